What follows belongs to an exercise in optimizing a design on an open flow for small area; a production flow would make more cautious choices. Only simulation tests tie the RTL to the original design; equivalence was not proved. Order is by start time. A run may have started before the one above it ended, and the first run may already hold edits. The series may have gaps, and a smaller design here may also do less where the tests do not look. Power and IR drop assume default switching activity.

==> design.v <==
module Countdown(
 clock,
 reset,
 beep,
 bs0,
 bs1,
 clock_5,
 clock_10,
 clock_f,
 TimeH,
 TimeL
);
 input clock;
 input reset;
 output [6:0] bs0;
 output [6:0] bs1;
 output beep;
 output clock_5;
 output clock_10;
 output clock_f;
 output [3:0] TimeL;
 output [3:0] TimeH;
 reg [3:0] a;  
 reg [4:0] b;  
 reg [3:0] c;  
 reg [4:0] s;  
 wire first = (s == 5'd0) & (c == 4'd0);  
 wire a9 = (a == 4'd9);
 wire b19 = (b == 5'd19);
 wire tick = (c == 4'd6) & (b == 5'd0) & (a == 4'd8);  
 always @(posedge clock or negedge reset)
  if (!reset) begin
   a <= 4'd0; b <= 5'd0; c <= 4'd0; s <= 5'd0;
  end else begin
   a <= a9 ? 4'd0 : a + 4'd1;
   if (a9) b <= b19 ? 5'd0 : b + 5'd1;
   if (a9 & b19) c <= (c == 4'd9) ? 4'd0 : c + 4'd1;
   if (tick & (s != 5'd17)) s <= s + 5'd1;
  end
 assign clock_5 = (a >= 4'd6);
 assign clock_10 = ((b == 5'd11) & (a >= 4'd1)) | (b >= 5'd12) |
                   ((b == 5'd0) & (a <= 4'd6) & ~first);
 assign clock_f = (c >= 4'd7) | ((c == 4'd6) & ((b != 5'd0) | (a >= 4'd8))) |
                  ((c == 4'd0) & ((b <= 5'd10) | ((b == 5'd11) & (a <= 4'd1))) & (s != 5'd0));
 wire [4:0] cnt = (s >= 5'd15) ? 5'd0 : 5'd15 - s;
 wire [4:0] shw = (s <= 5'd2) ? 5'd15 : 5'd17 - s;
 wire [3:0] cntL = (cnt >= 5'd10) ? cnt - 5'd10 : cnt;
 wire [3:0] shwL = (shw >= 5'd10) ? shw - 5'd10 : shw;
 assign TimeH = {3'b000, cnt >= 5'd10};
 assign TimeL = cntL;
 assign beep = (cnt == 5'd0);
 assign bs1 = (shw >= 5'd10) ? 7'h79 : 7'h40;
 reg [6:0] seg;
 always @(*)
  case (shwL)
   4'd0: seg = 7'h40;
   4'd1: seg = 7'h79;
   4'd2: seg = 7'h24;
   4'd3: seg = 7'h30;
   4'd4: seg = 7'h19;
   4'd5: seg = 7'h12;
   4'd6: seg = 7'h02;
   4'd7: seg = 7'h78;
   4'd8: seg = 7'h00;
   default: seg = 7'h10;
  endcase
 assign bs0 = seg;
endmodule
==> run.sh <==
#!/bin/bash
# synth_recipe.tcl (not shown) runs the flow's synth.tcl, then flattens the netlist and writes it again
# the make line also repeats each setting of config.mk as NAME=value (left out here)
make -C /OpenROAD-flow-scripts/flow DESIGN_CONFIG=/design/flow/config.mk WORK_HOME=/design/flow/orfs CLKGATE_MAP_FILE= SYNTH_SCRIPT=/design/flow/synth_recipe.tcl finish
==> config.mk <==
export PLATFORM = sky130hd
export DESIGN_NAME = Countdown
export DESIGN_NICKNAME = Countdown
export VERILOG_FILES = /design/flow/design.v
export SDC_FILE = /design/flow/constraint.sdc
export NUM_CORES = 4
export LEC_CHECK = 0
export CAP_MARGIN = 20
export CORE_MARGIN = 2
export CORE_UTILIZATION = 40
export SLEW_MARGIN = 20
==> constraint.sdc <==
create_clock -name core_clock -period 12.0 [get_ports {clock}]
set_input_delay 2.4000 -clock core_clock [delete_from_list [all_inputs] [get_ports {clock}]]
set_output_delay 2.4000 -clock core_clock [all_outputs]
set_load 0.01 [all_outputs]
==> metrics.md, run 1 <==
| Metric | Value |
|---|---|
| Starting Density | `41.89%` |
| FF-to-FF path depth | `6` |
| Critical path fanouts, max | `14` |
| Post-Synthesis Cells | `194` |
| Max Cap Violations | `0` |
| Max transition margin | `45.68%` |
| PortBufs | `21` |
| Fmax | `0.1514 GHz` |
| Most used cell, CP | `ha_1` |
| Root Driver | `clkbuf_8` |
| CP Data Arrival Time | `4.21 ns` |
| Worst path cell trace | `inv_1 > ha_1 > o21a_2 > nor2_1 > ha_1 > o21ai_1 > a21o_2 > a32oi_4 > nor3_1 > a21oi_1 > and2_1 > inv_1 > ha_1 > mux2_4 > a21oi_2 > clkdlybuf4s50_1` |
| Worst r2r dst | `s[4]$_DFFE_PN0P_` |
| CTS tree | `done` |
| RSZ-0062 raised after global routing | `no` |
| Worst Tran Pin Value | `0.8122 ns` |
| Ports | `28` |
| Number of global-route vias before repair | `1266` |
| R2R setup slack | `9.80 ns` |
| Multi-input combinational cell area | `0.001072 mm2` |
| Synth Cell Area | `0.001688 mm2` |
| Req. time, crit path | `9.60 ns` |
| Number of hold buffers added after CTS | `0` |
| H-tree Lvls | `1` |
| Worst hold start | `a[0]$_DFF_PN0_` |
| Yosys cell types | `55` |
| FF+latch area | `450.4 um2` |
| Clock sinks | `18` |
| Antenna Nets Post-Route | `0` |
| Clock latency on the worst-skew pair | `0.25 ns` |
| Die X | `68.96 um` |
| Placer Congestion | `0.8394` |
| Prevailing post-synth register cell | `dfrtp_1` |
| Fill cell count | `399` |
| Slowest library cell on the worst path | `dfrtp_1` |
| Post-DP HPWL | `2496 um` |
| Sequential fraction of the synthesis area | `26.69%` |
| Wire length per cell | `12.72 um` |
| Area contributors post-synth | `dfrtp_1 27%, ha_1 12%, inv_1 4.2%, xnor2_1 4.2%, buf_4 4.0%` |
| Worst Hold Endpoint | `a[1]$_DFF_PN0_` |
| Largest net degree at the start of global routing | `19` |
| FFs w/ async S/R, synth | `100.0%` |
| Final setup fails | `0` |
| Post-synth EDFFs | `0` |
| Post-synth top area cell | `dfrtp_1` |
| Global Route Usage Sum | `15.70%` |
| Post-layout net count | `227` |
| Clk_skew | `0.004104 ns` |
| Row cnt | `23` |
| ANT cells | `0` |
| Hold Path Class | `reg -> reg` |
| Share of layout cells above drive strength 1 | `8.696%` |
| Cts bufs inserted | `3` |
| Total congestion overflow | `0` |
| Synth warn | `1` |
| Die area | `0.004755 mm2` |
| Final wirelength | `3268 um` |
| #FFs+latches synth | `18` |
| Post-CTS sizing | `0` |
| Commonest non-fill, non-tap cells in the layout | `21 x clkdlybuf4s50_1, 19 x inv_1, 18 x dfrtp_1` |
| Final TNS setup | `0 ns` |
| Via count | `1357` |
| Fin crit period | `6.605 ns` |
| Final-report hold violation count | `0` |
| Final Max Tran Viols | `0` |
| First drt pass iteration count | `4` |
| Hold slack | `0.5561 ns` |
| DRC | `0` |
| Area growth, synth to finish | `13.05%` |
| Initial antenna violation count | `0` |
| 1st-iter DRT viols | `45` |
| Hold path depth | `1` |
| Worst setup EP type | `output port` |
| Crit Path Class | `reg -> out` |
| Clock Pin Slew Worst Setup and Hold Paths | `0.07 ns` |
| Crit path launch type | `register` |
| Worst r2r src | `s[1]$_DFFE_PN0P_` |
| Post-CTS Repair Setup Buffers | `0` |
| Commonest non-fill, non-tap cell in the layout | `clkdlybuf4s50_1` |
| Status | `no timing/DRC/antenna violations` |
| Mean Syn Cell Area | `8.700 um2` |
| Final period util | `55.04%` |
| First-pass GRT wire length | `5761 um` |
| Die Span Y | `68.96 um` |
| Share of the synthesized area in the top cell type | `26.69%` |
| Buffer depth of the longest clock path | `2` |
| Via/cell ratio | `5.280` |
| Core area | `0.004029 mm2` |
| Max incr delay on CP | `0.60 ns` |
## per-layer routing
metal  wire length (um)  up-vias  GRT usage (%)
li1                   -      688              -
met1               1575      637          21.25
met2               1560       30          26.08
met3                120        2          3.409
met4                 12        0          2.451
met5                  0        -              0
## worst max-delay path: cells and delay by family, from the launching register on
family	cells	cell delay (ns)
flip-flops	1	0.60
multiplexers	1	0.27
buffers and inverters	3	0.75
AND/OR/NAND/NOR	3	0.45
adder cells (fa/ha/maj)	3	0.80
AO/OA/AOI/OAI	6	1.08
## synthesized netlist by cell type (all sizes together), types with 2 or more instances
cell type	count
a211oi	2
a21o	4
a21oi	4
and2	2
and3	5
buf	14
conb	2
dfrtp	18
ha	16
inv	19
mux2	3
mux2i	5
nand2	14
nand2b	2
nand3	5
nand4	4
nor2	14
nor2b	5
nor3	6
o21a	2
o21ai	14
o22ai	3
o311ai	3
or2b	2
or3	2
xnor2	8
## flip-flops by register name, indices dropped and copies added (netlist names)
register	flops
a	4
b	5
c	4
s	5
## worst max path at each step
stage / from / to / slack [ns] / depth (start not counted)
6_report: s[1]$_DFFE_PN0P_ / bs0[4] / 5.39 / 16
5_1_grt: s[1]$_DFFE_PN0P_ / bs0[4] / 5.01 / 16
4_1_cts: s[1]$_DFFE_PN0P_ / bs0[4] / 5.40 / 16
3_5_place_dp: s[1]$_DFFE_PN0P_ / bs0[4] / 5.66 / 16
3_3_place_gp: s[1]$_DFFE_PN0P_ / bs0[4] / 5.81 / 16
2_1_floorplan: s[1]$_DFFE_PN0P_ / bs0[4] / 6.51 / 16
## cell type report
type | instances | share of cell area [%]
clock buffer | 3 | 2.164
multi-input combinational | 146 | 56.20
inverter | 19 | 3.738
sequential | 18 | 23.61
timing repair buffer | 21 | 11.02
tap | 50 | 3.279
## through the flow
step	instances	worst slack (ns)	cell area, um2	utilization [%]
2_1_floorplan	198	6.512	1703	-
3_5_place_dp	254	5.660	1867	46.34
4_1_cts	257	5.397	1908	47.36
5_1_grt	257	5.005	1908	47.36
6_report	257	5.395	1908	47.36
3_3_place_gp	254	5.809	1867	46.34
## cell families (layout without fill, tap and decap cells)
kind of cell | Yosys count | in the layout | share of synthesized area, %
DFF | 18 | 18 | 26.69
buffers and inverters | 34 | 43 | 10.67
AOI/OAI and AO/OA | 42 | 42 | 19.50
adders and majority gates | 16 | 16 | 11.86
muxes | 8 | 8 | 5.412
xor gates and xnor gates | 8 | 8 | 4.151
and+or+nand+nor | 66 | 66 | 21.28
other | 2 | 6 | 0.4449
Power of run 1 is not shown: the default activity estimate is doubtful for this run.
==> run 2: changes to the inputs <==
==> design.v (replaced) <==
module Countdown(
 clock,
 reset,
 beep,
 bs0,
 bs1,
 clock_5,
 clock_10,
 clock_f,
 TimeH,
 TimeL
);
 input clock;
 input reset;
 output [6:0] bs0;
 output [6:0] bs1;
 output beep;
 output clock_5;
 output clock_10;
 output clock_f;
 output [3:0] TimeL;
 output [3:0] TimeH;
 reg [4:0] a;
 reg [4:0] b;
 reg [3:0] c;
 wire [1:0] h;
 wire ca = (~a[2] & a[3]);
 wire bw = (b[0] & b[1] & ~b[2] & b[4]);
 wire cb = ca & bw;
 assign h[0] = (~b[3] & ~b[4]) | (~b[1] & ~b[2] & ~b[4]) | (~a[1] & ~a[3] & ~b[0] & ~b[2] & ~b[4]);
 assign h[1] = (~a[2] & a[3] & b[0] & b[1] & b[4]);
 wire [4:0] na;
 assign na[0] = (~a[4]);
 assign na[1] = (a[0]);
 assign na[2] = (a[1]);
 assign na[3] = (a[2]);
 assign na[4] = (a[3]);
 wire [4:0] nb;
 assign nb[0] = (b[0] & ~ca) | (~b[0] & ca);
 assign nb[1] = (b[1] & ~ca) | (b[0] & ~b[1] & ca) | (~b[0] & b[1]);
 assign nb[2] = (b[2] & ~ca) | (b[0] & b[1] & ~b[2] & ~b[4] & ca) | (~b[1] & b[2]) | (~b[0] & b[2]);
 assign nb[3] = (b[3] & ~ca) | (b[0] & b[1] & b[2] & ~b[3] & ca) | (~b[2] & b[3]) | (~b[1] & b[3]) | (~b[0] & b[3]);
 assign nb[4] = (b[0] & b[1] & b[2] & b[3] & ~b[4] & ca) | (~b[1] & b[4]) | (~b[0] & b[4]) | (b[4] & ~ca);
 wire [3:0] nc;
 assign nc[0] = (c[0] & ~cb) | (~c[0] & cb) | (c[1] & c[3]);
 assign nc[1] = (c[1] & ~cb) | (c[0] & ~c[1] & ~c[3] & cb) | (~c[0] & c[1]);
 assign nc[2] = (c[2] & ~cb) | (c[0] & c[1] & ~c[2] & cb) | (~c[1] & c[2]) | (~c[0] & c[2]) | (c[1] & c[3]);
 assign nc[3] = (c[0] & c[1] & c[2] & ~c[3] & cb) | (c[3] & ~cb) | (~c[0] & c[3]);
 always @(posedge clock or negedge reset)
  if (!reset) begin
   a <= 5'd0; b <= 5'd31; c <= 4'd15;
  end else begin
   a <= na; b <= nb; c <= nc;
  end
 assign clock_5 = (~a[0] & a[4]);
 assign clock_10 = (~b[1] & b[4]) | (~b[0] & b[4]) | (b[2] & b[3] & ~b[4]) | (a[2] & b[1] & b[3] & ~b[4]) | (~a[3] & ~b[3] & b[4]) | (b[0] & b[1] & b[3] & ~b[4]) | (a[1] & ~b[3] & b[4]) | (a[0] & ~b[0] & b[1] & b[3]) | (a[3] & ~b[0] & b[1] & b[3]);
 assign clock_f = (~c[2] & ~c[3]) | (c[0] & ~c[2] & h[1]) | (~c[0] & ~c[1] & ~c[3] & h[0]);
 wire tick = (c[0] & ~c[1] & c[3] & h[1]);
 reg [4:0] e;
 always @(posedge clock or negedge reset)
  if (!reset) e <= 5'd23;
  else e <= {((e[1] & e[4]) | (e[4] & ~tick) | (e[2] & e[4]) | (e[0] & e[4])), ((~e[0] & ~e[1] & ~e[2] & e[4] & tick) | (e[3] & ~tick) | (e[0] & e[3])), ((e[2] & ~tick) | (~e[0] & e[3] & tick) | (e[1] & e[2]) | (e[0] & e[2])), ((e[1] & ~tick) | (~e[0] & ~e[1] & e[2] & tick) | (e[0] & e[1]) | (~e[0] & e[3] & tick)), ((e[0] & ~tick) | (~e[0] & e[1] & tick) | (~e[0] & e[2] & tick) | (~e[0] & e[3] & tick) | (~e[0] & e[4] & tick))};
 assign TimeH = {3'b000, (e[1] & e[4]) | (e[2] & e[4])};
 assign TimeL = {((~e[1] & ~e[2] & e[4])), ((e[1] & e[2]) | (e[3])), ((~e[1] & e[2]) | (e[3])), ((e[0] & e[1]) | (e[0] & e[2]) | (e[0] & e[3]) | (e[0] & e[4]))};
 assign beep = (~e[1] & ~e[2] & ~e[3] & ~e[4]) | (~e[0] & ~e[2] & ~e[3] & ~e[4]);
 wire d1 = (e[4]);
 assign bs1 = {1'b1, d1, d1, d1, 2'b00, d1};
 assign bs0 = {((~e[1] & ~e[2] & ~e[3]) | (e[0] & e[1] & e[2] & ~e[4])), ((e[0] & ~e[2] & ~e[3]) | (e[1] & ~e[2]) | (e[0] & e[1] & ~e[4])), ((e[0]) | (~e[1] & e[2]) | (e[2] & e[4])), ((e[0] & ~e[1] & ~e[2] & ~e[3]) | (~e[0] & ~e[1] & e[2]) | (e[0] & e[1] & e[2] & ~e[4])), ((~e[0] & e[1] & ~e[2])), ((e[0] & ~e[1] & e[2]) | (~e[0] & e[1] & e[2]) | (e[0] & e[2] & e[4])), ((~e[0] & ~e[1] & e[2]) | (e[0] & ~e[1] & ~e[2] & ~e[3]))};
endmodule
==> flow/run.sh (new file) <==
#!/bin/bash
# The standard layout (standard.sh), with the smallest buffer cell
# (buf_1) used for the buffer that ORFS puts on every input and output port.
export BUFFER_PORTS_ARGS="-buffer_cell sky130_fd_sc_hd__buf_1"
bash standard.sh > standard.log 2>&1
==> standard.sh (new file) <==
#!/bin/bash
# synth_recipe.tcl (not shown) runs the flow's synth.tcl, then flattens the netlist and writes it again
# the make line also repeats each setting of config.mk as NAME=value (left out here)
make -C /OpenROAD-flow-scripts/flow DESIGN_CONFIG=/design/flow/config.mk WORK_HOME=/design/flow/orfs CLKGATE_MAP_FILE= SYNTH_SCRIPT=/design/flow/synth_recipe.tcl "${@:-finish}"
--- a/config.mk
+++ b/config.mk
@@ -5,7 +5,9 @@
 export SDC_FILE = /design/flow/constraint.sdc
 export NUM_CORES = 4
 export LEC_CHECK = 0
+export ABC_AREA = 1
 export CAP_MARGIN = 20
-export CORE_MARGIN = 2
-export CORE_UTILIZATION = 40
+export CORE_AREA = 5 5 85 85
+export CTS_BUF_LIST = sky130_fd_sc_hd__clkbuf_4
+export DIE_AREA = 0 0 90 90
 export SLEW_MARGIN = 20
removed: run.sh
==> metrics.md, run 2 <==
| Metric | Value |
|---|---|
| Final-report hold violation count | `0 (unchanged)` |
| Area contributors post-synth | `dfstp_2 30%, dfrtp_1 13%, nand2_1 9.2%, inv_1 6.9%, buf_4 6.6%` |
| Worst hold start | `a[2]$_DFF_PN0_` |
| ANT cells | `0 (unchanged)` |
| PD cells | `79.17 mW/mm2` |
| Crit. Startpoint | `a[2]$_DFF_PN0_` |
| Worst setup EP type | `output port` |
| Crit path launch type | `register` |
| First-pass GRT wire length | `3946 um (-32%)` |
| Post-synth top area cell | `dfstp_2` |
| Number of hold buffers added after CTS | `0 (unchanged)` |
| H-tree Lvls | `1 (unchanged)` |
| Post-CTS sizing | `0 (unchanged)` |
| Largest net degree at the start of global routing | `20 (+1)` |
| Hold Path Class | `reg -> reg` |
| WL met3 | `146 um (+22%)` |
| Share of the synthesized area in the top cell type | `29.80% (+3.1 points)` |
| Total congestion overflow | `0 (unchanged)` |
| Largest regs | `a: 5 flops, b: 5 flops, e: 5 flops` |
| Commonest non-fill, non-tap cell in the layout | `nand2_1` |
| CP Data Arrival Time | `1.60 ns (-2.61 ns)` |
| Via/cell ratio | `3.771 (-29%)` |
| Prevailing post-synth register cell | `dfstp_2` |
| RSZ-0062 raised after global routing | `no` |
| Synth warn | `1 (unchanged)` |
| Top cells by count, synth | `28 x nand2_1, 21 x inv_1, 15 x nand3_1` |
| Final setup fails | `0 (unchanged)` |
| Fin crit period | `4.005 ns (-2.601 ns)` |
| Wire length per cell | `9.522 um (-25%)` |
| Max Cap Violations | `0 (unchanged)` |
| Most used cell, CP | `inv_1` |
| Global Route Usage Sum | `5.733% (-10 points)` |
| Fmax | `0.2497 GHz (+65%)` |
| Mean Syn Cell Area | `7.692 um2 (-12%)` |
| Worst path cell trace | `inv_1 > nand2_2 > inv_1 > ha_1 > nand3_2 > nor3_1 > nor2_1 > nand2_1 > buf_1` |
| Clock Pin Slew Worst Setup and Hold Paths | `0.11 ns (+0.04 ns)` |
| Peak VDD IR | `0.04598 mV` |
| Placer Congestion | `0.8243 (-1.8%)` |
| Leakage | `0.5806 nW` |
| Via count | `924 (-32%)` |
| Highest Signal Layer | `met4` |
| Final TNS setup | `0 ns (unchanged)` |
| Top-count cell post-synth | `nand2_1` |
| Die area | `0.008100 mm2 (+70%)` |
| Final wirelength | `2333 um (-29%)` |
| Worst r2r src | `a[2]$_DFF_PN0_` |
| Clock sinks | `19 (+1)` |
| Post-Synthesis Cells | `149 (-23%)` |
| Die Span Y | `90 um (+31%)` |
| Sequential fraction of the synthesis area | `42.90% (+16 points)` |
| Post-DP HPWL | `1783 um (-29%)` |
| Synth Cell Area | `0.001146 mm2 (-32%)` |
| Die X | `90 um (+31%)` |
| Post-layout net count | `172 (-24%)` |
| Antenna Nets Post-Route | `0 (unchanged)` |
| Critical path fanouts, max | `4 (-10)` |
| Root Driver | `clkbuf_4` |
| PortBufs | `21 (unchanged)` |
| Final period util | `33.37% (-22 points)` |
| Area growth, synth to finish | `12.88%` |
| WL met1 | `1200 um (-24%)` |
| 1st-iter DRT viols | `28 (-38%)` |
| Yosys cell types | `27 (-51%)` |
| Commonest non-fill, non-tap cells in the layout | `28 x nand2_1, 21 x inv_1, 21 x buf_1` |
| Max incr delay on CP | `0.39 ns (-0.21 ns)` |
| Clock latency on the worst-skew pair | `0.29 ns (+0.04 ns)` |
| FFs w/ async S/R, synth | `100.0% (unchanged)` |
| First drt pass iteration count | `4 (unchanged)` |
| Starting Density | `18.26% (-24 points)` |
| CTS tree | `done` |
| Cts bufs inserted | `3 (unchanged)` |
| Post-CTS Repair Setup Buffers | `0 (unchanged)` |
| DRC | `0 (unchanged)` |
| #FFs+latches synth | `19 (+1)` |
| Core area | `0.006277 mm2 (+56%)` |
| Req. time, crit path | `9.60 ns (about the same)` |
| Slowest library cell on the worst path | `dfrtp_1` |
| Share of layout cells above drive strength 1 | `20.24% (+12 points)` |
| Buffer depth of the longest clock path | `2 (unchanged)` |
| Crit Path Class | `reg -> out` |
| Clk_skew | `0.001213 ns (-0.002891 ns)` |
| Status | `no timing/DRC/antenna violations` |
| Ports | `28 (unchanged)` |
| Hold slack | `0.3890 ns (-0.1670 ns)` |
| Number of global-route vias before repair | `863 (-32%)` |
| Row cnt | `29 (+26%)` |
| Initial antenna violation count | `0 (unchanged)` |
| Final Max Tran Viols | `0 (unchanged)` |
| Post-synth EDFFs | `0 (unchanged)` |
| WL met2 | `973 um (-38%)` |
## run 2: cell count changes in the layout (fill, tap and decap cells not counted), sizes merged, moves of 6 or more
cell,change
buf,+22
clkdlybuf4s50,-21
nand2,+17
ha,-15
dfstp,+13
dfrtp,-12
nand3,+11
xnor2,-8
inv,+6
## run 2: final timing paths
path                                  end  slack [ns]  cells after the start
max                               clock_f        8.00                      9
min                        a[3]$_DFF_PN0_        0.39                      0
max reg2reg                e[3]$_DFF_PN0_       10.59                      9
min reg2reg                a[3]$_DFF_PN0_        0.39                      0
max in group asynchronous  b[1]$_DFF_PN1_        9.69                      2
min in group asynchronous  a[2]$_DFF_PN0_        2.04                      2
## run 2: final cells by class
| class | instances | area (um2) |
|---|---|---|
| Fill cell | 704 | 4984 |
| Multi-Input combinational cell | 98 | 495.5 |
| Timing Repair Buffer | 22 | 86.33 |
| Sequential cell | 19 | 491.7 |
| Clock buffer | 4 | 30.03 |
| Tap cell | 77 | 96.34 |
| Inverter | 25 | 93.84 |
## run 2: worst max-delay path, delay by kind of cell (launching register included)
family                     cells  cell delay (ns)
buffers and inverters          3             0.30
and+or+nand+nor                5             0.47
adders and majority gates      1             0.15
DFF                            1             0.39
## run 2: cells by family (layout without fill, tap and decap cells)
group | after synthesis | count (layout) | synth area share, %
adder cells (fa/ha/maj) | 1 | 1 | 1.092
flip-flops | 19 | 19 | 42.90
other | 2 | 6 | 0.6553
AND/OR/NAND/NOR | 73 | 73 | 30.68
AO/OA/AOI/OAI | 17 | 17 | 8.734
XOR/XNOR | 1 | 1 | 0.7643
buffers and inverters | 36 | 51 | 15.17
## run 2: where the power goes
part	total (mW)	switching, mW	internal [mW]
Combinational	0.00243	0.00214	0.000292
Clock	0.0357	0.0206	0.0152
Sequential	0.0643	0	0.0643
## run 2: metal layers
metal  global-route usage (%)  vias to the layer above
met2                    8.598                       21
met5                        0                        -
met3                    2.421                        2
met4                    1.117                        0
met1                    7.720                      405
li1                         -                      496
## run 2: per-stage QoR
stage | power [mW] | utilization (%) | setup slack [ns] | instance area (um2) | instances
after CTS | 0.1062 | 20.61 | 7.943 | 1294 | 245
after global placement | 0.06779 | 20.13 | 8.345 | 1264 | 241
after floorplan | 0.06757 | - | 8.516 | 1161 | 153
after global routing | 0.1095 | 20.61 | 7.758 | 1294 | 245
final | 0.1024 | 20.61 | 7.995 | 1294 | 245
after detailed placement | 0.06782 | 20.13 | 8.315 | 1264 | 241
==> run 3: changes to the inputs <==
==> flow/run.sh (replaced) <==
#!/bin/bash
# The standard layout (standard.sh) with two changes:
#  - the buffer that ORFS puts on every input and output port is buf_1;
#  - after the floorplan, OpenROAD's restructure re-maps the combinational
#    logic between the registers for area (registers are left as they are).
# Each tool's output goes to a log file of its own in this folder.
set -e
export BUFFER_PORTS_ARGS="-buffer_cell sky130_fd_sc_hd__buf_1"
bash standard.sh floorplan > standard_floorplan.log 2>&1
openroad -no_init -exit flow/restructure.tcl > restructure.log 2>&1
bash standard.sh > standard_finish.log 2>&1
==> flow/restructure.tcl (new file) <==
# Re-map the combinational logic of the floorplanned design for area.
set base orfs/results/sky130hd/Countdown/base
set plat $::env(FLOW_HOME)/platforms/sky130hd
set lib $plat/lib/sky130_fd_sc_hd__tt_025C_1v80.lib
read_lef $plat/lef/sky130_fd_sc_hd.tlef
read_lef $plat/lef/sky130_fd_sc_hd_merged.lef
read_liberty $lib
read_db $base/2_floorplan.odb
read_sdc $base/2_floorplan.sdc
source $plat/setRC.tcl
set_dont_use [list sky130_fd_sc_hd__probe_p_8 sky130_fd_sc_hd__probec_p_8 sky130_fd_sc_hd__lpflow_*]
report_design_area
file mkdir restructure_work
restructure -liberty_file $lib -target area \
  -tiehi_port {sky130_fd_sc_hd__conb_1 HI} -tielo_port {sky130_fd_sc_hd__conb_1 LO} \
  -work_dir restructure_work
report_design_area
write_db $base/2_floorplan.odb
==> metrics.md, run 3 <==
| Metric | Value |
|---|---|
| Status | `no timing/DRC/antenna violations` |
| Highest Signal Layer | `met3` |
| #FFs+latches synth | `19 (unchanged)` |
| Fin crit period | `4.238 ns (+0.2333 ns)` |
| Post-CTS sizing | `0 (unchanged)` |
| 1st-iter DRT viols | `30 (+7.1%)` |
| Via count | `811 (-12%)` |
| Number of global-route vias before repair | `739 (-14%)` |
| Post-placement cell count | `205 (-15%)` |
| Ports | `28 (unchanged)` |
| Initial antenna violation count | `0 (unchanged)` |
| Starting Density | `18.26% (unchanged)` |
| Final setup fails | `0 (unchanged)` |
| Peak VDD IR | `0.04167 mV (-9.4%)` |
| ANT cells | `0 (unchanged)` |
| Placer Congestion | `0.8029 (-2.6%)` |
| WL met3 | `174 um (+19%)` |
| DRC | `0 (unchanged)` |
| Clock Pin Slew Worst Setup and Hold Paths | `0.11 ns (about the same)` |
| Share of layout cells above drive strength 1 | `13.64% (-6.6 points)` |
| Top cells by count, synth | `28 x nand2_1, 21 x inv_1, 15 x nand3_1` |
| Commonest non-fill, non-tap cell in the layout | `buf_1` |
| First-pass GRT wire length | `3505 um (-11%)` |
| Hold Path Class | `reg -> reg` |
| Clock latency on the worst-skew pair | `0.29 ns (about the same)` |
| Antenna Nets Post-Route | `0 (unchanged)` |
| Share of the synthesized area in the top cell type | `29.80% (unchanged)` |
| Post-Synthesis Cells | `149 (unchanged)` |
| CTS tree | `done` |
| Max Cap Violations | `0 (unchanged)` |
| Buffer depth of the longest clock path | `2 (unchanged)` |
| Global Route Usage Sum | `5.104% (-0.63 points)` |
| Largest net degree at the start of global routing | `20 (unchanged)` |
| Post-Layout Cell Count | `209 (-15%)` |
| Final-report hold violation count | `0 (unchanged)` |
| Setup WS pre-CTS | `8.086 ns (-0.2287 ns)` |
| Crit Path Class | `reg -> out` |
| Top-count cell post-synth | `nand2_1` |
| Number of hold buffers added after CTS | `0 (unchanged)` |
| Die Span Y | `90 um (unchanged)` |
| Area growth, synth to finish | `-0.1090%` |
| Fmax | `0.2360 GHz (-5.5%)` |
| Die area | `0.008100 mm2 (unchanged)` |
| Via/cell ratio | `3.880 (+2.9%)` |
| Crit path launch type | `register` |
| Fill cell count | `705 (+0.14%)` |
| Leakage | `0.4143 nW (-29%)` |
| Worst setup EP type | `output port` |
| Final Max Tran Viols | `0 (unchanged)` |
| Clock sinks | `19 (unchanged)` |
| Cts bufs inserted | `3 (unchanged)` |
| Post-CTS Repair Setup Buffers | `0 (unchanged)` |
| Critical path fanouts, max | `5 (+1)` |
| RSZ-0062 raised after global routing | `no` |
| FF-to-FF path depth | `8 (-1)` |
| Area contributors post-synth | `dfstp_2 30%, dfrtp_1 13%, nand2_1 9.2%, inv_1 6.9%, buf_4 6.6%` |
| FF+latch area | `491.7 um2 (unchanged)` |
| Multi-input combinational cell area | `379.1 um2 (-23%)` |
| Final wirelength | `2146 um (-8.0%)` |
| PD cells | `87.91 mW/mm2 (+11%)` |
| Synth Cell Area | `0.001146 mm2 (unchanged)` |
| Mean Syn Cell Area | `7.692 um2 (unchanged)` |
| Root Driver | `clkbuf_4` |
| Synth warn | `1 (unchanged)` |
| Post-DP HPWL | `1663 um (-6.7%)` |
| Largest regs | `a: 5 flops, b: 5 flops, e: 5 flops` |
| Post-synth EDFFs | `0 (unchanged)` |
| Post-layout net count | `135 (-22%)` |
| Wire length per cell | `10.27 um (+7.8%)` |
| Commonest non-fill, non-tap cells in the layout | `20 x buf_1, 18 x clkinv_1, 17 x nor2_1` |
| Die X | `90 um (unchanged)` |
| Final period util | `35.32% (+1.9 points)` |
| Post-synth top area cell | `dfstp_2` |
| WL met2 | `832 um (-14%)` |
| Sequential fraction of the synthesis area | `42.90% (unchanged)` |
| Prevailing post-synth register cell | `dfstp_2` |
| Setup WS post-layout | `7.762 ns (-0.2333 ns)` |
| PortBufs | `21 (unchanged)` |
| Hold path depth | `0 (unchanged)` |
| Row cnt | `29 (unchanged)` |
| Hold slack | `0.4038 ns (+0.01477 ns)` |
| Final TNS setup | `0 ns (unchanged)` |
| FFs w/ async S/R, synth | `100.0% (unchanged)` |
| Yosys cell types | `27 (unchanged)` |
| Clk_skew | `0.008878 ns (+0.007665 ns)` |
| Core area | `0.006277 mm2 (unchanged)` |
| First drt pass iteration count | `5 (+1)` |
| H-tree Lvls | `1 (unchanged)` |
| CP Data Arrival Time | `1.84 ns (+0.24 ns)` |
| Req. time, crit path | `9.60 ns (about the same)` |
| Total congestion overflow | `0 (unchanged)` |
| WL met1 | `1139 um (-5.1%)` |
[run 3: worst paths after layout]
path | slack, ns | start | to
worst min register to register | 0.40 | a[2]$_DFF_PN0_ | a[3]$_DFF_PN0_
min in group asynchronous | 2.04 | reset | a[1]$_DFF_PN0_
worst min-delay path | 0.40 | a[2]$_DFF_PN0_ | a[3]$_DFF_PN0_
max in group asynchronous | 9.61 | reset | b[0]$_DFF_PN1_
worst max-delay path | 7.76 | b[0]$_DFF_PN1_ | clock_f
worst max register to register | 9.61 | b[0]$_DFF_PN1_ | c[3]$_DFF_PN1_
[run 3: through the flow]
| step | cell area (um2) | utilization (%) | total power, mW |
|---|---|---|---|
| finish | 1145 | 18.24 | 0.1006 |
| global route | 1145 | 18.24 | 0.1078 |
| CTS | 1144 | 18.22 | 0.1037 |
| detailed placement | 1114 | 17.74 | 0.06749 |
| global placement | 1114 | 17.74 | 0.06743 |
| floorplan | 1161 | - | 0.06757 |
[run 3: power by group]
| group | total, mW | leakage (nW) | switching [mW] | internal, mW |
|---|---|---|---|---|
| Clock | 0.0342 | 0.0184 | 0.0190 | 0.0152 |
| Sequential | 0.0643 | 0.214 | 0 | 0.0643 |
| Combinational | 0.00217 | 0.182 | 0.00205 | 0.000113 |
| Total | 0.101 | 0.414 | 0.0211 | 0.0795 |
[run 3: final cells by class]
| cell class | instances | area share [%] |
|---|---|---|
| Sequential cell | 19 | 42.95 |
| Multi-Input combinational cell | 70 | 33.11 |
| Tap cell | 77 | 8.415 |
| Timing Repair Buffer | 21 | 6.995 |
| Inverter | 18 | 5.902 |
| Clock buffer | 4 | 2.623 |
[run 3: kinds of logic after synthesis]
family,Yosys count,synth area share [%]
and+or+nand+nor,73,30.68
buffers and inverters,36,15.17
DFF,19,42.90
AOI/OAI and AO/OA,17,8.734
other,2,0.6553
xor gates and xnor gates,1,0.7643
adders and majority gates,1,1.092
[run 3: worst max-delay path: stages, from the launching register on]
cell and delay [ns]:
dfstp_2 0.54, clkinv_1 0.12, nor3_1 0.41, a31oi_1 0.14, o21ai_0 0.16, buf_1 0.18
[run 3: per-layer routing]
| metal | track usage (%) | vias up |
|---|---|---|
| met5 | 0 | - |
| met1 | 7.551 | 365 |
| met4 | 0.7444 | 0 |
| li1 | - | 419 |
| met3 | 2.588 | 0 |
| met2 | 6.646 | 27 |
==> run 4: changes to the inputs <==
--- a/config.mk
+++ b/config.mk
@@ -9,5 +9,7 @@
 export CAP_MARGIN = 20
 export CORE_AREA = 5 5 85 85
 export CTS_BUF_LIST = sky130_fd_sc_hd__clkbuf_4
+export CTS_CLUSTER_DIAMETER = 200
+export CTS_CLUSTER_SIZE = 30
 export DIE_AREA = 0 0 90 90
 export SLEW_MARGIN = 20
==> metrics.md, run 4 <==
| Metric | Value |
|---|---|
| Top-count cell post-synth | `nand2_1` |
| Hold Path Class | `reg -> reg` |
| Leakage | `0.4143 nW (unchanged)` |
| #FFs+latches synth | `19 (unchanged)` |
| Slowest library cell on the worst path | `dfstp_2` |
| Post-DP HPWL | `1663 um (unchanged)` |
| Fmax | `0.2360 GHz (unchanged)` |
| Max Cap Violations | `0 (unchanged)` |
| Mean Syn Cell Area | `7.692 um2 (unchanged)` |
| Antenna Nets Post-Route | `0 (unchanged)` |
| Largest regs | `a: 5 flops, b: 5 flops, e: 5 flops` |
| CP delay by family, top | `flip-flops` |
| Root Driver | `clkbuf_4` |
| Final-report hold violation count | `0 (unchanged)` |
| Die Span Y | `90 um (unchanged)` |
| Row cnt | `29 (unchanged)` |
| Prevailing post-synth register cell | `dfstp_2` |
| Clock latency on the worst-skew pair | `0.29 ns (about the same)` |
| Switch Pwr | `0.02110 mW (unchanged)` |
| Total Power | `0.1006 mW (unchanged)` |
| Post-synth top area cell | `dfstp_2` |
| Post-CTS sizing | `0 (unchanged)` |
| Clk pwr share | `34.0% (about the same)` |
| Via count | `811 (unchanged)` |
| Yosys cell types | `27 (unchanged)` |
| Max incr delay on CP | `0.54 ns (about the same)` |
| Req. time, crit path | `9.60 ns (about the same)` |
| Die area | `0.008100 mm2 (unchanged)` |
| Post-Layout Cell Count | `209 (unchanged)` |
| PortBufs | `21 (unchanged)` |
| Multi-input combinational cell area | `379.1 um2 (unchanged)` |
| Area contributors post-synth | `dfstp_2 30%, dfrtp_1 13%, nand2_1 9.2%, inv_1 6.9%, buf_4 6.6%` |
| Global Route Usage Sum | `5.104% (unchanged)` |
| Area growth, synth to finish | `-0.1090% (unchanged)` |
| Post-CTS Repair Setup Buffers | `0 (unchanged)` |
| FF+latch area | `491.7 um2 (unchanged)` |
| H-tree Lvls | `1 (unchanged)` |
| Post-synth EDFFs | `0 (unchanged)` |
| Sequential fraction of the synthesis area | `42.90% (unchanged)` |
| Seq pwr share | `63.8% (about the same)` |
| Core area | `0.006277 mm2 (unchanged)` |
| Synth Cell Area | `0.001146 mm2 (unchanged)` |
| Final wirelength | `2146 um (unchanged)` |
| Ports | `28 (unchanged)` |
| CP Data Arrival Time | `1.84 ns (about the same)` |
| First drt pass iteration count | `5 (unchanged)` |
| Number of hold buffers added after CTS | `0 (unchanged)` |
| Share of the synthesized area in the top cell type | `29.80% (unchanged)` |
| Commonest non-fill, non-tap cell in the layout | `buf_1` |
| Buffer depth of the longest clock path | `2 (unchanged)` |
| Combinational share of power | `2.2% (about the same)` |
| Critical path fanouts, max | `5 (unchanged)` |
| Setup WS pre-CTS | `8.086 ns (unchanged)` |
| Post-placement cell count | `205 (unchanged)` |
| RSZ-0062 raised after global routing | `no` |
| Worst path cell trace | `clkinv_1 > nor3_1 > a31oi_1 > o21ai_0 > buf_1` |
| Post-layout net count | `135 (unchanged)` |
| Cts bufs inserted | `3 (unchanged)` |
| Worst r2r dst | `c[3]$_DFF_PN1_` |
| Worst setup EP type | `output port` |
| DP Area | `0.001114 mm2 (unchanged)` |
| Number of global-route vias before repair | `739 (unchanged)` |
| Status | `no timing/DRC/antenna violations` |
| Fin crit period | `4.238 ns (unchanged)` |
| Setup WS post-layout | `7.762 ns (unchanged)` |
| Final TNS setup | `0 ns (unchanged)` |
| Initial antenna violation count | `0 (unchanged)` |
| Wire length per cell | `10.27 um (unchanged)` |
| ANT cells | `0 (unchanged)` |
| Pint | `0.07954 mW (unchanged)` |
| CP bufs+invs | `2 (unchanged)` |
| Final period util | `35.32% (unchanged)` |
| Commonest non-fill, non-tap cells in the layout | `20 x buf_1, 18 x clkinv_1, 17 x nor2_1` |
| 1st-iter DRT viols | `30 (unchanged)` |
| Crit path launch type | `register` |
| Net Sw Frac | `20.97% (unchanged)` |
| Final Max Tran Viols | `0 (unchanged)` |
| Worst r2r src | `b[0]$_DFF_PN1_` |
| Starting Density | `18.26% (unchanged)` |
| Placer Congestion | `0.8029 (unchanged)` |
| Clk_skew | `0.008878 ns (unchanged)` |
| Worst path depth | `5 (unchanged)` |
| FF-to-FF path depth | `8 (unchanged)` |
| Clock sinks | `19 (unchanged)` |
| Worst Hold Endpoint | `a[3]$_DFF_PN0_` |
| Post-route cell area | `0.001145 mm2 (unchanged)` |
| Hold path depth | `0 (unchanged)` |
| Total congestion overflow | `0 (unchanged)` |
| Synth warn | `1 (unchanged)` |
| R2R setup slack | `9.61 ns (about the same)` |
| Crit Path Class | `reg -> out` |
| Post-Synthesis Cells | `149 (unchanged)` |
| CTS tree | `done` |
| Largest net degree at the start of global routing | `20 (unchanged)` |
| First-pass GRT wire length | `3505 um (unchanged)` |
| Die X | `90 um (unchanged)` |
| PD cells | `87.91 mW/mm2 (unchanged)` |
| Peak VDD IR | `0.04167 mV (unchanged)` |
| DRC | `0 (unchanged)` |
| Final setup fails | `0 (unchanged)` |
| Share of layout cells above drive strength 1 | `13.64% (unchanged)` |
| Via/cell ratio | `3.880 (unchanged)` |
| FFs w/ async S/R, synth | `100.0% (unchanged)` |
| Top cells by count, synth | `28 x nand2_1, 21 x inv_1, 15 x nand3_1` |
| Fill cell count | `705 (unchanged)` |
| Worst hold start | `a[2]$_DFF_PN0_` |
| Clock Pin Slew Worst Setup and Hold Paths | `0.11 ns (about the same)` |
run 4: cell families (layout without fill, tap and decap cells):
group	after synthesis	after routing	synth area share, %
and+or+nand+nor	73	34	30.68
buffers and inverters	36	43	15.17
DFF	19	19	42.90
AOI/OAI and AO/OA	17	30	8.734
other	2	6	0.6553
adders and majority gates	1	0	1.092
xor gates and xnor gates	1	0	0.7643
run 4: worst max path at each step:
| stage | start | to | slack (ns) |
|---|---|---|---|
| after CTS | b[0]$_DFF_PN1_ | clock_f | 7.73 |
| after global placement | b[0]$_DFF_PN1_ | clock_f | 8.09 |
| after global routing | b[0]$_DFF_PN1_ | clock_f | 7.52 |
| final | b[0]$_DFF_PN1_ | clock_f | 7.76 |
| after floorplan | a[2]$_DFF_PN0_ | clock_f | 8.52 |
| after detailed placement | b[0]$_DFF_PN1_ | clock_f | 8.09 |
run 4: layout make-up:
| class | instances | area share, % |
|---|---|---|
| multi-input combinational | 70 | 33.11 |
| timing repair buffer | 21 | 6.995 |
| sequential | 19 | 42.95 |
| clock buffer | 4 | 2.623 |
| tap | 77 | 8.415 |
| inverter | 18 | 5.902 |
run 4: through the flow:
stage / utilization (%) / hold slack, ns
6_report: 18.24 / 0.4038
5_1_grt: 18.24 / 0.4111
4_1_cts: 18.22 / 0.4092
3_5_place_dp: 17.74 / 0.3870
3_3_place_gp: 17.74 / 0.3744
2_1_floorplan: - / 0.3537
run 4: layer usage:
metal	wire length [um]	global-route usage (%)	up-vias
met3	174	2.588	0
met2	832	6.646	27
met4	0	0.7444	0
met5	0	0	-
met1	1139	7.551	365
li1	-	-	419
run 4: power by group through the flow:
stage	clock, mW	combinational, mW	sequential, mW
6_report	0.0342	0.00217	0.0643
4_1_cts	0.0372	0.00219	0.0643
3_5_place_dp	0	0.00220	0.0653
5_1_grt	0.0409	0.00262	0.0643
2_1_floorplan	0	0.00226	0.0653
3_3_place_gp	0	0.00215	0.0653
==> run 5: changes to the inputs <==
--- a/config.mk
+++ b/config.mk
@@ -8,7 +8,7 @@
 export ABC_AREA = 1
 export CAP_MARGIN = 20
 export CORE_AREA = 5 5 85 85
-export CTS_BUF_LIST = sky130_fd_sc_hd__clkbuf_4
+export CTS_BUF_LIST = sky130_fd_sc_hd__clkbuf_8
 export CTS_CLUSTER_DIAMETER = 200
 export CTS_CLUSTER_SIZE = 30
 export DIE_AREA = 0 0 90 90
==> metrics.md, run 5 <==
| Metric | Value |
|---|---|
| Status | `no timing/DRC/antenna violations` |
| Max incr delay on CP | `0.53 ns (about the same)` |
| Total congestion overflow | `0 (unchanged)` |
| Yosys cell types | `27 (unchanged)` |
| Core area | `0.006277 mm2 (unchanged)` |
| Largest regs | `a: 5 flops, b: 5 flops, e: 5 flops` |
| Post-Synthesis Cells | `149 (unchanged)` |
| Setup WS pre-CTS | `8.086 ns (unchanged)` |
| RSZ-0062 raised after global routing | `no` |
| Setup WS post-layout | `7.820 ns (+0.05741 ns)` |
| 1st-iter DRT viols | `29 (-3.3%)` |
| Number of hold buffers added after CTS | `0 (unchanged)` |
| Top cells by count, synth | `28 x nand2_1, 21 x inv_1, 15 x nand3_1` |
| Peak VDD IR | `0.05206 mV (+25%)` |
| PD cells | `94.18 mW/mm2 (+7.1%)` |
| Wire length per cell | `10.26 um (about the same)` |
| Leakage | `0.4228 nW (+2.0%)` |
| #FFs+latches synth | `19 (unchanged)` |
| Synth warn | `1 (unchanged)` |
| Share of layout cells above drive strength 1 | `12.88% (-0.76 points)` |
| Crit path launch type | `register` |
| Met1 global-route usage | `7.551% (unchanged)` |
| Commonest non-fill, non-tap cell in the layout | `buf_1` |
| Synth Cell Area | `0.001146 mm2 (unchanged)` |
| Sequential fraction of the synthesis area | `42.90% (unchanged)` |
| GRT busiest layer | `met1` |
| Buffer depth of the longest clock path | `2 (unchanged)` |
| Die area | `0.008100 mm2 (unchanged)` |
| Post-layout net count | `135 (unchanged)` |
| First-pass GRT wire length | `3498 um (-0.20%)` |
| Clk_skew | `0.004222 ns (-0.004656 ns)` |
| First drt pass iteration count | `5 (unchanged)` |
| Mean Syn Cell Area | `7.692 um2 (unchanged)` |
| Share of the synthesized area in the top cell type | `29.80% (unchanged)` |
| Post-DP HPWL | `1663 um (unchanged)` |
| Max Cap Violations | `0 (unchanged)` |
| Die Span Y | `90 um (unchanged)` |
| Fmax | `0.2392 GHz (+1.4%)` |
| H-tree Lvls | `1 (unchanged)` |
| Root Driver | `clkbuf_8` |
| DRC | `0 (unchanged)` |
| Via/cell ratio | `3.885 (+0.12%)` |
| CTS tree | `done` |
| Crit Path Class | `reg -> out` |
| Crit. Startpoint | `b[0]$_DFF_PN1_` |
| Final wirelength | `2145 um (about the same)` |
| ANT cells | `0 (unchanged)` |
| Met2 usage | `6.646% (unchanged)` |
| Number of global-route vias before repair | `736 (-0.41%)` |
| Starting Density | `18.26% (unchanged)` |
| PortBufs | `21 (unchanged)` |
| Cts bufs inserted | `3 (unchanged)` |
| Worst path cell trace | `clkinv_1 > nor3_1 > a31oi_1 > o21ai_0 > buf_1` |
| Initial antenna violation count | `0 (unchanged)` |
| R2R setup slack | `9.63 ns (+0.02 ns)` |
| Final TNS setup | `0 ns (unchanged)` |
| Antenna Nets Post-Route | `0 (unchanged)` |
| Final Max Tran Viols | `0 (unchanged)` |
| Fin crit period | `4.180 ns (-0.05741 ns)` |
| Clock sinks | `19 (unchanged)` |
| Post-CTS Repair Setup Buffers | `0 (unchanged)` |
| Global Route Usage Sum | `5.104% (unchanged)` |
| FFs w/ async S/R, synth | `100.0% (unchanged)` |
| Post-synth EDFFs | `0 (unchanged)` |
| Die X | `90 um (unchanged)` |
| Hold Path Class | `reg -> reg` |
| Top-count cell post-synth | `nand2_1` |
| Worst r2r src | `b[0]$_DFF_PN1_` |
| Post-CTS sizing | `0 (unchanged)` |
| Slowest library cell on the worst path | `dfstp_2` |
| Placer Congestion | `0.8029 (unchanged)` |
| Post-synth top area cell | `dfstp_2` |
| Req. time, crit path | `9.60 ns (about the same)` |
| Worst hold start | `a[2]$_DFF_PN0_` |
| CP delay by family, top | `flip-flops` |
| Via count | `812 (+0.12%)` |
| Final-report hold violation count | `0 (unchanged)` |
| Commonest non-fill, non-tap cells in the layout | `20 x buf_1, 18 x clkinv_1, 17 x nor2_1` |
| Ports | `28 (unchanged)` |
| Area contributors post-synth | `dfstp_2 30%, dfrtp_1 13%, nand2_1 9.2%, inv_1 6.9%, buf_4 6.6%` |
| Final period util | `34.84% (-0.48 points)` |
| Largest net degree at the start of global routing | `20 (unchanged)` |
| Worst setup EP type | `output port` |
| Fill cell count | `707 (+0.28%)` |
| M3 GR Usage | `2.588% (unchanged)` |
| Prevailing post-synth register cell | `dfstp_2` |
| Critical path fanouts, max | `5 (unchanged)` |
| Row cnt | `29 (unchanged)` |
| Clock Pin Slew Worst Setup and Hold Paths | `0.07 ns (-0.04 ns)` |
| Total Power | `0.1092 mW (+8.5%)` |
| Clock latency on the worst-skew pair | `0.25 ns (-0.04 ns)` |
| Final setup fails | `0 (unchanged)` |
| Area growth, synth to finish | `1.201%` |
| CP Data Arrival Time | `1.78 ns (-0.06 ns)` |
| CP bufs+invs | `2 (unchanged)` |
[run 5: cell counts after synthesis]
No cell type changed its count.
[run 5: cell type report]
class / instances / area, um2 / area share (%)
Multi-Input combinational cell: 70 / 379.1 / 32.69
Timing Repair Buffer: 21 / 80.08 / 6.904
Sequential cell: 19 / 491.7 / 42.39
Clock buffer: 3 / 41.29 / 3.560
Inverter: 18 / 67.56 / 5.825
Clock inverter: 1 / 3.754 / 0.3236
Tap cell: 77 / 96.34 / 8.306
[run 5: worst paths after layout]
kind / endpoint / cells past startpoint
max in group asynchronous: b[0]$_DFF_PN1_ / 1
max reg2reg: c[3]$_DFF_PN1_ / 8
max: clock_f / 5
min in group asynchronous: a[3]$_DFF_PN0_ / 1
min: a[3]$_DFF_PN0_ / 0
min reg2reg: a[3]$_DFF_PN0_ / 0
[run 5: stage by stage]
stage	std cells	area, um2	utilization (%)	hold slack (ns)
6_report	209	1160	18.48	0.4016
5_1_grt	209	1160	18.48	0.4064
4_1_cts	209	1159	18.46	0.4008
3_5_place_dp	205	1114	17.74	0.3870
3_3_place_gp	205	1114	17.74	0.3744
2_1_floorplan	153	1161	-	0.3537
[run 5: kinds of logic after synthesis]
logic type | share of synthesized area (%)
adder cells (fa/ha/maj) | 1.092
AO/OA/AOI/OAI | 8.734
XOR/XNOR | 0.7643
other | 0.6553
buffers and inverters | 15.17
AND/OR/NAND/NOR | 30.68
flip-flops | 42.90
[run 5: worst reg2reg max path, delay by kind of cell, from the launching register on]
kind | cells | cell delay (ns)
buf+inv | 3 | 0.52
simple gates | 4 | 1.07
compound gates | 1 | 0.18
flops | 1 | 0.53
[run 5: power breakdown]
group | switching [mW] | internal, mW
clock | 0.0201 | 0.0227
sequential | 0 | 0.0643
combinational | 0.00207 | 0.000113
[run 5: layer usage]
layer  share of wire (%)  routed length [um]  vias up
met5                   0                   0        -
met4                   0                   0        0
met3                 8.3                 177        0
met2                  39                 831       27
met1                  53                1137      365
li1                    -                   -      420
==> run 6: changes to the inputs <==
==> design.v (replaced) <==
module Countdown(
 clock,
 reset,
 beep,
 bs0,
 bs1,
 clock_5,
 clock_10,
 clock_f,
 TimeH,
 TimeL
);
 input clock;
 input reset;
 output [6:0] bs0;
 output [6:0] bs1;
 output beep;
 output clock_5;
 output clock_10;
 output clock_f;
 output [3:0] TimeL;
 output [3:0] TimeH;
 reg [4:0] a;
 reg [4:0] b;
 reg [3:0] c;
 wire [1:0] h;
 wire ca = (~a[0] & ~a[4]);
 wire bw = (b[0] & b[1] & ~b[2] & b[4]);
 wire cb = ca & bw;
 assign h[0] = (~b[3] & ~b[4]) | (~b[1] & ~b[2] & ~b[4]) | (a[0] & ~a[3] & ~b[0] & ~b[2] & ~b[4]);
 assign h[1] = (~a[0] & ~a[4] & b[0] & b[1] & b[4]);
 wire [4:0] na;
 assign na[0] = (~a[4]);
 assign na[1] = (a[0]);
 assign na[2] = (a[1]);
 assign na[3] = (a[2]);
 assign na[4] = (a[3]);
 wire [4:0] nb;
 assign nb[0] = (b[0] & ~ca) | (~b[0] & ca);
 assign nb[1] = (b[1] & ~ca) | (b[0] & ~b[1] & ca) | (~b[0] & b[1]);
 assign nb[2] = (b[2] & ~ca) | (b[0] & b[1] & ~b[2] & ~b[4] & ca) | (~b[1] & b[2]) | (~b[0] & b[2]);
 assign nb[3] = (b[3] & ~ca) | (b[0] & b[1] & b[2] & ~b[3] & ca) | (~b[2] & b[3]) | (~b[1] & b[3]) | (~b[0] & b[3]);
 assign nb[4] = (b[0] & b[1] & b[2] & b[3] & ~b[4] & ca) | (~b[1] & b[4]) | (~b[0] & b[4]) | (b[4] & ~ca);
 wire [3:0] nc;
 assign nc[0] = (c[0] & ~cb) | (~c[0] & cb);
 assign nc[1] = (c[1] & ~cb) | (~c[0] & ~c[1] & cb) | (c[0] & c[1]) | (c[1] & c[3]);
 assign nc[2] = (c[2] & ~cb) | (~c[0] & ~c[1] & ~c[2] & cb) | (c[0] & c[2]) | (c[1] & c[2]);
 assign nc[3] = (~c[0] & ~c[1] & ~c[2] & cb) | (c[3] & ~cb) | (c[0] & c[3]);
 always @(posedge clock or negedge reset)
  if (!reset) begin
   a <= 5'd3; b <= 5'd31; c <= 4'd12;
  end else begin
   a <= na; b <= nb; c <= nc;
  end
 assign clock_5 = (~a[1] & ~a[2]);
 assign clock_10 = (~b[1] & b[4]) | (~b[0] & b[4]) | (b[2] & b[3] & ~b[4]) | (~a[0] & b[1] & b[3] & ~b[4]) | (a[2] & b[1] & b[3] & ~b[4]) | (a[2] & ~b[3] & b[4]) | (a[0] & ~b[3] & b[4]) | (b[0] & b[1] & b[3] & ~b[4]) | (a[3] & ~b[3] & b[4]);
 assign clock_f = (c[2] & ~c[3] & h[0]) | (~c[0] & c[1] & c[2]) | (c[0] & c[2] & h[1]) | (c[0] & c[2] & ~c[3]);
 wire tick = (c[0] & c[3] & h[1]);
 reg [4:0] e;
 always @(posedge clock or negedge reset)
  if (!reset) e <= 5'd15;
  else e <= {((e[4]) | (~e[0] & ~e[1] & ~e[2] & tick)), ((e[1]) | (e[2]) | (e[3] & ~tick) | (e[0] & e[3]) | (~e[0] & e[4] & tick)), ((e[2] & ~tick) | (e[1] & e[2]) | (e[0] & e[2]) | (~e[0] & ~e[3] & tick)), ((e[0] & e[1]) | (e[1] & ~tick) | (~e[0] & ~e[1] & e[2] & tick) | (~e[0] & ~e[3] & tick)), ((e[0] & ~tick) | (~e[0] & ~e[4] & tick) | (~e[0] & ~e[3] & tick) | (~e[0] & e[1] & tick) | (~e[0] & e[2] & tick))};
 assign TimeH = {3'b000, (e[1] & ~e[4]) | (e[2] & ~e[4])};
 assign TimeL = {((~e[1] & ~e[2] & ~e[4])), ((~e[3]) | (e[1] & e[2])), ((~e[3]) | (~e[1] & e[2])), ((e[0] & ~e[4]) | (e[0] & ~e[3]) | (e[0] & e[1]) | (e[0] & e[2]))};
 assign beep = (~e[1] & ~e[2] & e[3] & e[4]) | (~e[0] & ~e[2] & e[3] & e[4]);
 wire d1 = (~e[4]);
 assign bs1 = {1'b1, d1, d1, d1, 2'b00, d1};
 assign bs0 = {((~e[1] & ~e[2] & e[3]) | (e[0] & e[1] & e[2] & e[4])), ((e[1] & ~e[2]) | (e[0] & ~e[2] & e[3]) | (e[0] & e[1] & e[4])), ((e[0]) | (e[2] & ~e[4]) | (~e[1] & e[2])), ((~e[0] & ~e[1] & e[2]) | (e[0] & ~e[1] & ~e[2] & e[3]) | (e[0] & e[1] & e[2] & e[4])), ((~e[0] & e[1] & ~e[2])), ((e[0] & ~e[1] & e[2]) | (~e[0] & e[1] & e[2]) | (e[0] & e[2] & ~e[4])), ((~e[0] & ~e[1] & e[2]) | (e[0] & ~e[1] & ~e[2] & e[3]))};
endmodule
==> flow/run.sh (replaced) <==
#!/bin/bash
# The standard layout (standard.sh) with three changes:
#  - the buffer that ORFS puts on every input and output port is buf_1;
#  - after the floorplan, OpenROAD's restructure re-maps the combinational
#    logic between the registers for area (registers are left as they are).
#  - clock tree synthesis inserts no dummy load buffers.
# Each tool's output goes to a log file of its own in this folder.
set -e
export BUFFER_PORTS_ARGS="-buffer_cell sky130_fd_sc_hd__buf_1"
export CTS_ARGS="-sink_clustering_enable -repair_clock_nets -buf_list sky130_fd_sc_hd__clkbuf_4 -dont_use_dummy_load"
bash standard.sh floorplan > standard_floorplan.log 2>&1
openroad -no_init -exit flow/restructure.tcl > restructure.log 2>&1
bash standard.sh > standard_finish.log 2>&1
--- a/config.mk
+++ b/config.mk
@@ -8,8 +8,6 @@
 export ABC_AREA = 1
 export CAP_MARGIN = 20
 export CORE_AREA = 5 5 85 85
-export CTS_BUF_LIST = sky130_fd_sc_hd__clkbuf_8
-export CTS_CLUSTER_DIAMETER = 200
-export CTS_CLUSTER_SIZE = 30
+export CTS_BUF_LIST = sky130_fd_sc_hd__clkbuf_4
 export DIE_AREA = 0 0 90 90
 export SLEW_MARGIN = 20
==> metrics.md, run 6 <==
| Metric | Value |
|---|---|
| WL met1 | `1043 um (-8.3%)` |
| First-pass GRT wire length | `3325 um (-4.9%)` |
| Fin crit period | `4.249 ns (+0.06801 ns)` |
| Root Driver | `clkbuf_4` |
| Clk_skew | `0.01470 ns (+0.01048 ns)` |
| Total congestion overflow | `0 (unchanged)` |
| Post-synth top area cell | `dfstp_2` |
| Top cells by count, synth | `25 x nand2_1, 19 x inv_1, 17 x nand3_1` |
| Placer Congestion | `0.7842 (-2.3%)` |
| Crit Path Class | `reg -> out` |
| Net Sw Frac | `21.68% (+1.4 points)` |
| Number of global-route vias before repair | `715 (-2.9%)` |
| Post-synthesis simple-gate area fraction | `31.12% (+0.44 points)` |
| Starting Density | `18.00% (-0.26 points)` |
| #FFs+latches synth | `19 (unchanged)` |
| Combinational share of power | `2.2% (+0.2 points)` |
| Status | `no timing/DRC/antenna violations` |
| Final TNS setup | `0 ns (unchanged)` |
| Fmax | `0.2354 GHz (-1.6%)` |
| CP Data Arrival Time | `1.85 ns (+0.07 ns)` |
| PD cells | `88.18 mW/mm2 (-6.4%)` |
| Area contributors post-synth | `dfstp_2 30%, dfrtp_1 13%, nand2_1 8.3%, nand3_1 7.5%, buf_4 7.3%` |
| Final wirelength | `2018 um (-5.9%)` |
| Largest net degree at the start of global routing | `20 (unchanged)` |
| Share of the synthesized area in the top cell type | `30.23% (+0.43 points)` |
| H-tree Lvls | `1 (unchanged)` |
| Clock Pin Slew Worst Setup and Hold Paths | `0.11 ns (+0.04 ns)` |
| Crit. Startpoint | `b[0]$_DFF_PN1_` |
| Post-CTS Repair Setup Buffers | `0 (unchanged)` |
| WL met3 | `126 um (-29%)` |
| Final setup fails | `0 (unchanged)` |
| FFs w/ async S/R, synth | `100.0% (unchanged)` |
| Peak VDD IR | `0.02918 mV (-44%)` |
| WL met2 | `848 um (+2.0%)` |
| Max Cap Violations | `0 (unchanged)` |
| Setup WS pre-CTS | `8.103 ns (+0.01696 ns)` |
| Die Span Y | `90 um (unchanged)` |
| Post-synth EDFFs | `0 (unchanged)` |
| Leakage | `0.3743 nW (-11%)` |
| Post-DP HPWL | `1560 um (-6.2%)` |
| Setup WS post-layout | `7.752 ns (-0.06801 ns)` |
| Die X | `90 um (unchanged)` |
| Row cnt | `29 (unchanged)` |
| Wire length per cell | `10.04 um (-2.2%)` |
| Synth Cell Area | `0.001130 mm2 (-1.4%)` |
| Largest regs | `a: 5 flops, b: 5 flops, e: 5 flops` |
| CTS tree | `done` |
| Ports | `28 (unchanged)` |
| Slowest library cell on the worst path | `dfstp_2` |
| Antenna Nets Post-Route | `0 (unchanged)` |
| 1st-iter DRT viols | `37 (+28%)` |
| Commonest non-fill, non-tap cells in the layout | `20 x buf_1, 16 x clkinv_1, 14 x o21ai_0` |
| Total Power | `0.09709 mW (-11%)` |
| Seq pwr share | `66.2% (+7.4 points)` |
| Cts bufs inserted | `3 (unchanged)` |
| Most used cell, CP | `nand2_1` |
| Compound-Gate Fraction of Synth Area | `7.752% (-0.98 points)` |
| Area growth, synth to finish | `-2.547%` |
| Worst r2r src | `b[0]$_DFF_PN1_` |
| Die area | `0.008100 mm2 (unchanged)` |
| Global Route Usage Sum | `4.898% (-0.21 points)` |
| Post-layout net count | `128 (-5.2%)` |
| Sequential fraction of the synthesis area | `43.52% (+0.62 points)` |
| RSZ-0062 raised after global routing | `no` |
| Prevailing post-synth register cell | `dfstp_2` |
| Largest family of logic cells by synthesized area | `simple AND/OR/NAND/NOR gates` |
| Max incr delay on CP | `0.57 ns (+0.04 ns)` |
| Worst hold start | `a[0]$_DFF_PN1_` |
| Clk pwr share | `31.6% (-7.6 points)` |
| Clock latency on the worst-skew pair | `0.30 ns (+0.05 ns)` |
| Commonest non-fill, non-tap cell in the layout | `buf_1` |
| Worst setup EP type | `output port` |
| Clock sinks | `19 (unchanged)` |
| Post-Synthesis Cells | `145 (-2.7%)` |
| PortBufs | `21 (unchanged)` |
| Share of layout cells above drive strength 1 | `13.71% (+0.83 points)` |
| Synth warn | `1 (unchanged)` |
| Core area | `0.006277 mm2 (unchanged)` |
| Final period util | `35.40% (+0.57 points)` |
| Hold Path Class | `reg -> reg` |
| Post-synthesis xor/xnor area fraction | `0.7752% (+0.011 points)` |
| Final-report hold violation count | `0 (unchanged)` |
| Yosys cell types | `26 (-3.7%)` |
| Mean Syn Cell Area | `7.792 um2 (+1.3%)` |
| Initial antenna violation count | `0 (unchanged)` |
| Switch Pwr | `0.02105 mW (-5.0%)` |
| DRC | `0 (unchanged)` |
| Buffer depth of the longest clock path | `2 (unchanged)` |
| Worst path cell trace | `nand2_1 > nor2_1 > nand2_1 > o22ai_1 > o21a_1 > buf_1` |
| Post-synthesis mux area share | `0% (unchanged)` |
| First drt pass iteration count | `4 (-1)` |
| Fill cell count | `702 (-0.71%)` |
| Crit path launch type | `register` |
| Post-CTS sizing | `0 (unchanged)` |
| ANT cells | `0 (unchanged)` |
| Final Max Tran Viols | `0 (unchanged)` |
| Req. time, crit path | `9.60 ns (about the same)` |
| Highest Signal Layer | `met3` |
| Top-count cell post-synth | `nand2_1` |
| Post-Synth Adder-Cell Area | `1.107% (+0.016 points)` |
| Pint | `0.07603 mW (-13%)` |
| Via/cell ratio | `3.816 (-1.8%)` |
| Number of hold buffers added after CTS | `0 (unchanged)` |
| Critical path fanouts, max | `5 (unchanged)` |
| Via count | `767 (-5.5%)` |
-- run 6: cell types whose count changed after synthesis, sizes merged, moves of 2 or more --
cell	delta
nor3	-3
nand3b	+3
nand2	-3
nand3	+2
inv	-3
a31oi	-2
-- run 6: per-layer routing --
| metal | up-vias | GRT usage, % |
|---|---|---|
| met5 | - | 0 |
| met4 | 0 | 0.3722 |
| met3 | 0 | 2.588 |
| met2 | 18 | 7.256 |
| met1 | 360 | 6.592 |
| li1 | 389 | - |
-- run 6: power groups by stage --
stage	Combinational, mW	Clock (mW)	Sequential [mW]
detailed placement	0.00216	0	0.0653
floorplan	0.00226	0	0.0653
global route	0.00251	0.0343	0.0643
CTS	0.00216	0.0321	0.0643
global placement	0.00214	0	0.0653
finish	0.00216	0.0307	0.0643
-- run 6: path summary, 6_finish.rpt --
kind | end | slack, ns | cells after the start
min reg2reg | a[1]$_DFF_PN1_ | 0.40 | 0
max in group asynchronous | c[2]$_DFF_PN1_ | 9.60 | 1
min | a[1]$_DFF_PN1_ | 0.40 | 0
min in group asynchronous | a[2]$_DFF_PN0_ | 2.03 | 1
max | clock_f | 7.75 | 6
max reg2reg | e[0]$_DFF_PN1_ | 10.15 | 8
-- run 6: cell families (layout without fill, tap and decap cells) --
logic type	after synthesis	in the layout
and+or+nand+nor	72	23
buffers and inverters	34	40
DFF	19	19
AOI/OAI and AO/OA	16	35
other	2	6
adders and majority gates	1	0
xor gates and xnor gates	1	1
-- run 6: final cells by class --
class	instances	area (um2)	area share [%]
Sequential cell	19	491.7	44.66
Multi-Input combinational cell	65	350.3	31.82
Tap cell	77	96.34	8.750
Timing Repair Buffer	21	80.08	7.273
Inverter	16	60.06	5.455
Clock buffer	3	22.52	2.045
-- run 6: critical path, delay by kind of cell (launching register included) --
kind / cells / cell delay (ns)
buffers and inverters: 1 / 0.16
flip-flops: 1 / 0.57
AO/OA/AOI/OAI: 2 / 0.32
AND/OR/NAND/NOR: 3 / 0.50
-- run 6: stage by stage --
| stage | instance area, um2 | utilization (%) | hold slack, ns | std cells |
|---|---|---|---|---|
| global placement | 1077 | 17.16 | 0.3783 | 198 |
| finish | 1101 | 17.54 | 0.4007 | 201 |
| floorplan | 1145 | - | 0.3537 | 149 |
| CTS | 1100 | 17.52 | 0.4024 | 201 |
| detailed placement | 1077 | 17.16 | 0.3855 | 198 |
| global route | 1101 | 17.54 | 0.4088 | 201 |
==> run 7: changes to the inputs <==
==> flow/run.sh (replaced) <==
#!/bin/bash
# The standard layout (standard.sh) with these changes:
#  - the buffer that ORFS puts on every input and output port is buf_1;
#  - after the floorplan, OpenROAD's restructure re-maps the combinational
#    logic between the registers for area (registers are left as they are);
#  - after placement, the constant outputs share one tie cell;
#  - clock tree synthesis inserts no dummy load buffers.
# Each tool's output goes to a log file of its own in this folder.
set -e
export BUFFER_PORTS_ARGS="-buffer_cell sky130_fd_sc_hd__buf_1"
export CTS_ARGS="-sink_clustering_enable -repair_clock_nets -buf_list sky130_fd_sc_hd__clkbuf_4 -dont_use_dummy_load"
bash standard.sh floorplan > standard_floorplan.log 2>&1
openroad -no_init -exit flow/restructure.tcl > restructure.log 2>&1
bash standard.sh place > standard_place.log 2>&1
openroad -no_init -exit flow/merge_ties.tcl > merge_ties.log 2>&1
bash standard.sh > standard_finish.log 2>&1
==> flow/merge_ties.tcl (new file) <==
# After placement: drive all constant outputs from one tie cell (conb_1 has
# both a HI and a LO output) instead of one tie cell per output.
set base orfs/results/sky130hd/Countdown/base
set plat $::env(FLOW_HOME)/platforms/sky130hd
read_lef $plat/lef/sky130_fd_sc_hd.tlef
read_lef $plat/lef/sky130_fd_sc_hd_merged.lef
read_liberty $plat/lib/sky130_fd_sc_hd__tt_025C_1v80.lib
read_db $base/3_place.odb
set block [ord::get_db_block]
set ties {}
foreach inst [$block getInsts] {
  if {[[$inst getMaster] getName] eq "sky130_fd_sc_hd__conb_1"} { lappend ties $inst }
}
puts "tie cells before merge: [llength $ties]"
if {[llength $ties] > 1} {
  set main [lindex $ties 0]
  foreach pin {HI LO} {
    set mterm [$main findITerm $pin]
    set mnet [$mterm getNet]
    foreach t [lrange $ties 1 end] {
      set it [$t findITerm $pin]
      set net [$it getNet]
      if {$net eq "NULL"} { continue }
      $it disconnect
      if {$mnet eq "NULL"} { $mterm connect $net; set mnet $net; continue }
      foreach iterm [$net getITerms] { $iterm disconnect; $iterm connect $mnet }
      foreach bterm [$net getBTerms] { $bterm disconnect; $bterm connect $mnet }
      odb::dbNet_destroy $net
    }
  }
  foreach t [lrange $ties 1 end] { odb::dbInst_destroy $t }
}
set n 0
foreach inst [$block getInsts] {
  if {[[$inst getMaster] getName] eq "sky130_fd_sc_hd__conb_1"} { incr n }
}
puts "tie cells after merge: $n"
write_db $base/3_place.odb
==> metrics.md, run 7 <==
| Metric | Value |
|---|---|
| Mean Syn Cell Area | `7.792 um2 (unchanged)` |
| CP Data Arrival Time | `1.85 ns (about the same)` |
| Post-CTS sizing | `0 (unchanged)` |
| Fin crit period | `4.248 ns (-0.0008300 ns)` |
| First-pass GRT wire length | `3532 um (+6.2%)` |
| Post-synth top area cell | `dfstp_2` |
| Max incr delay on CP | `0.57 ns (about the same)` |
| Worst Hold Endpoint | `a[1]$_DFF_PN1_` |
| Initial antenna violation count | `0 (unchanged)` |
| Final TNS setup | `0 ns (unchanged)` |
| Yosys cell types | `26 (unchanged)` |
| Placer Congestion | `0.7842 (unchanged)` |
| Share of layout cells above drive strength 1 | `14.29% (+0.58 points)` |
| Req. time, crit path | `9.60 ns (about the same)` |
| Final wirelength | `2167 um (+7.4%)` |
| ANT cells | `0 (unchanged)` |
| Fmax | `0.2354 GHz (about the same)` |
| Row cnt | `29 (unchanged)` |
| Prevailing post-synth register cell | `dfstp_2` |
| Clock latency on the worst-skew pair | `0.30 ns (about the same)` |
| Critical path fanouts, max | `5 (unchanged)` |
| CTS tree | `done` |
| Ports | `28 (unchanged)` |
| R2R setup slack | `10.15 ns (about the same)` |
| FF-to-FF path depth | `8 (unchanged)` |
| Die Span Y | `90 um (unchanged)` |
| Worst r2r src | `b[0]$_DFF_PN1_` |
| Post-CTS Repair Setup Buffers | `0 (unchanged)` |
| Post-Synthesis Cells | `145 (unchanged)` |
| Post-Layout Cell Count | `196 (-2.5%)` |
| Post-DP HPWL | `1560 um (unchanged)` |
| Clock sinks | `19 (unchanged)` |
| Commonest non-fill, non-tap cells in the layout | `20 x buf_1, 16 x clkinv_1, 14 x o21ai_0` |
| PD cells | `89.80 mW/mm2 (+1.8%)` |
| Post-synth EDFFs | `0 (unchanged)` |
| Synth warn | `1 (unchanged)` |
| Crit path launch type | `register` |
| Total congestion overflow | `0 (unchanged)` |
| FFs w/ async S/R, synth | `100.0% (unchanged)` |
| Max Cap Violations | `0 (unchanged)` |
| Largest regs | `a: 5 flops, b: 5 flops, e: 5 flops` |
| Via/cell ratio | `3.913 (+2.6%)` |
| Hold path depth | `0 (unchanged)` |
| Global Route Usage Sum | `5.333% (+0.43 points)` |
| Crit Path Class | `reg -> out` |
| Cts bufs inserted | `3 (unchanged)` |
| Top-count cell post-synth | `nand2_1` |
| Commonest non-fill, non-tap cell in the layout | `buf_1` |
| Peak VDD IR | `0.03030 mV (+3.8%)` |
| Crit. Startpoint | `b[0]$_DFF_PN1_` |
| Buffer depth of the longest clock path | `2 (unchanged)` |
| Starting Density | `18.00% (unchanged)` |
| Worst path cell trace | `nand2_1 > nor2_1 > nand2_1 > o22ai_1 > o21a_1 > buf_1` |
| Final-report hold violation count | `0 (unchanged)` |
| Synth Cell Area | `0.001130 mm2 (unchanged)` |
| Hold slack | `0.4007 ns (unchanged)` |
| 1st-iter DRT viols | `25 (-32%)` |
| #FFs+latches synth | `19 (unchanged)` |
| Final period util | `35.40% (about the same)` |
| Most used cell, CP | `nand2_1` |
| Final Max Tran Viols | `0 (unchanged)` |
| Hold Path Class | `reg -> reg` |
| Die X | `90 um (unchanged)` |
| Status | `no timing/DRC/antenna violations` |
| Largest net degree at the start of global routing | `20 (unchanged)` |
| Slowest library cell on the worst path | `dfstp_2` |
| Number of hold buffers added after CTS | `0 (unchanged)` |
| Clk_skew | `0.01530 ns (+0.0006028 ns)` |
| PortBufs | `21 (unchanged)` |
| DRC | `0 (unchanged)` |
| Number of global-route vias before repair | `724 (+1.3%)` |
| Area growth, synth to finish | `-4.208%` |
| Worst r2r dst | `e[0]$_DFF_PN1_` |
| Sequential fraction of the synthesis area | `43.52% (unchanged)` |
| Top cells by count, synth | `25 x nand2_1, 19 x inv_1, 17 x nand3_1` |
| Via count | `767 (unchanged)` |
| Share of the synthesized area in the top cell type | `30.23% (unchanged)` |
| H-tree Lvls | `1 (unchanged)` |
| First drt pass iteration count | `4 (unchanged)` |
| Post-placement cell count | `198 (unchanged)` |
| Area contributors post-synth | `dfstp_2 30%, dfrtp_1 13%, nand2_1 8.3%, nand3_1 7.5%, buf_4 7.3%` |
| Worst setup EP type | `output port` |
| RSZ-0062 raised after global routing | `no` |
| Post-layout net count | `124 (-3.1%)` |
| Utilization after layout | `17.24% (-0.30 points)` |
| Wire length per cell | `11.06 um (+10%)` |
| Antenna Nets Post-Route | `0 (unchanged)` |
| Clock Pin Slew Worst Setup and Hold Paths | `0.11 ns (about the same)` |
| Worst hold start | `a[0]$_DFF_PN1_` |
| Root Driver | `clkbuf_4` |
| Total Power | `0.09719 mW (+0.10%)` |
| Final setup fails | `0 (unchanged)` |
| Leakage | `0.3581 nW (-4.3%)` |
| Die area | `0.008100 mm2 (unchanged)` |
| Core area | `0.006277 mm2 (unchanged)` |
-- run 7: cell counts after synthesis --
Identical to the previous run, type by type.
-- run 7: worst max path at each step --
stage / to / cells past startpoint
3_3_place_gp: bs0[3] / 7
6_report: clock_f / 6
4_1_cts: clock_f / 6
3_5_place_dp: clock_f / 6
5_1_grt: bs0[3] / 7
2_1_floorplan: clock_f / 6
-- run 7: kinds of logic after synthesis --
family / after synthesis / share of synthesized area (%)
AND/OR/NAND/NOR: 72 / 31.12
flip-flops: 19 / 43.52
AO/OA/AOI/OAI: 16 / 7.752
buffers and inverters: 34 / 15.06
XOR/XNOR: 1 / 0.7753
adder cells (fa/ha/maj): 1 / 1.107
other: 2 / 0.6647
-- run 7: cell type report --
cell class | count | area, um2
fillers | 704 | 5195
flip-flops and latches | 19 | 491.7
multi-input cells | 60 | 331.6
well taps | 77 | 96.34
repair buffers | 21 | 80.08
inverters | 16 | 60.06
clock buffers | 3 | 22.52
-- run 7: per-layer routing --
layer | share of wire [%] | global-route usage (%) | up-vias | wire length (um)
met3 | 8.9 | 3.589 | 0 | 193
met5 | 0 | 0 | - | 0
met2 | 43 | 7.988 | 23 | 934
met1 | 48 | 6.643 | 358 | 1039
li1 | - | - | 386 | -
met4 | 0 | 0.3722 | 0 | 0
-- run 7: critical path: cells and delay by family, from the launching register on --
kind                   cells  cell delay [ns]
DFF                        1             0.57
and+or+nand+nor            3             0.50
AOI/OAI and AO/OA          2             0.32
buffers and inverters      1             0.16
-- run 7: through the flow --
stage	worst slack, ns	area (um2)
global placement	8.145	1077
CTS	7.754	1081
global route	7.604	1082
floorplan	8.488	1145
finish	7.752	1082
detailed placement	8.103	1077
-- run 7: where the power goes --
| group | total [mW] | leakage (nW) | internal (mW) | switching [mW] |
|---|---|---|---|---|
| Combinational | 0.00239 | 0.131 | 0.000113 | 0.00228 |
| Sequential | 0.0643 | 0.214 | 0.0643 | 0 |
| Clock | 0.0305 | 0.0138 | 0.0117 | 0.0189 |
==> run 8: changes to the inputs <==
--- a/design.v
+++ b/design.v
@@ -25,10 +25,10 @@
  reg [3:0] c;
  wire [1:0] h;
  wire ca = (~a[0] & ~a[4]);
- wire bw = (b[0] & b[1] & ~b[2] & b[4]);
+ wire bw = (~b[0] & ~b[1] & b[2] & b[4]);
  wire cb = ca & bw;
- assign h[0] = (~b[3] & ~b[4]) | (~b[1] & ~b[2] & ~b[4]) | (a[0] & ~a[3] & ~b[0] & ~b[2] & ~b[4]);
- assign h[1] = (~a[0] & ~a[4] & b[0] & b[1] & b[4]);
+ assign h[0] = (b[3] & ~b[4]) | (b[1] & b[2] & ~b[4]) | (a[0] & ~a[3] & b[0] & b[2] & ~b[4]);
+ assign h[1] = (~a[0] & ~a[4] & ~b[0] & ~b[1] & b[4]);
  wire [4:0] na;
  assign na[0] = (~a[4]);
  assign na[1] = (a[0]);
@@ -37,10 +37,10 @@
  assign na[4] = (a[3]);
  wire [4:0] nb;
  assign nb[0] = (b[0] & ~ca) | (~b[0] & ca);
- assign nb[1] = (b[1] & ~ca) | (b[0] & ~b[1] & ca) | (~b[0] & b[1]);
- assign nb[2] = (b[2] & ~ca) | (b[0] & b[1] & ~b[2] & ~b[4] & ca) | (~b[1] & b[2]) | (~b[0] & b[2]);
- assign nb[3] = (b[3] & ~ca) | (b[0] & b[1] & b[2] & ~b[3] & ca) | (~b[2] & b[3]) | (~b[1] & b[3]) | (~b[0] & b[3]);
- assign nb[4] = (b[0] & b[1] & b[2] & b[3] & ~b[4] & ca) | (~b[1] & b[4]) | (~b[0] & b[4]) | (b[4] & ~ca);
+ assign nb[1] = (b[1] & ~ca) | (~b[0] & ~b[1] & ca) | (b[0] & b[1]);
+ assign nb[2] = (b[2] & ~ca) | (~b[0] & ~b[1] & ~b[2] & ca) | (b[0] & b[2]) | (b[1] & b[2]) | (b[4] & ca);
+ assign nb[3] = (b[3] & ~ca) | (~b[0] & ~b[1] & ~b[2] & ~b[3] & ca) | (b[0] & b[3]) | (b[1] & b[3]) | (b[2] & b[3]) | (b[4]);
+ assign nb[4] = (~b[0] & ~b[1] & ~b[2] & ~b[3] & ca) | (b[4] & ~ca) | (b[0] & b[4]) | (b[1] & b[4]);
  wire [3:0] nc;
  assign nc[0] = (c[0] & ~cb) | (~c[0] & cb);
  assign nc[1] = (c[1] & ~cb) | (~c[0] & ~c[1] & cb) | (c[0] & c[1]) | (c[1] & c[3]);
@@ -48,12 +48,12 @@
  assign nc[3] = (~c[0] & ~c[1] & ~c[2] & cb) | (c[3] & ~cb) | (c[0] & c[3]);
  always @(posedge clock or negedge reset)
   if (!reset) begin
-   a <= 5'd3; b <= 5'd31; c <= 4'd12;
+   a <= 5'd3; b <= 5'd24; c <= 4'd12;
   end else begin
    a <= na; b <= nb; c <= nc;
   end
  assign clock_5 = (~a[1] & ~a[2]);
- assign clock_10 = (~b[1] & b[4]) | (~b[0] & b[4]) | (b[2] & b[3] & ~b[4]) | (~a[0] & b[1] & b[3] & ~b[4]) | (a[2] & b[1] & b[3] & ~b[4]) | (a[2] & ~b[3] & b[4]) | (a[0] & ~b[3] & b[4]) | (b[0] & b[1] & b[3] & ~b[4]) | (a[3] & ~b[3] & b[4]);
+ assign clock_10 = (~b[2] & ~b[3]) | (~b[0] & ~b[1] & ~b[3]) | (a[3] & b[2] & b[4]) | (~a[0] & ~b[1] & ~b[3]) | (b[0] & b[4]) | (a[2] & ~b[1] & ~b[3]) | (b[1] & b[4]) | (a[0] & b[2] & b[4]);
  assign clock_f = (c[2] & ~c[3] & h[0]) | (~c[0] & c[1] & c[2]) | (c[0] & c[2] & h[1]) | (c[0] & c[2] & ~c[3]);
  wire tick = (c[0] & c[3] & h[1]);
  reg [4:0] e;
==> metrics.md, run 8 <==
| Metric | Value |
|---|---|
| DRC | `0 (unchanged)` |
| Req. time, crit path | `9.60 ns (about the same)` |
| Area contributors post-synth | `dfstp_2 23%, dfrtp_1 20%, nand2_1 9.3%, buf_4 6.6%, inv_1 5.3%` |
| Top-count cell post-synth | `nand2_1` |
| Area growth, synth to finish | `-5.298%` |
| Placer Congestion | `0.7696 (-1.9%)` |
| Die Span Y | `90 um (unchanged)` |
| PD cells | `90.01 mW/mm2 (+0.24%)` |
| Combinational share of power | `2.6% (about the same)` |
| #FFs+latches synth | `19 (unchanged)` |
| Post-CTS sizing | `0 (unchanged)` |
| Final TNS setup | `0 ns (unchanged)` |
| Largest regs | `a: 5 flops, b: 5 flops, e: 5 flops` |
| Peak VDD IR | `0.03169 mV (+4.6%)` |
| Worst Hold Endpoint | `a[1]$_DFF_PN1_` |
| Fmax | `0.2282 GHz (-3.1%)` |
| Antenna Nets Post-Route | `0 (unchanged)` |
| Post-synthesis mux area share | `0% (unchanged)` |
| Synth warn | `1 (unchanged)` |
| Pint | `0.07595 mW (-0.11%)` |
| Initial antenna violation count | `0 (unchanged)` |
| Die X | `90 um (unchanged)` |
| R2R setup slack | `9.83 ns (-0.32 ns)` |
| Mean Syn Cell Area | `7.983 um2 (+2.5%)` |
| Post-synth top area cell | `dfstp_2` |
| Post-synthesis xor/xnor area fraction | `0% (-0.78 points)` |
| Synth Cell Area | `0.001134 mm2 (+0.33%)` |
| First drt pass iteration count | `4 (unchanged)` |
| Top cells by count, synth | `28 x nand2_1, 16 x inv_1, 13 x nor2_1` |
| Switch Pwr | `0.02069 mW (-2.2%)` |
| Net Sw Frac | `21.41% (-0.36 points)` |
| CP Data Arrival Time | `1.98 ns (+0.13 ns)` |
| Via/cell ratio | `3.887 (-0.67%)` |
| PortBufs | `21 (unchanged)` |
| Total Power | `0.09663 mW (-0.57%)` |
| Wire length per cell | `11.53 um (+4.3%)` |
| Number of global-route vias before repair | `695 (-4.0%)` |
| Ports | `28 (unchanged)` |
| CTS tree | `done` |
| Final-report hold violation count | `0 (unchanged)` |
| Final setup fails | `0 (unchanged)` |
| Compound-Gate Fraction of Synth Area | `9.161% (+1.4 points)` |
| Buffer depth of the longest clock path | `2 (unchanged)` |
| Worst path cell trace | `or3_1 > nor2_1 > nand2_1 > a31o_1 > o41ai_1 > buf_1` |
| Root Driver | `clkbuf_4` |
| Clk_skew | `0.03354 ns (+0.01824 ns)` |
| Utilization after layout | `17.10% (-0.14 points)` |
| Die area | `0.008100 mm2 (unchanged)` |
| Yosys cell types | `25 (-3.8%)` |
| RSZ-0062 raised after global routing | `no` |
| Status | `no timing/DRC/antenna violations` |
| Max incr delay on CP | `0.42 ns (-0.15 ns)` |
| Post-Synthesis Cells | `142 (-2.1%)` |
| Clk pwr share | `31.0% (-0.4 points)` |
| Seq pwr share | `66.4% (+0.3 points)` |
| Share of layout cells above drive strength 1 | `11.86% (-2.4 points)` |
| ANT cells | `0 (unchanged)` |
| Largest net degree at the start of global routing | `20 (unchanged)` |
| Core area | `0.006277 mm2 (unchanged)` |
| 1st-iter DRT viols | `69 (+180%)` |
| Hold slack | `0.3956 ns (-0.005146 ns)` |
| Post-layout net count | `123 (-0.81%)` |
| FF-to-FF path depth | `7 (-1)` |
| Post-DP HPWL | `1566 um (+0.40%)` |
| Commonest non-fill, non-tap cell in the layout | `buf_1` |
| Post-Synth Adder-Cell Area | `1.104% (-0.0037 points)` |
| Hold path depth | `0 (unchanged)` |
| Via count | `758 (-1.2%)` |
| Starting Density | `18.06% (+0.060 points)` |
| Row cnt | `29 (unchanged)` |
| Slowest library cell on the worst path | `or3_1` |
| Leakage | `0.3568 nW (-0.37%)` |
| Worst setup EP type | `output port` |
| Clock sinks | `19 (unchanged)` |
| Critical path fanouts, max | `5 (unchanged)` |
| Fin crit period | `4.382 ns (+0.1345 ns)` |
| Final wirelength | `2248 um (+3.7%)` |
| Share of the synthesized area in the top cell type | `23.18% (-7.1 points)` |
| Worst hold start | `a[0]$_DFF_PN1_` |
| Crit Path Class | `reg -> out` |
| Max Cap Violations | `0 (unchanged)` |
| Worst r2r dst | `c[2]$_DFF_PN1_` |
| Commonest non-fill, non-tap cells in the layout | `20 x buf_1, 14 x clkinv_1, 13 x o21ai_0` |
| H-tree Lvls | `1 (unchanged)` |
| Worst r2r src | `a[0]$_DFF_PN1_` |
| FFs w/ async S/R, synth | `100.0% (unchanged)` |
| Largest family of logic cells by synthesized area | `simple AND/OR/NAND/NOR gates` |
| Crit path launch type | `register` |
| Global Route Usage Sum | `5.330% (about the same)` |
| Number of hold buffers added after CTS | `0 (unchanged)` |
| First-pass GRT wire length | `3525 um (-0.20%)` |
| Clock Pin Slew Worst Setup and Hold Paths | `0.12 ns (about the same)` |
| Final period util | `36.52% (+1.1 points)` |
| Clock latency on the worst-skew pair | `0.30 ns (about the same)` |
| Post-synthesis simple-gate area fraction | `31.02% (-0.10 points)` |
| Post-synth EDFFs | `0 (unchanged)` |
| Hold Path Class | `reg -> reg` |
| Fill cell count | `699 (-0.71%)` |
| Cts bufs inserted | `3 (unchanged)` |
| Post-CTS Repair Setup Buffers | `0 (unchanged)` |
| Prevailing post-synth register cell | `dfstp_2` |
| Sequential fraction of the synthesis area | `43.05% (-0.48 points)` |
| Total congestion overflow | `0 (unchanged)` |
| Final Max Tran Viols | `0 (unchanged)` |
[run 8: cell count changes after synthesis, sizes merged, moves of 2 or more]
cell | previous run | this run
dfrtp | 6 | 9
nand2 | 28 | 33
o21ai | 10 | 12
dfstp | 13 | 10
nand3 | 18 | 13
nand3b | 3 | 0
[run 8: per-layer routing]
metal  routed length (um)  up-vias  track usage [%]
met3                  103        2            1.836
met2                 1127       10            9.329
met4                   16        0            1.489
li1                     -      381                -
met1                 1001      365            6.122
met5                    0        -                0
[run 8: cells by family after synthesis]
family                     Yosys count
buffers and inverters               33
AOI/OAI and AO/OA                   17
DFF                                 19
adders and majority gates            1
other                                2
and+or+nand+nor                     70
[run 8: power by group through the flow]
stage               registers, mW  logic, mW  clock network (mW)
detailed placement         0.0653    0.00222                   0
global route               0.0642    0.00307              0.0348
finish                     0.0642    0.00250              0.0299
floorplan                  0.0653    0.00226                   0
CTS                        0.0642    0.00225              0.0328
global placement           0.0653    0.00224                   0
[run 8: worst max-delay path by stage]
stage	start	endpoint
global route	a[0]$_DFF_PN1_	clock_f
detailed placement	a[0]$_DFF_PN1_	clock_f
finish	a[0]$_DFF_PN1_	clock_f
floorplan	a[0]$_DFF_PN1_	clock_f
CTS	a[0]$_DFF_PN1_	clock_f
global placement	a[0]$_DFF_PN1_	clock_f
[run 8: metrics by stage]
stage	std cells	area [um2]	worst slack [ns]
floorplan	146	1149	8.515
global placement	197	1069	7.997
detailed placement	197	1069	7.967
CTS	195	1072	7.598
global route	195	1074	7.501
finish	195	1074	7.618
[run 8: layout make-up]
cell class                 instances  area [um2]  area share [%]
inverter                          14       52.55           4.895
clock buffer                       3       22.52           2.098
multi-input combinational         61       334.1           31.12
sequential                        19       488.0           45.45
timing repair buffer              21       80.08           7.459
tap                               77       96.34           8.974
[run 8: worst max-delay path: cells and delay by family (launching register included)]
kind | cells | cell delay (ns)
flops | 1 | 0.41
buf+inv | 1 | 0.19
simple gates | 3 | 0.83
compound gates | 2 | 0.27
==> run 9: changes to the inputs <==
--- a/config.mk
+++ b/config.mk
@@ -7,7 +7,8 @@
 export LEC_CHECK = 0
 export ABC_AREA = 1
 export CAP_MARGIN = 20
-export CORE_AREA = 5 5 85 85
+export CORE_AREA = 5 5 75 75
 export CTS_BUF_LIST = sky130_fd_sc_hd__clkbuf_4
-export DIE_AREA = 0 0 90 90
+export DIE_AREA = 0 0 80 80
+export PLACE_DENSITY = 0.85
 export SLEW_MARGIN = 20
==> metrics.md, run 9 <==
| Metric | Value |
|---|---|
| Status | `no timing/DRC/antenna violations` |
| Worst r2r src | `a[0]$_DFF_PN1_` |
| Commonest non-fill, non-tap cell in the layout | `buf_1` |
| Number of hold buffers added after CTS | `0 (unchanged)` |
| Number of global-route vias before repair | `744 (+7.1%)` |
| Worst Hold Endpoint | `a[1]$_DFF_PN1_` |
| Fin crit period | `4.366 ns (-0.01575 ns)` |
| Leakage | `0.3568 nW (unchanged)` |
| Sequential fraction of the synthesis area | `43.05% (unchanged)` |
| Placer Congestion | `0.7564 (-1.7%)` |
| Fmax | `0.2290 GHz (+0.36%)` |
| Slowest library cell on the worst path | `or3_1` |
| Post-DP HPWL | `1567 um (about the same)` |
| 1st-iter DRT viols | `17 (-75%)` |
| Die Span Y | `80 um (-11%)` |
| Clk_skew | `0.01755 ns (-0.01598 ns)` |
| Cts bufs inserted | `3 (unchanged)` |
| Root Driver | `clkbuf_4` |
| Commonest non-fill, non-tap cells in the layout | `20 x buf_1, 14 x clkinv_1, 13 x o21ai_0` |
| Mean Syn Cell Area | `7.983 um2 (unchanged)` |
| Final wirelength | `2169 um (-3.5%)` |
| CTS tree | `done` |
| Post-synth top area cell | `dfstp_2` |
| PD cells | `89.70 mW/mm2 (-0.34%)` |
| Worst path cell trace | `or3_1 > nor2_1 > nand2_1 > a31o_1 > o41ai_1 > buf_1` |
| Top cells by count, synth | `28 x nand2_1, 16 x inv_1, 13 x nor2_1` |
| Ports | `28 (unchanged)` |
| Final setup fails | `0 (unchanged)` |
| Yosys cell types | `25 (unchanged)` |
| Hold path depth | `0 (unchanged)` |
| Die area | `0.006400 mm2 (-21%)` |
| FF-to-FF path depth | `7 (unchanged)` |
| PortBufs | `21 (unchanged)` |
| Global Route Usage Sum | `6.681% (+1.4 points)` |
| Clock Pin Slew Worst Setup and Hold Paths | `0.08 ns (-0.04 ns)` |
| Synth Cell Area | `0.001134 mm2 (unchanged)` |
| Die X | `80 um (-11%)` |
| Crit path launch type | `register` |
| H-tree Lvls | `1 (unchanged)` |
| Via/cell ratio | `4.184 (+7.6%)` |
| Final-report hold violation count | `0 (unchanged)` |
| Post-CTS Repair Setup Buffers | `0 (unchanged)` |
| #FFs+latches synth | `19 (unchanged)` |
| Post-synth EDFFs | `0 (unchanged)` |
| Prevailing post-synth register cell | `dfstp_2` |
| Initial antenna violation count | `0 (unchanged)` |
| Worst setup EP type | `output port` |
| Via count | `774 (+2.1%)` |
| Share of layout cells above drive strength 1 | `11.86% (unchanged)` |
| Max Cap Violations | `0 (unchanged)` |
| Req. time, crit path | `9.60 ns (about the same)` |
| Largest regs | `a: 5 flops, b: 5 flops, e: 5 flops` |
| ANT cells | `0 (unchanged)` |
| Final TNS setup | `0 ns (unchanged)` |
| Total congestion overflow | `0 (unchanged)` |
| Hold Path Class | `reg -> reg` |
| Clock sinks | `19 (unchanged)` |
| Worst hold start | `a[0]$_DFF_PN1_` |
| Largest net degree at the start of global routing | `20 (unchanged)` |
| CP bufs+invs | `1 (unchanged)` |
| First drt pass iteration count | `4 (unchanged)` |
| First-pass GRT wire length | `3394 um (-3.7%)` |
| CP Data Arrival Time | `1.97 ns (about the same)` |
| Row cnt | `25 (-14%)` |
| DRC | `0 (unchanged)` |
| Starting Density | `23.84% (+5.8 points)` |
| Post-layout net count | `123 (unchanged)` |
| FFs w/ async S/R, synth | `100.0% (unchanged)` |
| Critical path fanouts, max | `5 (unchanged)` |
| Share of the synthesized area in the top cell type | `23.18% (unchanged)` |
| Peak VDD IR | `0.04554 mV (+44%)` |
| Worst r2r dst | `c[2]$_DFF_PN1_` |
| Area contributors post-synth | `dfstp_2 23%, dfrtp_1 20%, nand2_1 9.3%, buf_4 6.6%, inv_1 5.3%` |
| R2R setup slack | `9.82 ns (about the same)` |
| Post-Synthesis Cells | `142 (unchanged)` |
| Hold slack | `0.3959 ns (+0.0002860 ns)` |
| Area growth, synth to finish | `-6.402%` |
| Antenna Nets Post-Route | `0 (unchanged)` |
| Top-count cell post-synth | `nand2_1` |
| Synth warn | `1 (unchanged)` |
| CP delay by family, top | `simple AND/OR/NAND/NOR gates` |
| Wire length per cell | `11.72 um (+1.7%)` |
| Buffer depth of the longest clock path | `2 (unchanged)` |
| Crit Path Class | `reg -> out` |
| Final period util | `36.39% (-0.13 points)` |
| Post-CTS sizing | `0 (unchanged)` |
| Clock latency on the worst-skew pair | `0.29 ns (about the same)` |
| Final Max Tran Viols | `0 (unchanged)` |
| Core area | `0.004755 mm2 (-24%)` |
| RSZ-0062 raised after global routing | `no` |
| Max incr delay on CP | `0.41 ns (about the same)` |
[run 9: cell counts after synthesis]
Identical to the previous run, type by type.
[run 9: worst max-delay path by stage]
stage	from	to	slack, ns	cells after the start
after global placement	a[0]$_DFF_PN1_	clock_f	8.01	6
after detailed placement	a[0]$_DFF_PN1_	clock_f	7.98	6
after floorplan	a[0]$_DFF_PN1_	clock_f	8.52	6
final	a[0]$_DFF_PN1_	clock_f	7.63	6
after global routing	a[0]$_DFF_PN1_	clock_f	7.53	6
after CTS	a[0]$_DFF_PN1_	clock_f	7.66	6
[run 9: layout make-up]
class	instances	area (um2)
fill	562	3694
timing repair buffer	21	80.08
tap	67	83.83
multi-input combinational	61	334.1
inverter	14	52.55
sequential	19	488.0
clock buffer	3	22.52
[run 9: layer usage]
metal	vias up	wire, um	track usage [%]
met5	-	0	0
met4	0	0	1.520
met3	0	71	1.129
met2	20	1124	12.00
met1	369	973	8.247
li1	385	-	-
[run 9: power by group]
group          internal [mW]  total, mW  leakage, nW  switching [mW]
clock network         0.0116     0.0286       0.0138          0.0170
registers             0.0642     0.0642        0.199               0
logic               0.000113    0.00236        0.144         0.00225
total                 0.0759     0.0952        0.357          0.0192
[run 9: kinds of logic (layout without fill, tap and decap cells)]
group | Yosys count | after routing | share of synthesized area (%)
AOI/OAI and AO/OA | 17 | 34 | 9.160
adders and majority gates | 1 | 0 | 1.104
buffers and inverters | 33 | 38 | 15.01
DFF | 19 | 19 | 43.05
other | 2 | 1 | 0.6625
and+or+nand+nor | 70 | 26 | 31.02
[run 9: through the flow]
step | cell area, um2 | util, % | worst slack, ns | std cells | total power, mW
after CTS | 1060 | 22.29 | 7.656 | 185 | 0.09659
after floorplan | 1149 | - | 8.515 | 146 | 0.06756
after detailed placement | 1056 | 22.21 | 7.976 | 187 | 0.06739
after global placement | 1056 | 22.21 | 8.007 | 187 | 0.06735
after global routing | 1061 | 22.32 | 7.529 | 185 | 0.1012
final | 1061 | 22.32 | 7.634 | 185 | 0.09518
==> run 10: changes to the inputs <==
--- a/design.v
+++ b/design.v
@@ -20,21 +20,20 @@
  output clock_f;
  output [3:0] TimeL;
  output [3:0] TimeH;
- reg [4:0] a;
+ reg [3:0] a;
  reg [4:0] b;
  reg [3:0] c;
  wire [1:0] h;
- wire ca = (~a[0] & ~a[4]);
+ wire ca = (~a[0] & ~a[1] & a[2]);
  wire bw = (~b[0] & ~b[1] & b[2] & b[4]);
  wire cb = ca & bw;
- assign h[0] = (b[3] & ~b[4]) | (b[1] & b[2] & ~b[4]) | (a[0] & ~a[3] & b[0] & b[2] & ~b[4]);
- assign h[1] = (~a[0] & ~a[4] & ~b[0] & ~b[1] & b[4]);
- wire [4:0] na;
- assign na[0] = (~a[4]);
+ assign h[0] = (b[3] & ~b[4]) | (b[1] & b[2] & ~b[4]) | (~a[1] & ~a[2] & b[0] & b[2] & ~b[3]);
+ assign h[1] = (~a[0] & ~a[1] & a[2] & ~b[0] & ~b[1] & b[4]);
+ wire [3:0] na;
+ assign na[0] = (~a[0] & ~a[3]) | (a[0] & ~a[1]) | (a[0] & a[3]);
  assign na[1] = (a[0]);
  assign na[2] = (a[1]);
  assign na[3] = (a[2]);
- assign na[4] = (a[3]);
  wire [4:0] nb;
  assign nb[0] = (b[0] & ~ca) | (~b[0] & ca);
  assign nb[1] = (b[1] & ~ca) | (~b[0] & ~b[1] & ca) | (b[0] & b[1]);
@@ -48,12 +47,12 @@
  assign nc[3] = (~c[0] & ~c[1] & ~c[2] & cb) | (c[3] & ~cb) | (c[0] & c[3]);
  always @(posedge clock or negedge reset)
   if (!reset) begin
-   a <= 5'd3; b <= 5'd24; c <= 4'd12;
+   a <= 4'd0; b <= 5'd24; c <= 4'd12;
   end else begin
    a <= na; b <= nb; c <= nc;
   end
- assign clock_5 = (~a[1] & ~a[2]);
- assign clock_10 = (~b[2] & ~b[3]) | (~b[0] & ~b[1] & ~b[3]) | (a[3] & b[2] & b[4]) | (~a[0] & ~b[1] & ~b[3]) | (b[0] & b[4]) | (a[2] & ~b[1] & ~b[3]) | (b[1] & b[4]) | (a[0] & b[2] & b[4]);
+ assign clock_5 = (~a[0] & a[3]) | (a[0] & a[1] & a[2]);
+ assign clock_10 = (~b[2] & ~b[3]) | (~b[0] & ~b[1] & ~b[3]) | (a[0] & ~b[1] & ~b[3]) | (a[2] & ~b[1] & ~b[3]) | (~a[3] & b[2] & b[4]) | (a[0] & b[2] & b[4]) | (b[0] & b[4]) | (b[1] & b[4]) | (~a[2] & b[2] & b[4]);
  assign clock_f = (c[2] & ~c[3] & h[0]) | (~c[0] & c[1] & c[2]) | (c[0] & c[2] & h[1]) | (c[0] & c[2] & ~c[3]);
  wire tick = (c[0] & c[3] & h[1]);
  reg [4:0] e;
==> metrics.md, run 10 <==
| Metric | Value |
|---|---|
| Status | `no timing/DRC/antenna violations` |
| Clock Pin Slew Worst Setup and Hold Paths | `0.10 ns (+0.02 ns)` |
| Via count | `783 (+1.2%)` |
| Post-layout net count | `128 (+4.1%)` |
| Synth Cell Area | `0.001097 mm2 (-3.2%)` |
| Die X | `80 um (unchanged)` |
| Commonest non-fill, non-tap cell in the layout | `buf_1` |
| Multi-input combinational cell area | `345.3 um2 (+3.4%)` |
| Worst r2r dst | `e[2]$_DFF_PN1_` |
| Req. time, crit path | `9.60 ns (about the same)` |
| H-tree Lvls | `1 (unchanged)` |
| WL met2 | `894 um (-20%)` |
| R2R setup slack | `9.97 ns (+0.15 ns)` |
| Starting Density | `23.08% (-0.76 points)` |
| Post-DP HPWL | `1471 um (-6.2%)` |
| Clock latency on the worst-skew pair | `0.29 ns (about the same)` |
| Sequential fraction of the synthesis area | `41.96% (-1.1 points)` |
| Final setup fails | `0 (unchanged)` |
| Worst path cell trace | `nor3b_1 > nand2_1 > nor2_1 > nand2_1 > a21oi_1 > o21a_1 > buf_1` |
| Max Cap Violations | `0 (unchanged)` |
| Max incr delay on CP | `0.44 ns (+0.03 ns)` |
| Critical path fanouts, max | `6 (+1)` |
| Commonest non-fill, non-tap cells in the layout | `21 x buf_1, 16 x clkinv_1, 15 x o21ai_0` |
| Root Driver | `clkbuf_4` |
| 1st-iter DRT viols | `20 (+3)` |
| Die Span Y | `80 um (unchanged)` |
| Share of the synthesized area in the top cell type | `22.81% (-0.37 points)` |
| Max transition margin | `39.51%` |
| Row cnt | `25 (unchanged)` |
| PD cells | `87.48 mW/mm2 (-2.5%)` |
| Total congestion overflow | `0 (unchanged)` |
| Top-count cell post-synth | `nand2_1` |
| Setup WS pre-CTS | `7.974 ns (-0.001940 ns)` |
| Number of global-route vias before repair | `708 (-4.8%)` |
| Via/cell ratio | `4.121 (-1.5%)` |
| Area growth, synth to finish | `-4.219%` |
| Post-Synthesis Cells | `146 (+2.8%)` |
| Global Route Usage Sum | `6.436% (-0.24 points)` |
| Synth warn | `1 (unchanged)` |
| First drt pass iteration count | `4 (unchanged)` |
| Worst setup EP type | `output port` |
| Post-synth EDFFs | `0 (unchanged)` |
| Buffer depth of the longest clock path | `2 (unchanged)` |
| RSZ-0062 raised after global routing | `no` |
| Post-CTS sizing | `0 (unchanged)` |
| WL met1 | `943 um (-3.1%)` |
| Antenna Nets Post-Route | `0 (unchanged)` |
| Clock sinks | `18 (-1)` |
| Largest net degree at the start of global routing | `19 (-5.0%)` |
| First-pass GRT wire length | `3305 um (-2.6%)` |
| Initial antenna violation count | `0 (unchanged)` |
| Worst r2r src | `a[0]$_DFF_PN0_` |
| Post-CTS Repair Setup Buffers | `0 (unchanged)` |
| Die area | `0.006400 mm2 (unchanged)` |
| ANT cells | `0 (unchanged)` |
| #FFs+latches synth | `18 (-1)` |
| PortBufs | `21 (unchanged)` |
| Yosys cell types | `26 (+4.0%)` |
| Crit path launch type | `register` |
| CP delay by family, top | `simple AND/OR/NAND/NOR gates` |
| Prevailing post-synth register cell | `dfrtp_1` |
| Clk_skew | `0.01434 ns (-0.003218 ns)` |
| Fin crit period | `4.385 ns (+0.01881 ns)` |
| Final period util | `36.54% (+0.16 points)` |
| FF-to-FF path depth | `8 (+1)` |
| FF+latch area | `460.4 um2 (-5.6%)` |
| Worst Hold Endpoint | `a[2]$_DFF_PN0_` |
| Wire length per cell | `10.68 um (-8.9%)` |
| Core area | `0.004755 mm2 (unchanged)` |
| Setup WS post-layout | `7.615 ns (-0.01881 ns)` |
| Share of layout cells above drive strength 1 | `8.943% (-2.9 points)` |
| Slowest library cell on the worst path | `dfrtp_1` |
| Total Power | `0.09194 mW (-3.4%)` |
| Worst Tran Pin Value | `0.9073 ns` |
| CTS tree | `done` |
| Final-report hold violation count | `0 (unchanged)` |
| Ports | `28 (unchanged)` |
| DRC | `0 (unchanged)` |
| Most used cell, CP | `nand2_1` |
| Final Max Tran Viols | `0 (unchanged)` |
| Peak VDD IR | `0.03318 mV (-27%)` |
| Cts bufs inserted | `3 (unchanged)` |
| Fill cell count | `548 (-2.5%)` |
| Final wirelength | `2029 um (-6.5%)` |
| Fmax | `0.2280 GHz (-0.43%)` |
| Post-synth top area cell | `dfrtp_1` |
| Final TNS setup | `0 ns (unchanged)` |
| Top cells by count, synth | `34 x nand2_1, 17 x inv_1, 17 x nor2_1` |
| CP bufs+invs | `1 (unchanged)` |
| Worst hold start | `a[1]$_DFF_PN0_` |
| Largest regs | `b: 5 flops, e: 5 flops` |
| Number of hold buffers added after CTS | `0 (unchanged)` |
| Leakage | `0.3722 nW (+4.3%)` |
| CP Data Arrival Time | `1.99 ns (+0.02 ns)` |
| Hold Path Class | `reg -> reg` |
| WL met3 | `173 um (+140%)` |
| Crit Path Class | `reg -> out` |
| Placer Congestion | `0.7792 (+3.0%)` |
| Area contributors post-synth | `dfrtp_1 23%, dfstp_2 19%, nand2_1 12%, buf_4 6.8%, nand3_1 6.4%` |
| Mean Syn Cell Area | `7.516 um2 (-5.9%)` |
| Hold path depth | `0 (unchanged)` |
| FFs w/ async S/R, synth | `100.0% (unchanged)` |
| Highest Signal Layer | `met4` |
run 10: report_power, final:
group          internal, mW  switching (mW)
Clock                0.0117          0.0174
Sequential           0.0608               0
Combinational     0.0000654         0.00205
run 10: worst max path at each step:
stage	start	to	cells after the start
3_5_place_dp	a[0]$_DFF_PN0_	clock_f	7
6_report	a[0]$_DFF_PN0_	clock_f	7
2_1_floorplan	a[0]$_DFF_PN0_	clock_f	8
5_1_grt	a[0]$_DFF_PN0_	clock_f	7
3_3_place_gp	a[0]$_DFF_PN0_	clock_f	7
4_1_cts	a[0]$_DFF_PN0_	clock_f	7
run 10: cell type report:
type,instances,share of cell area [%]
inverter,16,5.714
multi-input combinational,65,32.86
timing repair buffer,21,7.500
sequential,18,43.81
clock buffer,3,2.143
tap,67,7.976
run 10: routing by layer:
layer | track usage, % | vias to the layer above
li1 | - | 397
met1 | 8.556 | 355
met2 | 9.851 | 29
met3 | 2.709 | 2
met4 | 1.014 | 0
met5 | 0 | -
run 10: metrics by stage:
stage	cell area [um2]	hold slack [ns]	util, %	instances
finish	1051	0.4501	22.11	190
global route	1051	0.4799	22.11	190
floorplan	1112	0.4504	-	150
global placement	1047	0.4286	22.03	192
CTS	1051	0.4503	22.11	190
detailed placement	1047	0.4435	22.03	192
run 10: kinds of logic after synthesis:
| group | share of synthesized area, % |
|---|---|
| AOI/OAI and AO/OA | 8.667 |
| adders and majority gates | 1.140 |
| DFF | 41.96 |
| other | 0.6844 |
| and+or+nand+nor | 33.75 |
| buffers and inverters | 13.80 |
==> run 11: changes to the inputs <==
==> design.v (replaced) <==
module Countdown(
 clock,
 reset,
 beep,
 bs0,
 bs1,
 clock_5,
 clock_10,
 clock_f,
 TimeH,
 TimeL
);
 input clock;
 input reset;
 output [6:0] bs0;
 output [6:0] bs1;
 output beep;
 output clock_5;
 output clock_10;
 output clock_f;
 output [3:0] TimeL;
 output [3:0] TimeH;
 reg [3:0] a;
 reg [4:0] b;
 reg [3:0] c;
 wire [1:0] h;
 wire ca = (~a[0] & ~a[1] & a[2]);
 wire bw = (~b[0] & ~b[1] & b[2] & b[4]);
 wire cb = ca & bw;
 assign h[0] = (b[3] & ~b[4]) | (b[1] & b[2] & ~b[4]) | (~a[1] & ~a[2] & b[0] & b[2] & ~b[3]);
 assign h[1] = (~a[0] & ~a[1] & a[2] & ~b[0] & ~b[1] & b[4]);
 wire [3:0] na;
 assign na[0] = (~a[0] & ~a[3]) | (a[0] & ~a[1]) | (a[0] & a[3]);
 assign na[1] = (a[0]);
 assign na[2] = (a[1]);
 assign na[3] = (a[2]);
 wire [4:0] nb;
 assign nb[0] = (b[0] & ~ca) | (~b[0] & ca);
 assign nb[1] = (b[1] & ~ca) | (~b[0] & ~b[1] & ca) | (b[0] & b[1]);
 assign nb[2] = (b[2] & ~ca) | (~b[0] & ~b[1] & ~b[2] & ca) | (b[0] & b[2]) | (b[1] & b[2]) | (b[4] & ca);
 assign nb[3] = (b[3] & ~ca) | (~b[0] & ~b[1] & ~b[2] & ~b[3] & ca) | (b[0] & b[3]) | (b[1] & b[3]) | (b[2] & b[3]) | (b[4]);
 assign nb[4] = (~b[0] & ~b[1] & ~b[2] & ~b[3] & ca) | (b[4] & ~ca) | (b[0] & b[4]) | (b[1] & b[4]);
 wire [3:0] nc;
 assign nc[0] = (c[0] & ~cb) | (~c[0] & cb);
 assign nc[1] = (c[1] & ~cb) | (~c[0] & ~c[1] & cb) | (c[0] & c[1]) | (c[3]);
 assign nc[2] = (c[2] & ~cb) | (~c[0] & ~c[1] & ~c[2] & cb) | (c[0] & c[2]) | (c[1] & c[2]);
 assign nc[3] = (~c[0] & ~c[1] & c[2] & cb) | (c[0] & c[3]) | (c[3] & ~cb);
 always @(posedge clock or negedge reset)
  if (!reset) begin
   a <= 4'd0; b <= 5'd24; c <= 4'd14;
  end else begin
   a <= na; b <= nb; c <= nc;
  end
 assign clock_5 = (~a[0] & a[3]) | (a[0] & a[1] & a[2]);
 assign clock_10 = (~b[2] & ~b[3]) | (~b[0] & ~b[1] & ~b[3]) | (a[0] & ~b[1] & ~b[3]) | (a[2] & ~b[1] & ~b[3]) | (~a[3] & b[2] & b[4]) | (a[0] & b[2] & b[4]) | (b[0] & b[4]) | (b[1] & b[4]) | (~a[2] & b[2] & b[4]);
 assign clock_f = (c[1] & ~c[2] & ~c[3]) | (~c[2] & h[0] & h[1]) | (c[0] & ~c[2] & ~c[3]) | (~c[0] & c[1] & ~c[2]) | (~c[0] & ~c[2] & h[0]) | (c[0] & ~c[2] & h[1]);
 wire tick = (c[0] & c[3] & h[1]);
 reg [4:0] e;
 always @(posedge clock or negedge reset)
  if (!reset) e <= 5'd6;
  else e <= {((e[4]) | (e[0] & ~e[1] & ~e[2] & tick)), ((e[0] & ~e[1] & ~e[2] & ~e[4] & tick) | (~e[0] & e[3]) | (e[3] & ~tick)), ((~e[0] & e[2]) | (e[1] & e[2]) | (e[2] & ~tick) | (e[0] & e[3] & tick)), ((~e[0] & e[1]) | (e[1] & ~tick) | (e[0] & ~e[1] & e[2] & tick) | (e[0] & e[3] & tick)), ((e[0] & ~tick) | (~e[0] & tick) | (~e[1] & ~e[2] & ~e[3] & e[4] & tick))};
 assign TimeH = {3'b000, (e[1] & ~e[4]) | (e[2] & ~e[4])};
 assign TimeL = {((~e[1] & ~e[2] & ~e[4])), ((e[1] & e[2]) | (e[3])), ((~e[1] & e[2]) | (e[3])), ((~e[0] & ~e[4]) | (~e[0] & e[1]) | (~e[0] & e[2]) | (~e[0] & e[3]))};
 assign beep = (~e[1] & ~e[2] & ~e[3] & e[4]) | (e[0] & e[1] & ~e[2] & e[4]);
 wire d1 = (~e[4]);
 assign bs1 = {1'b1, d1, d1, d1, 2'b00, d1};
 assign bs0 = {((~e[1] & ~e[2] & ~e[3]) | (~e[0] & e[1] & e[2] & e[4])), ((~e[0] & ~e[2] & ~e[3]) | (e[1] & ~e[2]) | (~e[0] & e[1] & e[4])), ((~e[0]) | (e[2] & ~e[4]) | (~e[1] & e[2])), ((~e[0] & ~e[1] & ~e[2] & ~e[3]) | (e[0] & ~e[1] & e[2]) | (~e[0] & e[1] & e[2] & e[4])), ((e[0] & e[1] & ~e[2])), ((~e[0] & ~e[1] & e[2]) | (e[0] & e[1] & e[2]) | (~e[0] & e[2] & ~e[4])), ((~e[0] & ~e[1] & ~e[2] & ~e[3]) | (e[0] & ~e[1] & e[2]))};
endmodule
==> metrics.md, run 11 <==
| Metric | Value |
|---|---|
| Post-Layout Cell Count | `181 (-4.7%)` |
| Area growth, synth to finish | `-6.908%` |
| Largest net degree at the start of global routing | `19 (unchanged)` |
| Final setup fails | `0 (unchanged)` |
| Setup WS pre-CTS | `7.837 ns (-0.1366 ns)` |
| Hold Path Class | `reg -> reg` |
| Fill cell count | `541 (-1.3%)` |
| Post-CTS Repair Setup Buffers | `0 (unchanged)` |
| Area contributors post-synth | `dfrtp_1 25%, dfstp_2 17%, nand2_1 10%, inv_1 7.8%, buf_4 7.5%` |
| Post-synthesis mux area share | `0% (unchanged)` |
| Die Span Y | `80 um (unchanged)` |
| Starting Density | `23.24% (+0.16 points)` |
| PortBufs | `21 (unchanged)` |
| FF-to-FF path depth | `7 (-1)` |
| Total congestion overflow | `0 (unchanged)` |
| Placer Congestion | `0.7232 (-7.2%)` |
| Peak VDD IR | `0.02709 mV (-18%)` |
| Post-DP HPWL | `1438 um (-2.2%)` |
| Core area | `0.004755 mm2 (unchanged)` |
| Final TNS setup | `0 ns (unchanged)` |
| Via/cell ratio | `4.066 (-1.3%)` |
| Crit path launch type | `register` |
| Clock sinks | `18 (unchanged)` |
| Status | `no timing/DRC/antenna violations` |
| Post-placement cell count | `183 (-4.7%)` |
| Worst setup EP type | `output port` |
| Largest regs | `b: 5 flops, e: 5 flops` |
| Commonest non-fill, non-tap cell in the layout | `buf_1` |
| Largest family of logic cells by synthesized area | `simple AND/OR/NAND/NOR gates` |
| Top cells by count, synth | `30 x nand2_1, 23 x inv_1, 17 x nor2_1` |
| Row cnt | `25 (unchanged)` |
| Hold slack | `0.4535 ns (+0.003405 ns)` |
| Commonest non-fill, non-tap cells in the layout | `20 x buf_1, 13 x clkinv_1, 11 x dfrtp_1` |
| Post-synth top area cell | `dfrtp_1` |
| Number of hold buffers added after CTS | `0 (unchanged)` |
| Fin crit period | `4.510 ns (+0.1243 ns)` |
| Prevailing post-synth register cell | `dfrtp_1` |
| Antenna Nets Post-Route | `0 (unchanged)` |
| Sequential fraction of the synthesis area | `41.56% (-0.40 points)` |
| Post-Synth Adder-Cell Area | `1.133% (-0.0077 points)` |
| Root Driver | `clkbuf_4` |
| Clk_skew | `0.01556 ns (+0.001228 ns)` |
| Final Max Tran Viols | `0 (unchanged)` |
| Die X | `80 um (unchanged)` |
| Mean Syn Cell Area | `7.619 um2 (+1.4%)` |
| Buffer depth of the longest clock path | `2 (unchanged)` |
| FFs w/ async S/R, synth | `100.0% (unchanged)` |
| Worst r2r src | `a[0]$_DFF_PN0_` |
| Synth warn | `1 (unchanged)` |
| First-pass GRT wire length | `2932 um (-11%)` |
| Leakage | `0.3575 nW (-4.0%)` |
| Post-Synthesis Cells | `145 (-0.68%)` |
| Clock latency on the worst-skew pair | `0.29 ns (about the same)` |
| Global Route Usage Sum | `5.994% (-0.44 points)` |
| CP Data Arrival Time | `2.11 ns (+0.12 ns)` |
| Post-layout net count | `119 (-7.0%)` |
| Crit. Startpoint | `a[0]$_DFF_PN0_` |
| R2R setup slack | `9.91 ns (-0.06 ns)` |
| Final period util | `37.58% (+1.0 points)` |
| Cts bufs inserted | `3 (unchanged)` |
| Max Cap Violations | `0 (unchanged)` |
| PD cells | `89.70 mW/mm2 (+2.5%)` |
| Setup crit end | `clock_f` |
| First drt pass iteration count | `4 (unchanged)` |
| RSZ-0062 raised after global routing | `no` |
| Wire length per cell | `10.85 um (+1.6%)` |
| 1st-iter DRT viols | `32 (+60%)` |
| Ports | `28 (unchanged)` |
| Post-synth EDFFs | `0 (unchanged)` |
| Final-report hold violation count | `0 (unchanged)` |
| Compound-Gate Fraction of Synth Area | `10.42% (+1.8 points)` |
| Clock Pin Slew Worst Setup and Hold Paths | `0.11 ns (about the same)` |
| CTS tree | `done` |
| Number of global-route vias before repair | `611 (-14%)` |
| H-tree Lvls | `1 (unchanged)` |
| Req. time, crit path | `9.60 ns (about the same)` |
| Synth Cell Area | `0.001105 mm2 (+0.68%)` |
| Top-count cell post-synth | `nand2_1` |
| Post-synthesis xor/xnor area fraction | `0% (unchanged)` |
| Die area | `0.006400 mm2 (unchanged)` |
| Share of the synthesized area in the top cell type | `24.92% (+2.1 points)` |
| DRC | `0 (unchanged)` |
| Worst r2r dst | `e[3]$_DFF_PN0_` |
| Critical path fanouts, max | `6 (unchanged)` |
| Share of layout cells above drive strength 1 | `9.649% (+0.71 points)` |
| Total Power | `0.09225 mW (+0.34%)` |
| Initial antenna violation count | `0 (unchanged)` |
| Setup WS post-layout | `7.490 ns (-0.1243 ns)` |
| Final wirelength | `1963 um (-3.3%)` |
| #FFs+latches synth | `18 (unchanged)` |
| Post-CTS sizing | `0 (unchanged)` |
| Fmax | `0.2218 GHz (-2.8%)` |
| Via count | `736 (-6.0%)` |
| Crit Path Class | `reg -> out` |
| Yosys cell types | `24 (-7.7%)` |
| Post-synthesis simple-gate area fraction | `29.90% (-3.9 points)` |
| ANT cells | `0 (unchanged)` |
[run 11: changes by cell type after synthesis, sizes merged, moves of 2 or more]
cell	delta
nand3	-5
inv	+4
a21oi	+3
nand2	-2
[run 11: critical path, stage by stage (launching register included)]
cell,delay [ns]
dfrtp_1,0.44
nor3b_1,0.36
nand2_1,0.15
nor2_1,0.27
nand2_1,0.14
a311oi_1,0.27
buf_1,0.18
[run 11: cell type report]
cell class | count | area (um2) | area share, %
Timing Repair Buffer | 21 | 80.08 | 7.786
Multi-Input combinational cell | 59 | 334.1 | 32.48
Clock buffer | 3 | 22.52 | 2.190
Inverter | 13 | 48.80 | 4.745
Sequential cell | 18 | 459.2 | 44.65
Tap cell | 67 | 83.83 | 8.151
[run 11: how the worst min path moves through the flow]
stage	slack, ns	to	cells after the start	from
finish	0.45	a[3]$_DFF_PN0_	0	a[2]$_DFF_PN0_
global route	0.48	a[3]$_DFF_PN0_	0	a[2]$_DFF_PN0_
CTS	0.45	a[3]$_DFF_PN0_	0	a[2]$_DFF_PN0_
detailed placement	0.43	a[3]$_DFF_PN0_	0	a[2]$_DFF_PN0_
global placement	0.42	a[3]$_DFF_PN0_	0	a[2]$_DFF_PN0_
floorplan	0.43	a[3]$_DFF_PN0_	0	a[2]$_DFF_PN0_
[run 11: kinds of logic (layout without fill, tap and decap cells)]
group,Yosys count,after routing
DFF,18,18
buffers and inverters,35,37
AOI/OAI and AO/OA,19,31
and+or+nand+nor,70,26
adders and majority gates,1,0
other,2,1
xor gates and xnor gates,0,1
[run 11: metrics by stage]
stage                     utilization [%]  area [um2]
after floorplan                         -        1120
after global placement              21.53        1023
after detailed placement            21.53        1023
after CTS                           21.61        1027
after global routing                21.63        1028
final                               21.63        1028
[run 11: power by group]
group          total (mW)  internal [mW]  switching, mW  leakage, nW
clock network      0.0292         0.0116         0.0176       0.0138
registers          0.0608         0.0608              0        0.201
logic             0.00229       0.000113        0.00218        0.143
total              0.0923         0.0725         0.0197        0.357
[run 11: layer usage]
metal	vias to the layer above	track usage [%]	share of wire, %
li1	376	-	-
met1	333	7.750	47
met2	27	9.106	43
met3	0	2.596	10
met4	0	1.520	0
met5	-	0	0
==> run 12: changes to the inputs <==
--- a/design.v
+++ b/design.v
@@ -30,10 +30,10 @@
  assign h[0] = (b[3] & ~b[4]) | (b[1] & b[2] & ~b[4]) | (~a[1] & ~a[2] & b[0] & b[2] & ~b[3]);
  assign h[1] = (~a[0] & ~a[1] & a[2] & ~b[0] & ~b[1] & b[4]);
  wire [3:0] na;
- assign na[0] = (~a[0] & ~a[3]) | (a[0] & ~a[1]) | (a[0] & a[3]);
+ assign na[0] = (~a[0] & a[3]) | (a[0] & ~a[1]) | (a[0] & ~a[3]);
  assign na[1] = (a[0]);
  assign na[2] = (a[1]);
- assign na[3] = (a[2]);
+ assign na[3] = (~a[2]);
  wire [4:0] nb;
  assign nb[0] = (b[0] & ~ca) | (~b[0] & ca);
  assign nb[1] = (b[1] & ~ca) | (~b[0] & ~b[1] & ca) | (b[0] & b[1]);
@@ -47,12 +47,12 @@
  assign nc[3] = (~c[0] & ~c[1] & c[2] & cb) | (c[0] & c[3]) | (c[3] & ~cb);
  always @(posedge clock or negedge reset)
   if (!reset) begin
-   a <= 4'd0; b <= 5'd24; c <= 4'd14;
+   a <= 4'd8; b <= 5'd24; c <= 4'd14;
   end else begin
    a <= na; b <= nb; c <= nc;
   end
- assign clock_5 = (~a[0] & a[3]) | (a[0] & a[1] & a[2]);
- assign clock_10 = (~b[2] & ~b[3]) | (~b[0] & ~b[1] & ~b[3]) | (a[0] & ~b[1] & ~b[3]) | (a[2] & ~b[1] & ~b[3]) | (~a[3] & b[2] & b[4]) | (a[0] & b[2] & b[4]) | (b[0] & b[4]) | (b[1] & b[4]) | (~a[2] & b[2] & b[4]);
+ assign clock_5 = (~a[0] & ~a[3]) | (a[0] & a[2] & a[3]);
+ assign clock_10 = (~b[2] & ~b[3]) | (~b[0] & ~b[1] & ~b[3]) | (a[2] & ~b[1] & ~b[3]) | (a[0] & ~b[1] & ~b[3]) | (a[0] & b[2] & b[4]) | (a[3] & b[2] & b[4]) | (b[0] & b[4]) | (b[1] & b[4]) | (~a[2] & b[2] & b[4]);
  assign clock_f = (c[1] & ~c[2] & ~c[3]) | (~c[2] & h[0] & h[1]) | (c[0] & ~c[2] & ~c[3]) | (~c[0] & c[1] & ~c[2]) | (~c[0] & ~c[2] & h[0]) | (c[0] & ~c[2] & h[1]);
  wire tick = (c[0] & c[3] & h[1]);
  reg [4:0] e;
==> flow/restructure.tcl (replaced) <==
# Re-map the combinational logic of the floorplanned design for area.
set base orfs/results/sky130hd/Countdown/base
set plat $::env(FLOW_HOME)/platforms/sky130hd
set lib $plat/lib/sky130_fd_sc_hd__tt_025C_1v80.lib

# restructure hands its liberty file to ABC as is, so give it a copy
# without the cells the platform marks don't-use.
proc filter_lib {src dst pats} {
  set in [open $src r]; set out [open $dst w]
  set skip 0; set depth 0; set dropped 0
  while {[gets $in line] >= 0} {
    if {!$skip && [regexp {^\s*cell\s*\(\s*"?([A-Za-z0-9_]+)"?\s*\)} $line -> name]} {
      foreach p $pats {
        if {[string match $p $name]} { set skip 1; set depth 0; incr dropped; break }
      }
    }
    if {$skip} {
      incr depth [expr {[regexp -all {\{} $line] - [regexp -all {\}} $line]}]
      if {$depth <= 0} { set skip 0 }
      continue
    }
    puts $out $line
  }
  close $in; close $out
  return $dropped
}
set dont_use {sky130_fd_sc_hd__probe_p_8 sky130_fd_sc_hd__probec_p_8 sky130_fd_sc_hd__lpflow_*}
file mkdir restructure_work
set abc_lib [file normalize restructure_work/abc_cells.lib]
puts "cells left out of the liberty file for restructure: [filter_lib $lib $abc_lib $dont_use]"

read_lef $plat/lef/sky130_fd_sc_hd.tlef
read_lef $plat/lef/sky130_fd_sc_hd_merged.lef
read_liberty $lib
read_db $base/2_floorplan.odb
read_sdc $base/2_floorplan.sdc
source $plat/setRC.tcl
set_dont_use $dont_use
report_design_area
restructure -liberty_file $abc_lib -target area \
  -tiehi_port {sky130_fd_sc_hd__conb_1 HI} -tielo_port {sky130_fd_sc_hd__conb_1 LO} \
  -work_dir restructure_work
report_design_area
set bad 0
foreach inst [[ord::get_db_block] getInsts] {
  set m [[$inst getMaster] getName]
  foreach p $dont_use { if {[string match $p $m]} { incr bad } }
}
puts "don't-use cells after restructure: $bad"
if {$bad > 0} { error "restructure used don't-use cells" }
write_db $base/2_floorplan.odb
==> metrics.md, run 12 <==
| Metric | Value |
|---|---|
| Final-report hold violation count | `0 (unchanged)` |
| Mean Syn Cell Area | `7.683 um2 (+0.84%)` |
| Fin crit period | `4.668 ns (+0.1587 ns)` |
| Die X | `80 um (unchanged)` |
| Crit. Startpoint | `a[0]$_DFF_PN0_` |
| Via count | `734 (-0.27%)` |
| Number of hold buffers added after CTS | `0 (unchanged)` |
| Critical path fanouts, max | `6 (unchanged)` |
| PD cells | `88.55 mW/mm2 (-1.3%)` |
| Post-synth EDFFs | `0 (unchanged)` |
| Post-synthesis simple-gate area fraction | `28.67% (-1.2 points)` |
| WL met1 | `953 um (+4.0%)` |
| Commonest non-fill, non-tap cell in the layout | `buf_1` |
| First drt pass iteration count | `4 (unchanged)` |
| #FFs+latches synth | `18 (unchanged)` |
| Fmax | `0.2142 GHz (-3.4%)` |
| Status | `no timing/DRC/antenna violations` |
| Area contributors post-synth | `dfrtp_1 23%, dfstp_2 19%, nand2_1 11%, inv_1 8.3%, buf_4 6.9%` |
| Post-synthesis mux area share | `0% (unchanged)` |
| CTS tree | `done` |
| Share of the synthesized area in the top cell type | `22.94% (-2.0 points)` |
| Total congestion overflow | `0 (unchanged)` |
| Core area | `0.004755 mm2 (unchanged)` |
| Final Max Tran Viols | `0 (unchanged)` |
| Global Route Usage Sum | `6.562% (+0.57 points)` |
| Post-CTS Repair Setup Buffers | `0 (unchanged)` |
| Prevailing post-synth register cell | `dfrtp_1` |
| Number of global-route vias before repair | `680 (+11%)` |
| Placer Congestion | `0.8554 (+18%)` |
| Final setup fails | `0 (unchanged)` |
| Peak VDD IR | `0.05818 mV (+110%)` |
| Largest regs | `b: 5 flops, e: 5 flops` |
| Post-synthesis xor/xnor area fraction | `0% (unchanged)` |
| Die Span Y | `80 um (unchanged)` |
| Post-layout net count | `118 (-0.84%)` |
| Fill cell count | `542 (+0.18%)` |
| Hold Path Class | `reg -> reg` |
| Row cnt | `25 (unchanged)` |
| Cts bufs inserted | `3 (unchanged)` |
| CP Data Arrival Time | `2.27 ns (+0.16 ns)` |
| Buffer depth of the longest clock path | `2 (unchanged)` |
| Largest family of logic cells by synthesized area | `simple AND/OR/NAND/NOR gates` |
| ANT cells | `0 (unchanged)` |
| Yosys cell types | `24 (unchanged)` |
| Clk_skew | `0.01520 ns (-0.0003653 ns)` |
| Post-synth top area cell | `dfrtp_1` |
| Post-Synth Adder-Cell Area | `1.147% (+0.014 points)` |
| Req. time, crit path | `9.60 ns (about the same)` |
| First-pass GRT wire length | `3208 um (+9.4%)` |
| Post-Synthesis Cells | `142 (-2.1%)` |
| Root Driver | `clkbuf_4` |
| Final period util | `38.90% (+1.3 points)` |
| DRC | `0 (unchanged)` |
| Crit Path Class | `reg -> out` |
| Largest net degree at the start of global routing | `19 (unchanged)` |
| Worst Tran Pin Value | `0.9131 ns` |
| Antenna Nets Post-Route | `0 (unchanged)` |
| 1st-iter DRT viols | `26 (-19%)` |
| FFs w/ async S/R, synth | `100.0% (unchanged)` |
| Final TNS setup | `0 ns (unchanged)` |
| Post-DP HPWL | `1426 um (-0.85%)` |
| Worst r2r src | `a[0]$_DFF_PN0_` |
| Max transition margin | `39.13%` |
| Share of layout cells above drive strength 1 | `9.735% (+0.085 points)` |
| Die area | `0.006400 mm2 (unchanged)` |
| H-tree Lvls | `1 (unchanged)` |
| Initial antenna violation count | `0 (unchanged)` |
| Clock sinks | `18 (unchanged)` |
| Max Cap Violations | `0 (unchanged)` |
| Setup WS pre-CTS | `7.669 ns (-0.1681 ns)` |
| Area growth, synth to finish | `-5.964%` |
| Wire length per cell | `10.88 um (+0.35%)` |
| Highest Signal Layer | `met4` |
| WL met2 | `803 um (-5.1%)` |
| Starting Density | `22.95% (-0.29 points)` |
| Top cells by count, synth | `31 x nand2_1, 24 x inv_1, 13 x nor2_1` |
| Compound-Gate Fraction of Synth Area | `11.70% (+1.3 points)` |
| Worst hold start | `a[1]$_DFF_PN0_` |
| Sequential fraction of the synthesis area | `42.20% (+0.64 points)` |
| Synth warn | `1 (unchanged)` |
| Final wirelength | `1959 um (-0.20%)` |
| Post-CTS sizing | `0 (unchanged)` |
| Ports | `28 (unchanged)` |
| Crit path launch type | `register` |
| WL met3 | `184 um (-8.0%)` |
| Top-count cell post-synth | `nand2_1` |
| Clock Pin Slew Worst Setup and Hold Paths | `0.08 ns (-0.03 ns)` |
| Setup WS post-layout | `7.332 ns (-0.1587 ns)` |
| PortBufs | `21 (unchanged)` |
| Commonest non-fill, non-tap cells in the layout | `21 x buf_1, 11 x clkinv_1, 10 x dfrtp_1` |
| Synth Cell Area | `0.001091 mm2 (-1.2%)` |
| Total Power | `0.09085 mW (-1.5%)` |
| Leakage | `0.3825 nW (+7.0%)` |
| Clock latency on the worst-skew pair | `0.29 ns (about the same)` |
| Worst setup EP type | `output port` |
| Via/cell ratio | `4.078 (+0.28%)` |
| RSZ-0062 raised after global routing | `no` |
## run 12: where the power goes
part           total (mW)  internal [mW]  leakage, nW  switching [mW]
clock              0.0279         0.0116       0.0138          0.0162
sequential         0.0608         0.0608        0.216               0
combinational     0.00219      0.0000654        0.153         0.00213
total              0.0909         0.0725        0.382          0.0184
## run 12: path summary, 6_finish.rpt
check                                  to  slack (ns)  cells past startpoint
setup / recovery                  clock_f        7.33                      6
hold / removal             a[2]$_DFF_PN0_        0.43                      0
setup reg to reg           e[3]$_DFF_PN0_        9.69                      7
hold reg to reg            a[2]$_DFF_PN0_        0.43                      0
max in group asynchronous  a[0]$_DFF_PN0_        9.22                      1
min in group asynchronous  b[0]$_DFF_PN0_        2.21                      1
## run 12: worst max-delay path, stage by stage (launching register included)
cell,delay [ns]
dfrtp_1,0.43
or3_1,0.42
or2_0,0.25
nor2_1,0.28
nand2_1,0.15
a311oi_1,0.28
buf_1,0.18
## run 12: cells by family after synthesis
logic type	count (synthesis)
buffers and inverters	35
AO/OA/AOI/OAI	21
flip-flops	18
other	2
adder cells (fa/ha/maj)	1
AND/OR/NAND/NOR	65
## run 12: routing by layer
layer,vias to the layer above,global-route usage [%]
met5,-,0
met4,0,2.027
met3,4,3.047
met2,36,9.685
met1,322,8.448
li1,372,-
## run 12: through the flow
step                area, um2  utilization (%)  std cells  hold slack (ns)
floorplan                1106                -        146           0.3959
global placement         1022            21.50        182           0.4044
detailed placement       1022            21.50        182           0.4199
CTS                      1026            21.58        180           0.4378
global route             1026            21.58        180           0.4650
finish                   1026            21.58        180           0.4339
## run 12: area by class of cell
type                       count  area [um2]  share of cell area [%]
inverter                      11       41.29                   4.024
clock buffer                   3       22.52                   2.195
sequential                    18       460.4                   44.88
multi-input combinational     60       339.1                   33.05
tap                           67       83.83                   8.171
timing repair buffer          21       78.83                   7.683

[afterwards: timing with drivers on the ports]
How much do the figures lean on ideal ports? The routed layouts below were timed once more, with nothing changed but the port constraints. Step 1, drivers: a clkbuf_16 drives clock and a buf_2 each remaining input, both assumed. Step 2, shift: input delay + t, output delay - t, t = (earliest + latest rising clock arrival at the registers) / 2. This alone moves slack from input paths to output paths. Slacks: ideal ports / drivers / drivers and shift; pairs: ideal ports / drivers.
run	t (ns)	slack for setup (ns)	hold slack, ns
run 1	0.272	5.395 / 5.370 / 5.642	0.556 / 0.556 / 0.556
run 2	0.314	7.995 / 7.974 / 8.287	0.389 / 0.389 / 0.389
run 3	0.309	7.762 / 7.740 / 8.050	0.404 / 0.404 / 0.404
run 4	0.309	7.762 / 7.740 / 8.050	0.404 / 0.404 / 0.404
run 5	0.273	7.820 / 7.795 / 8.068	0.402 / 0.402 / 0.402
run 6	0.310	7.752 / 7.730 / 8.040	0.401 / 0.401 / 0.401
run 7	0.309	7.752 / 7.730 / 8.040	0.401 / 0.401 / 0.401
run 8	0.304	7.618 / 7.596 / 7.900	0.396 / 0.396 / 0.396
run 9	0.298	7.634 / 7.616 / 7.914	0.396 / 0.396 / 0.396
run 10	0.302	7.615 / 7.596 / 7.898	0.450 / 0.450 / 0.450
run 11	0.303	7.490 / 7.470 / 7.773	0.454 / 0.454 / 0.454
run 12	0.301	7.332 / 7.311 / 7.612	0.434 / 0.434 / 0.434
After both steps setup and hold are still met in every run listed.
